From an optimization exercise on the open Yosys and OpenROAD flow, aimed at small area and a short achievable clock period; shortcuts taken in it are not production practice.
In this exercise RTL edits were held to simulation tests only and were not proved equivalent to the original.
Order is by start time. A run may have started before the one above it ended, and the first run may already hold edits.
The series may have gaps, and a smaller design here may also do less where the tests do not look.
Power and IR drop assume default switching activity.

<file path="design/flow/design.v">
module sort2in1 
#(parameter W =12 ) 
(
    input clk,
    input synrst,
    input DataEn,
    input [W-1:0]DataIn,
    output     [W-1:0] DataMax,
    output reg [W+4-1:0]DataSumOut
    );
    reg [W-1:0]R00;
    reg [W-1:0]R01;
    reg [W-1:0]R02;
    reg [W-1:0]R03;
    reg [W-1:0]R04;
    reg [W-1:0]R05;
    reg [W-1:0]R06;
    reg [W-1:0]R07;
    reg [W-1:0]R08;
    reg [W-1:0]R09;
    reg [W-1:0]R10;
    reg [W-1:0]R11;
    reg [W-1:0]R12;
    reg [W-1:0]R13;
    reg [W-1:0]R14;
    reg [W-1:0]R15;
    reg [W-1:0]R00_next;
    reg [W-1:0]R01_next;
    reg [W-1:0]R02_next;
    reg [W-1:0]R03_next;
    reg [W-1:0]R04_next;
    reg [W-1:0]R05_next;
    reg [W-1:0]R06_next;
    reg [W-1:0]R07_next;
    reg [W-1:0]R08_next;
    reg [W-1:0]R09_next;
    reg [W-1:0]R10_next;
    reg [W-1:0]R11_next;
    reg [W-1:0]R12_next;
    reg [W-1:0]R13_next;
    reg [W-1:0]R14_next;
    reg [W-1:0]R15_next;
assign DataMax=R15;
always@(posedge clk)
    if(synrst)begin
        R00<=0;
        R01<=0;
        R02<=0;
        R03<=0;
        R04<=0;
        R05<=0;
        R06<=0;
        R07<=0;
        R08<=0;
        R09<=0;
        R10<=0;
        R11<=0;
        R12<=0;
        R13<=0;
        R14<=0;
        R15<=0;
    end
    else if(DataEn)begin
        R00<=R00_next;
        R01<=R01_next;
        R02<=R02_next;
        R03<=R03_next;
        R04<=R04_next;
        R05<=R05_next;
        R06<=R06_next;
        R07<=R07_next;
        R08<=R08_next;
        R09<=R09_next;
        R10<=R10_next;
        R11<=R11_next;
        R12<=R12_next;
        R13<=R13_next;
        R14<=R14_next;
        R15<=R15_next;
    end
wire  R00_flag=DataIn>=R00;
wire  R01_flag=DataIn>=R01;
wire  R02_flag=DataIn>=R02;
wire  R03_flag=DataIn>=R03;
wire  R04_flag=DataIn>=R04;
wire  R05_flag=DataIn>=R05;
wire  R06_flag=DataIn>=R06;
wire  R07_flag=DataIn>=R07;
wire  R08_flag=DataIn>=R08;
wire  R09_flag=DataIn>=R09;
wire  R10_flag=DataIn>=R10;
wire  R11_flag=DataIn>=R11;
wire  R12_flag=DataIn>=R12;
wire  R13_flag=DataIn>=R13;
wire  R14_flag=DataIn>=R14;
wire  R15_flag=DataIn>=R15;
wire R00_shift_flag;
wire R01_shift_flag;
wire R02_shift_flag;
wire R03_shift_flag;
wire R04_shift_flag;
wire R05_shift_flag;
wire R06_shift_flag;
wire R07_shift_flag;
wire R08_shift_flag;
wire R09_shift_flag;
wire R10_shift_flag;
wire R11_shift_flag;
wire R12_shift_flag;
wire R13_shift_flag;
wire R14_shift_flag;
wire R15_shift_flag;
assign  R00_shift_flag=R01_shift_flag | R01_flag;
assign  R01_shift_flag=R02_shift_flag | R02_flag;
assign  R02_shift_flag=R03_shift_flag | R03_flag;
assign  R03_shift_flag=R04_shift_flag | R04_flag;
assign  R04_shift_flag=R05_shift_flag | R05_flag;
assign  R05_shift_flag=R06_shift_flag | R06_flag;
assign  R06_shift_flag=R07_shift_flag | R07_flag;
assign  R07_shift_flag=R08_shift_flag | R08_flag;
assign  R08_shift_flag=R09_shift_flag | R09_flag;
assign  R09_shift_flag=R10_shift_flag | R10_flag;
assign  R10_shift_flag=R11_shift_flag | R11_flag;
assign  R11_shift_flag=R12_shift_flag | R12_flag;
assign  R12_shift_flag=R13_shift_flag | R13_flag;
assign  R13_shift_flag=R14_shift_flag | R14_flag;
assign  R14_shift_flag=R15_shift_flag | R15_flag;
assign  R15_shift_flag=1'b0;
always @(*)                                     		 if(R15_flag)  R15_next = DataIn ; else R15_next=R15;
always @(*)  if(R14_shift_flag)  R14_next=R15;  else if(R14_flag)  R14_next = DataIn ; else R14_next=R14;
always @(*)  if(R13_shift_flag)  R13_next=R14;  else if(R13_flag)  R13_next = DataIn ; else R13_next=R13;
always @(*)  if(R12_shift_flag)  R12_next=R13;  else if(R12_flag)  R12_next = DataIn ; else R12_next=R12;
always @(*)  if(R11_shift_flag)  R11_next=R12;  else if(R11_flag)  R11_next = DataIn ; else R11_next=R11;
always @(*)  if(R10_shift_flag)  R10_next=R11;  else if(R10_flag)  R10_next = DataIn ; else R10_next=R10;
always @(*)  if(R09_shift_flag)  R09_next=R10;  else if(R09_flag)  R09_next = DataIn ; else R09_next=R09;
always @(*)  if(R08_shift_flag)  R08_next=R09;  else if(R08_flag)  R08_next = DataIn ; else R08_next=R08;
always @(*)  if(R07_shift_flag)  R07_next=R08;  else if(R07_flag)  R07_next = DataIn ; else R07_next=R07;
always @(*)  if(R06_shift_flag)  R06_next=R07;  else if(R06_flag)  R06_next = DataIn ; else R06_next=R06;
always @(*)  if(R05_shift_flag)  R05_next=R06;  else if(R05_flag)  R05_next = DataIn ; else R05_next=R05;
always @(*)  if(R04_shift_flag)  R04_next=R05;  else if(R04_flag)  R04_next = DataIn ; else R04_next=R04;
always @(*)  if(R03_shift_flag)  R03_next=R04;  else if(R03_flag)  R03_next = DataIn ; else R03_next=R03;
always @(*)  if(R02_shift_flag)  R02_next=R03;  else if(R02_flag)  R02_next = DataIn ; else R02_next=R02;
always @(*)  if(R01_shift_flag)  R01_next=R02;  else if(R01_flag)  R01_next = DataIn ; else R01_next=R01;
always @(*)  if(R00_shift_flag)  R00_next=R01;  else if(R00_flag)  R00_next = DataIn ; else R00_next=R00;
wire [W:0] s_0;
wire [W:0] s_1;
wire [W:0] s_2;
wire [W:0] s_3;
wire [W:0] s_4;
wire [W:0] s_5;
wire [W:0] s_6;
wire [W:0] s_7;
assign s_0={1'b0,R15}+{1'b0,R00};
assign s_1={1'b0,R14}+{1'b0,R01};
assign s_2={1'b0,R13}+{1'b0,R02};
assign s_3={1'b0,R12}+{1'b0,R03};
assign s_4={1'b0,R11}+{1'b0,R04};
assign s_5={1'b0,R10}+{1'b0,R05};
assign s_6={1'b0,R09}+{1'b0,R06};
assign s_7={1'b0,R08}+{1'b0,R07};
wire [W+1:0] s0_0;
wire [W+1:0] s0_1;
wire [W+1:0] s0_2;
wire [W+1:0] s0_3;
assign s0_0={1'b0,s_0}+{1'b0,s_7};
assign s0_1={1'b0,s_1}+{1'b0,s_6};
assign s0_2={1'b0,s_2}+{1'b0,s_5};
assign s0_3={1'b0,s_3}+{1'b0,s_4};
wire [W+2:0] s1_0;
wire [W+2:0] s1_1;
assign s1_0={1'b0,s0_0}+{1'b0,s0_3};
assign s1_1={1'b0,s0_1}+{1'b0,s0_2};
wire [W+3:0] s2_0;                   
assign s2_0={1'b0,s1_0}+{1'b0,s1_1}; 
always @(posedge clk)
	if(synrst)
		DataSumOut<='b0;
	else
		DataSumOut<=s2_0;
endmodule
</file>
<file path="design/flow/run.sh">
#!/bin/bash
# synth_recipe.tcl (not shown) runs the flow's synth.tcl, then flattens the netlist and writes it again
# the make line also repeats each setting of config.mk as NAME=value (left out here)
make -C /OpenROAD-flow-scripts/flow DESIGN_CONFIG=/design/flow/config.mk WORK_HOME=/design/flow/orfs CLKGATE_MAP_FILE= SYNTH_SCRIPT=/design/flow/synth_recipe.tcl finish
</file>
<file path="design/flow/config.mk">
export PLATFORM = sky130hd
export DESIGN_NAME = sort2in1
export DESIGN_NICKNAME = sort2in1
export VERILOG_FILES = /design/flow/design.v
export SDC_FILE = /design/flow/constraint.sdc
export NUM_CORES = 4
export LEC_CHECK = 0
export CAP_MARGIN = 20
export CORE_MARGIN = 2
export CORE_UTILIZATION = 40
export SLEW_MARGIN = 20
</file>
<file path="design/flow/constraint.sdc">
create_clock -name core_clock -period 6.5 [get_ports {clk}]
set_input_delay 1.3000 -clock core_clock [delete_from_list [all_inputs] [get_ports {clk}]]
set_output_delay 1.3000 -clock core_clock [all_outputs]
set_load 0.01 [all_outputs]
</file>
==> flow_summary.toml, run 1 <==
[outcome]
status = "finished clean"

[grt]
gr-total-overflow = 0
antenna_found_initial = 1
grt_pass1_vias = 15400
grt_pass1_wl_mm = 90.5
grt_max_degree = 94
track_usage = 0.245

[routing]
ant_nets = 0
drc = 0
wirelength_mm = 57.6
vias_per_cell = 5.57
wl_per_cell_um = 20.9
firstDrtPassIters = 6
num_vias = 15400
drt_iter0_drc = 1150

[clock_network]
postCtsSetupRepairBufs = 0
clock_sinks = 208
clock_latency_ns = 0.57
post_cts_resized = 0
numCtsBuffers = 27
clkTransAtPathRegs_ns = 0.06
cts_hold_buffers = 0
cts_tree = "built"
cts_max_path_buffers = 3
htree_num_levels = 1
root_buffer = "clkbuf_16"

[cells_and_area]
largest_reg_flops = 16
drive_above_1_share = 0.0686
largest-register = "DataSumOut"
utilization = 0.454
n_antenna_cell = 0
syn_to_final_growth_pct = 11.7
fin_cells = 2759
nets = 2535
fill_cells = 4456

[run]
cap_violations = 0

[setup_path]
endpoint_kind = "flip-flop"
rr_worst_depth = 20
path_delay_family = "adder cells"
worst_path_largest_cell_delay_ns = 0.58
r2r-start = "R09[2]"
cp_data_arrival_time_ns = 6.50
required_ns = 6.92
path_common_cell = "fa_1"
rr_endpoint = "DataSumOut[14]"
crit_buf_inv = 4
critPathSlowestCell = "fa_1"
path_cells = "fa_1 > inv_1 > fa_1 > inv_1 > fa_1 > inv_1 > fa_1 > fa_1 > inv_1 > fa_1 > ha_1 > fa_1 > a21o_1 > a21oi_1 > o21bai_1 > a2111o_1 > a41oi_1 > o21ai_0 > xnor2_1 > nor2_1"
rrSetupSlack_ns = 0.42
crit_path_start_kind = "flip-flop"
path_class = "reg -> reg"
crit_fanout = 4

[timing]
maxSlewViolCount = 0
fmax_mhz = 165
fin_tns_setup_ns = 0
worstMarginPinSlew_ns = 1.04
max_slew_margin = 0.309
min_period_ns = 6.08
period_share = 0.935
rsz0062_at_grt = "no"
hold_viol_final = 0
finClkSkew_ns = 0.0206
final-setup-viol-count = 0

[synthesis]
synth_edf_count = 0
ys_async_sr_fraction = 0
synth_ff_type = "dfxtp_1"
synth_warnings = 1
ys_ff_latch = 208
ys_types = 70
synth.cell_area_um2 = 18500
ys_seq_area_frac = 0.225
synth_area_per_cell_um2 = 8.70
syn-instance-count = 2128

[floorplan]
row_count = 78
die_w_um = 219
die_area_um2 = 48000
initial_core_util = 0.406
die_y_um = 219
core_um2 = 45600
io_pins = 43

[placed_design]
hpwl_mm = 43.8
port_buffers = 42
dp.cells = 2709
gp_congestion = 0.916

[worst_hold_path]
hold_class = "reg -> reg"
min_from = "R11[1]"
whs_path_depth = 2
hold_end = "R10[1]"

[power_and_ir_drop]
power_density_nw_per_um2 = 398
p_leak_nw = 9.27
peakVddDrop_mv = 0.654
==> synthesized netlist by cell type (all sizes together) (3+ instances only) <==
| cell type | number | area [um2] |
|---|---|---|
| fa | 164 | 3280 |
| nand3 | 36 | 185 |
| o21a | 3 | 22.5 |
| xnor2 | 4 | 35.0 |
| nor4 | 3 | 18.8 |
| o211ai | 13 | 97.6 |
| nor2 | 220 | 826 |
| ha | 217 | 2720 |
| nor3 | 33 | 165 |
| a31oi | 7 | 43.8 |
| and3 | 5 | 36.3 |
| dfxtp | 208 | 4160 |
| buf | 42 | 229 |
| a21o | 16 | 120 |
| a211oi | 82 | 616 |
| a311oi | 48 | 420 |
| mux2i | 99 | 991 |
| o22ai | 4 | 25.0 |
| o21ai | 94 | 470 |
| a2111oi | 4 | 60.1 |
| nor3b | 3 | 27.5 |
| o221a | 12 | 135 |
| or3 | 4 | 25.0 |
| inv | 375 | 1410 |
| nand4 | 7 | 50.1 |
| a21oi | 163 | 820 |
| xor2 | 7 | 61.3 |
| nor4b | 3 | 53.8 |
| nor2b | 14 | 87.6 |
| o2111ai | 6 | 52.6 |
| a221oi | 5 | 43.8 |
| nand2b | 5 | 31.3 |
| nand2 | 70 | 263 |
| clkbuf | 86 | 324 |
| o311a | 11 | 110 |
| o31ai | 4 | 43.8 |
| a41oi | 26 | 228 |
==> worst max-delay path by stage <==
stage	start	end	slack, ns	cells past startpoint
2_1_floorplan	R09[2]	DataSumOut[14]	0.80	20
3_3_place_gp	R09[2]	DataSumOut[14]	0.47	20
3_5_place_dp	R09[2]	DataSumOut[14]	0.41	20
4_1_cts	R09[2]	DataSumOut[14]	0.39	20
5_1_grt	R09[2]	DataSumOut[14]	0.06	20
6_report	R09[2]	DataSumOut[14]	0.42	20
==> kinds of logic after synthesis <==
logic type | Yosys count | share of synthesized area
flops | 208 | 0.225
mux | 100 | 0.0541
xor+xnor | 11 | 0.00520
compound gates | 515 | 0.187
buf+inv | 503 | 0.106
fa+ha+maj | 381 | 0.324
simple gates | 410 | 0.0992
==> per-layer routing <==
layer	vias up	global-route usage	wire, um
met5	-	0	0
met4	0	0.0764	1920
met3	105	0.0286	3360
met2	475	0.409	27000
met1	7469	0.332	25300
li1	7305	-	-
==> stage by stage <==
| stage | total power, mW | hold slack [ns] | setup WS (ns) | instance area [um2] |
|---|---|---|---|---|
| floorplan | 5.31 | 0.468 | 0.797 | 18500 |
| global placement | 6.68 | 0.485 | 0.470 | 19700 |
| detailed placement | 6.68 | 0.488 | 0.408 | 19700 |
| CTS | 8.33 | 0.496 | 0.390 | 20700 |
| global route | 9.11 | 0.510 | 0.0615 | 20700 |
| finish | 8.24 | 0.497 | 0.425 | 20700 |
==> report_power, final <==
group,internal (mW),switching (mW),total (mW)
logic,2.17,2.90,5.07
clock network,0.970,0.641,1.61
registers,1.44,0.119,1.56
==> layout by cell type (no fill, tap or decap), types with 70 or more instances in the layout <==
master,instances
dfxtp_1,208
mux2i_1,99
o21ai_0,93
a211oi_1,82
nand2_1,70
nor2_1,220
inv_1,375
a21oi_1,161
ha_1,217
fa_1,164
==> worst register-to-register path: cells and delay by family, from the launching register on <==
kind	cells	cell delay [ns]
buffers and inverters	4	0.24
and+or+nand+nor	1	0.05
DFF	1	0.35
xor gates and xnor gates	1	0.16
adders and majority gates	8	3.74
AOI/OAI and AO/OA	6	1.40
==> cell type report <==
cell class / count / area (um2) / share of cell area
Timing Repair Buffer: 110 / 972 / 0.0470
Clock inverter: 9 / 97.6 / 0.00472
Inverter: 375 / 1410 / 0.0681
Multi-Input combinational cell: 1417 / 12400 / 0.602
Tap cell: 600 / 751 / 0.0363
Sequential cell: 208 / 4160 / 0.201
Clock buffer: 40 / 845 / 0.0408
==> inputs of run 2 (changes only) <==
==> design/flow/design.v (replaced) <==
module sort2in1
#(parameter W = 12)
(
    input clk,
    input synrst,
    input DataEn,
    input [W-1:0] DataIn,
    output [W-1:0] DataMax,
    output reg [W+4-1:0] DataSumOut
);
    reg [W-1:0] Rn [0:15];
    wire [W-1:0] R [0:15];
    reg [W-1:0] Delta;
    wire [16:0] flag;
    assign flag[16] = 1'b0;
    wire go = DataEn & ~synrst;
    genvar i;
    generate
        for (i = 0; i < 16; i = i + 1) begin : g_slot
            assign flag[i] = DataIn >= R[i];
            wire [W-1:0] up = (i == 15) ? {W{1'b0}} : R[(i == 15) ? 15 : i + 1];
            wire s_up   = go & flag[i+1];
            wire s_in   = go & flag[i] & ~flag[i+1];
            wire s_hold = ~synrst & ~(DataEn & flag[i]);
            assign R[i] = ~Rn[i];
            always @(posedge clk)
                Rn[i] <= ~(({W{s_up}} & up) | ({W{s_in}} & DataIn) | ({W{s_hold}} & R[i]));
        end
    endgenerate
    assign DataMax = R[15];
    always @(posedge clk)
        if (synrst || !(DataEn && flag[0]))
            Delta <= {W{1'b0}};
        else
            Delta <= DataIn - R[0];
    always @(posedge clk)
        if (synrst)
            DataSumOut <= {(W+4){1'b0}};
        else
            DataSumOut <= DataSumOut + {4'b0, Delta};
endmodule
==> run 2 against run 1 <==
  * Still clean on timing, DRC and antenna
  * Power down 53%
  * Hold slack worse by 0.0035 ns
  * Combinational power down 85%
  * Final cell count down 33%
  * Register-to-register slack better by 3.1 ns
  * Utilization up 0.34 points
  * Sequential cell count up 12
  * Maximum frequency up 37%
  * First-iteration DRC count down 54%
  * Clock power down 4%
  * Synthesized cell count down 34%
  * Critical path type is now in -> reg
==> flow_summary.toml, run 2 <==
[outcome]
status = "finished clean"

[floorplan]
core_um2 = 31400
die_y_um = 182
io_pins = 43
die_w_um = 182
initial_core_util = 0.405
row_count = 65
die_area_um2 = 33200

[clock_network]
root_buffer = "clkbuf_16"
numCtsBuffers = 26
clock_latency_ns = 0.54
cts_max_path_buffers = 3
clkTransAtPathRegs_ns = 0.06
postCtsSetupRepairBufs = 0
post_cts_resized = 0
clock_sinks = 220
htree_num_levels = 1
cts_hold_buffers = 0
cts_tree = "built"

[placed_design]
gp_congestion = 0.784
placed_area_um2 = 13400
hpwl_mm = 24.2
port_buffers = 42

[cells_and_area]
nets = 1649
largest-register = "Rn"
utilization = 0.457
n_antenna_cell = 0
reg.largest.list = "Rn x192, DataSumOut x16, Delta x12"
final_common_cell = "dfxtp_1"
drive_above_1_share = 0.0892
mostFrequentLayoutCells = "dfxtp_1, ha_1, a21oi_1"
largest_reg_flops = 192
stdcell_area_um2 = 14400
syn_to_final_growth_pct = 12.9
fill_cells = 3030

[setup_path]
crit_path_start_kind = "primary input"
required_ns = 6.89
rr_endpoint = "Rn[1][5]"
endpoint_kind = "flip-flop"
cp_data_arrival_time_ns = 4.81
path_class = "in -> reg"
crit_fanout = 17
rr_worst_depth = 9
endpoint = "Rn[0][6]"
critPathLaunch = "DataIn[0]"
rrSetupSlack_ns = 3.50
r2r-start = "Rn[1][0]"

[synthesis]
synth_most_common_cell = "dfxtp_1"
synth_compound_area_frac = 0.280
yosysTopAreaCell = "dfxtp_1"
synth_top_family_by_area = "compound AO/OA/AOI/OAI gates"
synth_edf_count = 0
synth_ff_type = "dfxtp_1"
synth.cell_area_um2 = 12700
synth_xor_area_frac = 0.0131
ys_ff_latch = 220
syn-instance-count = 1409
synth_top_area_share = 0.346
ys_seq_area_frac = 0.346
synth_warnings = 2
ys_async_sr_fraction = 0
ys_types = 59
synthMuxAreaShare = 0.000886
synthSimpleGateAreaFrac = 0.101
synthTopCellsByArea = "dfxtp_1, ha_1, a21oi_1"
synth_commonest_cells = "dfxtp_1, ha_1, a21oi_1"
synth_area_per_cell_um2 = 9.02
synth_fa_ha_area_frac = 0.204

[timing]
worstMarginPinSlew_ns = 1.10
period_share = 0.680
min_period_ns = 4.42
rsz0062_at_grt = "no"
final-setup-viol-count = 0
fin_tns_setup_ns = 0
hold_viol_final = 0
maxSlewViolCount = 0
max_slew_margin = 0.265
fmax_mhz = 226
finClkSkew_ns = 0.0120

[grt]
grt_pass1_vias = 10700
gr-total-overflow = 0
antenna_found_initial = 0
track_usage = 0.209
grt_pass1_wl_mm = 56.9
grt_max_degree = 29

[routing]
drc = 0
firstDrtPassIters = 5
drt_iter0_drc = 529
ant_nets = 0
num_vias = 10800
wl_per_cell_um = 18.8
wirelength_mm = 34.8
vias_per_cell = 5.83

[power_and_ir_drop]
peakVddDrop_mv = 0.222
total_power_mw = 3.87
p_leak_nw = 6.05
power_density_nw_per_um2 = 270

[worst_hold_path]
hold_class = "reg -> reg"

[run]
cap_violations = 0
run 2: cell count changes after synthesis, moves of 45 or more:
cell | previous run | this run
inv_1 | 375 | 92
mux2i_1 | 99 | 0
clkbuf_1 | 85 | 40
o22ai_1 | 4 | 97
nor2_1 | 220 | 154
o21ai_0 | 93 | 28
a211oi_1 | 82 | 11
a221oi_1 | 5 | 64
fa_1 | 164 | 2
a311oi_1 | 48 | 0
run 2: kinds of logic (layout without fill, tap and decap cells):
| family | Yosys count | in the layout |
|---|---|---|
| AO/OA/AOI/OAI | 504 | 504 |
| AND/OR/NAND/NOR | 288 | 288 |
| flip-flops | 220 | 220 |
| adder cells (fa/ha/maj) | 206 | 206 |
| buffers and inverters | 171 | 208 |
| XOR/XNOR | 19 | 19 |
| multiplexers | 1 | 1 |
run 2: layer usage:
layer | track usage | part of all wire
met1 | 0.269 | 0.46
met2 | 0.367 | 0.48
met3 | 0.0249 | 0.035
met4 | 0.0594 | 0.027
met5 | 0 | 0
run 2: report_power, final:
group          total, mW  leakage (nW)  switching, mW  internal (mW)
Clock               1.54         0.450          0.591          0.951
Combinational      0.766          3.80          0.446          0.320
Sequential          1.56          1.80         0.0988           1.46
run 2: how the worst min path moves through the flow:
stage | from | to | slack, ns | depth (start not counted)
after global placement | Rn[15][0] | Rn[15][0] | 0.48 | 2
after global routing | Rn[13][1] | Rn[13][1] | 0.51 | 2
after detailed placement | Rn[12][1] | Rn[12][1] | 0.48 | 2
after floorplan | Rn[1][10] | Rn[1][10] | 0.46 | 2
after CTS | Rn[13][1] | Rn[13][1] | 0.50 | 2
final | Rn[13][1] | Rn[13][1] | 0.49 | 2
run 2: worst max-delay path, cell delays in order:
cell and delay, ns:
clkdlybuf4s50_1 0.45, buf_4 0.26, inv_1 0.23, ha_1 0.27, inv_1 0.07, fa_1 0.21, a21o_1 0.14, a21oi_1 0.06
a2111o_1 0.36, o211ai_1 0.14, nand2_1 0.30, a21oi_1 0.84, a21oi_1 0.15
run 2: area by class of cell:
class	instances	area, um2	area share
flip-flops and latches	220	4400	0.307
clock inverters	8	115	0.00802
multi-input cells	1018	7620	0.531
well taps	402	503	0.0350
repair buffers	69	573	0.0399
inverters	93	349	0.0243
clock buffers	38	787	0.0548
run 2: metrics by stage:
step	instances	setup WS, ns	hold slack [ns]
after global placement	1802	1.47	0.478
after global routing	1848	1.77	0.512
final	1848	2.08	0.494
after CTS	1848	2.14	0.498
after floorplan	1409	2.46	0.458
after detailed placement	1802	1.57	0.484
==> inputs of run 3 (changes only) <==
--- a/design/flow/design.v
+++ b/design/flow/design.v
@@ -11,13 +11,32 @@
     reg [W-1:0] Rn [0:15];
     wire [W-1:0] R [0:15];
     reg [W-1:0] Delta;
+    function automatic ge12(input [11:0] a, input [11:0] b);
+        reg [11:0] g, l;
+        reg [5:0] g1, l1;
+        reg [2:0] g2, l2;
+        integer k;
+        begin
+            g = a & ~b;
+            l = ~a & b;
+            for (k = 0; k < 6; k = k + 1) begin
+                g1[k] = g[2*k+1] | (~l[2*k+1] & g[2*k]);
+                l1[k] = l[2*k+1] | (~g[2*k+1] & l[2*k]);
+            end
+            for (k = 0; k < 3; k = k + 1) begin
+                g2[k] = g1[2*k+1] | (~l1[2*k+1] & g1[2*k]);
+                l2[k] = l1[2*k+1] | (~g1[2*k+1] & l1[2*k]);
+            end
+            ge12 = g2[2] | (~l2[2] & (g2[1] | (~l2[1] & ~l2[0])));
+        end
+    endfunction
     wire [16:0] flag;
     assign flag[16] = 1'b0;
     wire go = DataEn & ~synrst;
     genvar i;
     generate
         for (i = 0; i < 16; i = i + 1) begin : g_slot
-            assign flag[i] = DataIn >= R[i];
+            assign flag[i] = ge12(DataIn, R[i]);
             wire [W-1:0] up = (i == 15) ? {W{1'b0}} : R[(i == 15) ? 15 : i + 1];
             wire s_up   = go & flag[i+1];
             wire s_in   = go & flag[i] & ~flag[i+1];
==> run 3 against run 2 <==
  * Via count up 26%
  * Maximum frequency shrank 11%
  * Hold slack lost 0.0028 ns
  * Combinational power shrank about 50%
  * Sequential cell count stayed put
  * Largest power group is now the clock network
  * Register-to-register slack got worse by 0.57 ns
  * Wire length increased by 34%
  * Worst setup slack lost 0.52 ns
  * Critical path depth fell by 4
  * Still clean
  * Non-clock buffer count is 8 higher
==> flow_summary.toml, run 3 <==
[outcome]
status = "finished clean"

[setup_path]
path_class = "in -> reg"
path_cells = "clkdlybuf4s50_1 > inv_2 > a221oi_2 > a31oi_1 > o211ai_1 > a31oi_1 > nor2_2 > a21oi_1 > a221oi_1"
required_ns = 6.87
path_delay_family = "compound AO/OA/AOI/OAI gates"
critPathSlowestCell = "a21oi_1"
endpoint_kind = "flip-flop"
cp_data_arrival_time_ns = 5.31
crit_fanout = 23
path_common_cell = "a31oi_1"
worst_path_largest_cell_delay_ns = 0.86
crit_path_start_kind = "primary input"
crit_buf_inv = 2

[timing]
hold_viol_final = 0
finClkSkew_ns = 0.0229
hold_slack_ns = 0.491
maxSlewViolCount = 0
min_period_ns = 4.94
worstMarginPinSlew_ns = 1.09
rsz0062_at_grt = "no"
fmax_mhz = 202
max_slew_margin = 0.270
setup_ws_ns = 1.56
fin_tns_setup_ns = 0
final-setup-viol-count = 0
period_share = 0.761

[clock_network]
post_cts_resized = 0
htree_num_levels = 1
cts_max_path_buffers = 3
cts_tree = "built"
numCtsBuffers = 25
clock_latency_ns = 0.54
clkTransAtPathRegs_ns = 0.06
clock_sinks = 220
postCtsSetupRepairBufs = 0
cts_hold_buffers = 0
root_buffer = "clkbuf_16"

[cells_and_area]
mostFrequentLayoutCells = "dfxtp_1, nor2_1, inv_1"
fin_cells = 2131
n_antenna_cell = 0
largest-register = "Rn"
syn_to_final_growth_pct = 10.4
largest_reg_flops = 192
drive_above_1_share = 0.100
nets = 1719
final_common_cell = "dfxtp_1"
reg.largest.list = "Rn x192, DataSumOut x16, Delta x12"

[grt]
grt_pass1_wl_mm = 72.0
grt_max_degree = 55
grt_pass1_vias = 12500
gr-total-overflow = 0
track_usage = 0.257
antenna_found_initial = 0

[routing]
ant_nets = 0
vias_per_cell = 6.35
wl_per_cell_um = 21.8
firstDrtPassIters = 7
drc = 0
drt_iter0_drc = 1207
wirelength_mm = 46.5
num_vias = 13500

[synthesis]
synth_top_area_share = 0.327
ys_types = 77
synth_most_common_cell = "dfxtp_1"
synth_warnings = 2
ys_ff_latch = 220
synth_area_per_cell_um2 = 7.94
ys_async_sr_fraction = 0
yosysTopAreaCell = "dfxtp_1"
synth_commonest_cells = "dfxtp_1, nor2_1, inv_1"
ys_seq_area_frac = 0.327
synth.cell_area_um2 = 13500
synth_ff_type = "dfxtp_1"
syn-instance-count = 1697
synth_edf_count = 0
synthTopCellsByArea = "dfxtp_1, nor2_1, a221oi_1"

[floorplan]
die_w_um = 187
initial_core_util = 0.404
core_um2 = 33400
die_y_um = 187
io_pins = 43
die_area_um2 = 35200
row_count = 67

[placed_design]
pre_cts_slack_ns = 1.18
hpwl_mm = 31.9
port_buffers = 42
gp_congestion = 0.877
dp.cells = 2087

[power_and_ir_drop]
power_density_nw_per_um2 = 225
peakVddDrop_mv = 0.203
p_leak_nw = 6.07
total_power_mw = 3.34

[worst_hold_path]
hold_class = "reg -> reg"

[run]
cap_violations = 0
[run 3: layout make-up]
type	instances	area, um2
multi-input cells	1184	7760
fillers	3330	18500
clock inverters	5	128
well taps	448	561
clock buffers	39	768
repair buffers	77	653
flip-flops and latches	220	4400
inverters	158	593
[run 3: path summary, 6_finish.rpt]
path              start    endpoint  slack [ns]  cells after the start
max           DataIn[7]   Rn[10][9]        1.56                      9
min          Rn[15][11]  Rn[15][11]        0.49                      2
max reg2reg   Rn[10][1]   Rn[10][9]        2.93                      8
min reg2reg  Rn[15][11]  Rn[15][11]        0.49                      2
[run 3: worst register-to-register path, delay by kind of cell, from the launching register on]
family | cells | cell delay (ns)
AO/OA/AOI/OAI | 6 | 2.59
AND/OR/NAND/NOR | 2 | 0.49
flip-flops | 1 | 0.32
[run 3: cells by family (layout without fill, tap and decap cells)]
kind of cell    Yosys count  after routing  share of synthesized area
compound gates          595            595                      0.337
simple gates            518            518                      0.178
buf+inv                 293            279                     0.0975
flops                   220            220                      0.327
fa+ha+maj                53             53                     0.0478
xor+xnor                 15             15                    0.00976
mux                       3              3                    0.00242
[run 3: layer usage]
layer	vias to the layer above	GRT usage	routed length, um
li1	6363	-	-
met1	6436	0.348	20200
met2	614	0.418	20900
met3	123	0.0311	3490
met4	0	0.0996	1940
met5	-	0	0
[run 3: power breakdown]
part           internal (mW)  leakage (nW)  switching, mW
clock                  0.964         0.435          0.585
combinational          0.121          3.84          0.264
sequential              1.38          1.79         0.0261
total                   2.46          6.07          0.875
[run 3: through the flow]
stage	cell area, um2	util
5_1_grt	14900	0.446
3_5_place_dp	14000	0.419
2_1_floorplan	13500	-
4_1_cts	14900	0.446
6_report	14900	0.446
3_3_place_gp	14000	0.419
==> inputs of run 4 (changes only) <==
==> design/flow/design.v (replaced) <==
module s2i_ge #(parameter W = 12) (
    input  [W-1:0] a,
    input  [W-1:0] bn,
    output         ge
);
    wire [11:0] g = a & bn;
    wire [11:0] l = ~a & ~bn;
    wire [5:0] g1, l1;
    wire [2:0] g2, l2;
    genvar k;
    generate
        for (k = 0; k < 6; k = k + 1) begin : g_l1
            assign g1[k] = g[2*k+1] | (~l[2*k+1] & g[2*k]);
            assign l1[k] = l[2*k+1] | (~g[2*k+1] & l[2*k]);
        end
        for (k = 0; k < 3; k = k + 1) begin : g_l2
            assign g2[k] = g1[2*k+1] | (~l1[2*k+1] & g1[2*k]);
            assign l2[k] = l1[2*k+1] | (~g1[2*k+1] & l1[2*k]);
        end
    endgenerate
    assign ge = g2[2] | (~l2[2] & (g2[1] | (~l2[1] & ~l2[0])));
endmodule
module s2i_sel #(parameter W = 12) (
    input          s_up,
    input          s_in,
    input          s_hold,
    input  [W-1:0] up,
    input  [W-1:0] din,
    input  [W-1:0] cur,
    output [W-1:0] nxt_n
);
    assign nxt_n = ~(({W{s_up}} & up) | ({W{s_in}} & din) | ({W{s_hold}} & cur));
endmodule
module sort2in1
#(parameter W = 12)
(
    input clk,
    input synrst,
    input DataEn,
    input [W-1:0] DataIn,
    output [W-1:0] DataMax,
    output reg [W+4-1:0] DataSumOut
);
    reg  [W-1:0] Rn [0:15];
    wire [W-1:0] R  [0:15];
    reg  [W-1:0] Delta;
    wire [16:0] flag;
    assign flag[16] = 1'b0;
    wire go = DataEn & ~synrst;
    genvar i;
    generate
        for (i = 0; i < 16; i = i + 1) begin : g_slot
            wire [W-1:0] nxt_n;
            wire [W-1:0] up = (i == 15) ? {W{1'b0}} : R[(i == 15) ? 15 : i + 1];
            assign R[i] = ~Rn[i];
            s2i_ge #(.W(W)) u_ge (.a(DataIn), .bn(Rn[i]), .ge(flag[i]));
            s2i_sel #(.W(W)) u_sel (
                .s_up(go & flag[i+1]),
                .s_in(go & flag[i] & ~flag[i+1]),
                .s_hold(~synrst & ~(DataEn & flag[i])),
                .up(up), .din(DataIn), .cur(R[i]), .nxt_n(nxt_n));
            always @(posedge clk)
                Rn[i] <= nxt_n;
        end
    endgenerate
    assign DataMax = R[15];
    always @(posedge clk)
        if (synrst || !(DataEn && flag[0]))
            Delta <= {W{1'b0}};
        else
            Delta <= DataIn - R[0];
    always @(posedge clk)
        if (synrst)
            DataSumOut <= {(W+4){1'b0}};
        else
            DataSumOut <= DataSumOut + {4'b0, Delta};
endmodule
--- a/design/flow/config.mk
+++ b/design/flow/config.mk
@@ -8,4 +8,6 @@
 export CAP_MARGIN = 20
 export CORE_MARGIN = 2
 export CORE_UTILIZATION = 40
+export SETUP_SLACK_MARGIN = 3.5
 export SLEW_MARGIN = 20
+export SYNTH_HIERARCHICAL = 1
==> run 4 against run 3 <==
  * Synthesized cell count is 15% lower
  * Critical endpoint is now Rn[4][1]
  * Combinational power increased by 71%
  * Maximum frequency increased by 58%
  * Via count grew 1.7%
  * Wire length up 2.0%
  * Critical path depth increased by 2
  * Die area decreased by 5.1%
  * Clock power decreased by 6%
  * Design area increased by 17%
==> flow_summary.toml, run 4 <==
[cells_and_area]
final_common_cell = "dfxtp_1"
n_antenna_cell = 0
stdcell_area_um2 = 17400
mostFrequentLayoutCells = "dfxtp_1, inv_1, a222oi_1"
multi_input_area_um2 = 8490
fill_cells = 2724
syn_to_final_growth_pct = 36.6
regArea_um2 = 4400
largest_reg_flops = 192
drive_above_1_share = 0.234
reg.largest.list = "Rn x192, DataSumOut x16, Delta x12"
fin_cells = 2030
largest-register = "Rn"
nets = 1651

[timing]
fin_tns_setup_ns = 0
hold_viol_final = 0
worstMarginPinSlew_ns = 0.764
max_slew_margin = 0.490
period_share = 0.480
hold_slack_ns = 0.504
rsz0062_at_grt = "yes"
fmax_mhz = 321
min_period_ns = 3.12
maxSlewViolCount = 0
finClkSkew_ns = 0.00852
final-setup-viol-count = 0

[setup_path]
critPathLaunch = "DataIn[0]"
path_common_cell = "buf_16"
r2r-start = "Rn[4][1]"
endpoint_kind = "flip-flop"
crit_path_start_kind = "primary input"
rrSetupSlack_ns = 4.00
critPathSlowestCell = "a2111oi_2"
path_cells = "buf_16 > buf_16 > o21ai_4 > a211oi_2 > a2111oi_2 > o211ai_1 > maj3_2 > and2_4 > nor2b_4 > buf_12 > a222oi_1"
rr_worst_depth = 9
required_ns = 6.91
rr_endpoint = "Rn[4][1]"
path_class = "in -> reg"
cp_data_arrival_time_ns = 3.53
crit_fanout = 11
worst_path_largest_cell_delay_ns = 0.40

[placed_design]
hpwl_mm = 25.6
port_buffers = 42
gp_congestion = 0.832
dp.cells = 1862
placed_area_um2 = 13600

[synthesis]
ys_async_sr_fraction = 0
synth_top_area_share = 0.345
synth_area_per_cell_um2 = 8.85
ys_types = 54
ys_ff_latch = 220
synth_warnings = 9
syn-instance-count = 1443
synthTopCellsByArea = "dfxtp_1, a222oi_1, inv_1"
synth_fa_ha_area_frac = 0.0398
synth_most_common_cell = "dfxtp_1"
synthSimpleGateAreaFrac = 0.0673
synth_commonest_cells = "dfxtp_1, inv_1, a222oi_1"
synth_edf_count = 0
yosysTopAreaCell = "dfxtp_1"
synthMuxAreaShare = 0.00686
ys_seq_area_frac = 0.345
synth_ff_type = "dfxtp_1"
synth_top_family_by_area = "compound AO/OA/AOI/OAI gates"
synth_xor_area_frac = 0.00480
synth_compound_area_frac = 0.437
synth.cell_area_um2 = 12800

[floorplan]
io_pins = 43
die_w_um = 183
die_area_um2 = 33400
die_y_um = 183
core_um2 = 31500
initial_core_util = 0.406
row_count = 65

[clock_network]
numCtsBuffers = 26
clkTransAtPathRegs_ns = 0.06
cts_max_path_buffers = 3
htree_num_levels = 1
clock_latency_ns = 0.54
clock_sinks = 220
cts_tree = "built"
root_buffer = "clkbuf_16"
cts_hold_buffers = 0

[run]
cap_violations = 0

[grt]
grt_pass1_wl_mm = 66.2
grt_max_degree = 70
gr-total-overflow = 0
grt_pass1_vias = 12500
antenna_found_initial = 0
track_usage = 0.242

[routing]
ant_nets = 0
vias_per_cell = 6.78
wirelength_mm = 47.4
drc = 0
drt_iter0_drc = 2029
wl_per_cell_um = 23.4
num_vias = 13800
firstDrtPassIters = 12

[worst_hold_path]
min_from = "Rn[13][11]"
whs_path_depth = 2
hold_class = "reg -> reg"
hold_end = "Rn[13][11]"

[power_and_ir_drop]
total_power_mw = 3.58
power_density_nw_per_um2 = 205
peakVddDrop_mv = 0.210
p_leak_nw = 7.64

[outcome]
status = "finished clean"
## run 4: cell count changes after synthesis, sizes merged, moves of 45 or more
cell    before  now
inv        155  211
nand2      116   28
clkbuf      51    6
a221oi      91    0
nor4        69    0
nor2       198   48
o21ai       46  123
a222oi      11  192
a31oi       69   18
## run 4: cells by family (layout without fill, tap and decap cells)
| logic type | count (synthesis) | count (layout) |
|---|---|---|
| compound gates | 723 | 723 |
| xor+xnor | 7 | 7 |
| fa+ha+maj | 41 | 41 |
| buf+inv | 267 | 429 |
| flops | 220 | 220 |
| mux | 8 | 8 |
| other cells | 1 | 15 |
| simple gates | 176 | 185 |
## run 4: repair_timing
item	CTS	global route
pin swaps	57	151
resized for setup	171	123
buffers inserted	53	35
endpoints found under the hold margin	0	0
cloned	15	20
endpoints found under the setup margin	204	186
## run 4: layer usage
layer,share of wire,global-route usage,vias to the layer above
li1,-,-,6242
met2,0.47,0.407,638
met5,0,0,-
met4,0.039,0.0855,0
met1,0.41,0.319,6771
met3,0.075,0.0305,115
## run 4: metrics by stage
step,util,worst slack [ns]
finish,0.554,3.38
global route,0.554,3.35
CTS,0.509,3.42
detailed placement,0.432,1.45
global placement,0.432,1.50
floorplan,-,3.43
## run 4: layout make-up
cell class / count / share of cell area
Clock buffer: 40 / 0.0433
Clock inverter: 5 / 0.00430
Inverter: 211 / 0.0454
Multi-Input combinational cell: 979 / 0.487
Sequential cell: 220 / 0.252
Tap cell: 402 / 0.0288
Timing Repair Buffer: 173 / 0.139
## run 4: worst max path at each step
stage | to | slack [ns]
finish | Rn[4][1] | 3.38
global route | Rn[6][11] | 3.35
CTS | Rn[8][0] | 3.42
detailed placement | Rn[0][11] | 1.45
global placement | Rn[0][8] | 1.50
floorplan | Rn[1][1] | 3.43
## run 4: power breakdown
| part | total [mW] | switching (mW) | leakage (nW) | internal (mW) |
|---|---|---|---|---|
| logic | 0.659 | 0.368 | 5.44 | 0.290 |
| registers | 1.45 | 0.0581 | 1.79 | 1.40 |
| clock network | 1.46 | 0.593 | 0.406 | 0.871 |
## run 4: worst max-delay path: cells and delay by family
kind	cells	cell delay [ns]
compound gates	5	1.15
simple gates	2	0.29
buf+inv	3	0.42
fa+ha+maj	1	0.36
==> inputs of run 5 (changes only) <==
--- a/design/flow/config.mk
+++ b/design/flow/config.mk
@@ -8,6 +8,6 @@
 export CAP_MARGIN = 20
 export CORE_MARGIN = 2
 export CORE_UTILIZATION = 40
-export SETUP_SLACK_MARGIN = 3.5
+export SETUP_SLACK_MARGIN = 2.5
 export SLEW_MARGIN = 20
 export SYNTH_HIERARCHICAL = 1
==> run 5 against run 4 <==
  * Sequential power barely moved
  * Non-clock buffer count fell by 116
  * Clock-buffer cell count fell by 1
  * Combinational power fell by 31%
  * Via count fell by 9.9%
  * Final cell count fell by 6.2%
  * First-iteration DRC count fell by 16%
  * Sequential cell count did not move
  * Die area did not move
  * Synthesized cell count did not move
  * Critical path type unchanged
==> flow_summary.toml, run 5 <==
[outcome]
status = "finished clean"

[synthesis]
synth_top_area_share = 0.345
synth_area_per_cell_um2 = 8.85
synth_top_family_by_area = "compound AO/OA/AOI/OAI gates"
synthSimpleGateAreaFrac = 0.0673
ys_types = 54
synthTopCellsByArea = "dfxtp_1, a222oi_1, inv_1"
synthMuxAreaShare = 0.00686
ys_async_sr_fraction = 0
synth_most_common_cell = "dfxtp_1"
ys_seq_area_frac = 0.345
synth_ff_type = "dfxtp_1"
ys_ff_latch = 220
synth_warnings = 9
synth_edf_count = 0
synth_compound_area_frac = 0.437
synth_xor_area_frac = 0.00480
synth_commonest_cells = "dfxtp_1, inv_1, a222oi_1"
yosysTopAreaCell = "dfxtp_1"
synth_fa_ha_area_frac = 0.0398
synth.cell_area_um2 = 12800
syn-instance-count = 1443

[setup_path]
path_class = "in -> reg"
critPathLaunch = "DataIn[0]"
crit_fanout = 49
endpoint_kind = "flip-flop"
cp_data_arrival_time_ns = 4.17
crit_path_start_kind = "primary input"
required_ns = 6.86
r2r-start = "Rn[12][1]"

[timing]
final-setup-viol-count = 0
period_share = 0.585
fmax_mhz = 263
maxSlewViolCount = 0
hold_viol_final = 0
rsz0062_at_grt = "no"
max_slew_margin = 0.289
finClkSkew_ns = 0.0187
min_period_ns = 3.80
fin_tns_setup_ns = 0
worstMarginPinSlew_ns = 1.07
setup_ws_ns = 2.70

[clock_network]
numCtsBuffers = 26
clock_latency_ns = 0.54
cts_tree = "built"
cts_hold_buffers = 0
clkTransAtPathRegs_ns = 0.06
clock_sinks = 220
root_buffer = "clkbuf_16"
htree_num_levels = 1
cts_max_path_buffers = 3

[cells_and_area]
nets = 1526
multi_input_area_um2 = 7250
fill_cells = 3087
largest_reg_flops = 192
mostFrequentLayoutCells = "dfxtp_1, inv_1, a222oi_1"
n_antenna_cell = 0
final_common_cell = "dfxtp_1"
regArea_um2 = 4400
reg.largest.list = "Rn x192, DataSumOut x16, Delta x12"
drive_above_1_share = 0.0905
largest-register = "Rn"
fin_cells = 1905
syn_to_final_growth_pct = 12.2

[power_and_ir_drop]
p_leak_nw = 6.34
total_power_mw = 3.35
power_density_nw_per_um2 = 234
peakVddDrop_mv = 0.184

[floorplan]
row_count = 65
core_um2 = 31500
die_area_um2 = 33400
die_y_um = 183
io_pins = 43
die_w_um = 183
initial_core_util = 0.406

[worst_hold_path]
min_from = "Rn[0][11]"
hold_class = "reg -> reg"

[grt]
grt_max_degree = 99
gr-total-overflow = 0
track_usage = 0.213
grt_pass1_vias = 11400
antenna_found_initial = 0
grt_pass1_wl_mm = 59.1

[routing]
ant_nets = 0
num_vias = 12400
vias_per_cell = 6.51
drc = 0
firstDrtPassIters = 10
wirelength_mm = 37.0
drt_iter0_drc = 1708
wl_per_cell_um = 19.4

[placed_design]
port_buffers = 42
pre_cts_slack_ns = 1.32
hpwl_mm = 24.9
dp.cells = 1860
gp_congestion = 0.826

[run]
cap_violations = 0
## run 5: cell counts after synthesis
No cell type changed its count.
## run 5: worst paths after layout
kind                endpoint  slack [ns]  cells past startpoint
hold reg to reg    Rn[0][11]        0.49                      2
setup reg to reg  Rn[12][10]        3.58                      7
setup / recovery  Rn[12][10]        2.70                      8
hold / removal     Rn[0][11]        0.49                      2
## run 5: timing repair
action | 4_1_cts | 5_1_grt
gates resized for setup | 22 | 19
endpoints found under the hold margin | 0 | 0
setup buffers | 0 | 0
setup endpoints to repair | 193 | 193
## run 5: through the flow
stage	cell area, um2	util	hold WS [ns]
final	14300	0.455	0.492
after global routing	14300	0.455	0.518
after CTS	14200	0.453	0.495
after detailed placement	13300	0.424	0.486
after global placement	13300	0.424	0.479
after floorplan	12800	-	0.459
## run 5: logic make-up after synthesis
family / count (synthesis)
and+or+nand+nor: 176
xor gates and xnor gates: 7
AOI/OAI and AO/OA: 723
DFF: 220
muxes: 8
buffers and inverters: 267
adders and majority gates: 41
other: 1
## run 5: layer usage
| metal | GRT usage | wire length (um) | vias up |
|---|---|---|---|
| met4 | 0.0429 | 497 | 0 |
| met3 | 0.0247 | 2390 | 43 |
| met5 | 0 | 0 | - |
| met2 | 0.362 | 17400 | 414 |
| li1 | - | - | 5957 |
| met1 | 0.292 | 16700 | 5984 |
## run 5: where the power goes
group          total, mW  switching (mW)  internal [mW]
registers           1.44          0.0451           1.40
logic              0.458           0.290          0.167
clock network       1.45           0.587          0.864
## run 5: final cells by class
cell class | instances | share of cell area
clock buffers | 39 | 0.0544
clock inverters | 6 | 0.00507
inverters | 211 | 0.0553
multi-input cells | 970 | 0.506
flip-flops and latches | 220 | 0.308
well taps | 402 | 0.0351
repair buffers | 57 | 0.0366
## run 5: worst max-delay path, cell delays in order
cell       delay, ns
clkbuf_4        0.34
o21ai_0         0.31
a211oi_1        0.11
a2111oi_1       0.53
o211ai_1        0.19
maj3_2          0.36
a21oi_1         0.81
a222oi_1        0.20
==> inputs of run 6 (changes only) <==
==> design/flow/design.v (replaced) <==
module s2i_take #(parameter W = 12) (
    input          go,
    input  [W-1:0] a,
    input  [W-1:0] bn,
    output         take
);
    wire [W:0] c;
    assign c[0] = 1'b1;
    genvar k;
    generate
        for (k = 0; k < W; k = k + 1) begin : g_bit
            assign c[k+1] = (a[k] & bn[k]) | (a[k] & c[k]) | (bn[k] & c[k]);
        end
    endgenerate
    assign take = go & c[W];
endmodule
module s2i_sel #(parameter W = 12) (
    input          s_up,
    input          s_in,
    input          s_hold,
    input  [W-1:0] up,
    input  [W-1:0] din,
    input  [W-1:0] cur,
    output [W-1:0] nxt_n
);
    assign nxt_n = ~(({W{s_up}} & up) | ({W{s_in}} & din) | ({W{s_hold}} & cur));
endmodule
module sort2in1
#(parameter W = 12)
(
    input clk,
    input synrst,
    input DataEn,
    input [W-1:0] DataIn,
    output [W-1:0] DataMax,
    output reg [W+4-1:0] DataSumOut
);
    reg  [W-1:0] Rn [0:14];
    reg  [W-1:0] R15;
    wire [W-1:0] R  [0:15];
    wire [W-1:0] RnAll [0:15];
    reg  [W-1:0] Delta;
    wire [16:0] take;
    assign take[16] = 1'b0;
    wire go = DataEn & ~synrst;
    genvar i;
    generate
        for (i = 0; i < 15; i = i + 1) begin : g_slot
            wire [W-1:0] nxt_n;
            assign R[i] = ~Rn[i];
            assign RnAll[i] = Rn[i];
            s2i_sel #(.W(W)) u_sel (
                .s_up(take[i+1]),
                .s_in(take[i] & ~take[i+1]),
                .s_hold(~synrst & ~take[i]),
                .up(R[i+1]), .din(DataIn), .cur(R[i]), .nxt_n(nxt_n));
            always @(posedge clk)
                Rn[i] <= nxt_n;
        end
        for (i = 0; i < 16; i = i + 1) begin : g_cmp
            s2i_take #(.W(W)) u_take (.go(go), .a(DataIn), .bn(RnAll[i]), .take(take[i]));
        end
    endgenerate
    assign R[15] = R15;
    assign RnAll[15] = ~R15;
    always @(posedge clk)
        if (synrst)
            R15 <= {W{1'b0}};
        else if (take[15])
            R15 <= DataIn;
    assign DataMax = R15;
    always @(posedge clk)
        if (take[0])
            Delta <= DataIn - R[0];
        else
            Delta <= {W{1'b0}};
    always @(posedge clk)
        if (synrst)
            DataSumOut <= {(W+4){1'b0}};
        else
            DataSumOut <= DataSumOut + {4'b0, Delta};
endmodule
--- a/design/flow/config.mk
+++ b/design/flow/config.mk
@@ -8,6 +8,7 @@
 export CAP_MARGIN = 20
 export CORE_MARGIN = 2
 export CORE_UTILIZATION = 40
-export SETUP_SLACK_MARGIN = 2.5
+export CTS_BUF_LIST = sky130_fd_sc_hd__clkbuf_4 sky130_fd_sc_hd__clkbuf_8
+export SETUP_SLACK_MARGIN = 3.5
 export SLEW_MARGIN = 20
 export SYNTH_HIERARCHICAL = 1
==> run 6 against run 5 <==
  * Clock-buffer cell count is 25 higher
  * Largest power group is now registers
  * Critical path depth stayed put
  * Design area is 7.6% lower
==> flow_summary.toml, run 6 <==
[setup_path]
crit_fanout = 29
endpoint_kind = "flip-flop"
rr_endpoint = "DataSumOut[14]"
path_class = "in -> reg"
path_delay_family = "compound AO/OA/AOI/OAI gates"
critPathSlowestCell = "nor2_1"
rr_worst_depth = 7
path_cells = "buf_2 > buf_4 > a31oi_1 > o21ai_0 > o211ai_1 > a31oi_2 > nor2_1 > a222oi_1"
rrSetupSlack_ns = 4.20
crit_path_start_kind = "primary input"
cp_data_arrival_time_ns = 3.30
crit_buf_inv = 2
r2r-start = "DataSumOut[0]"
worst_path_largest_cell_delay_ns = 0.73
required_ns = 6.87

[timing]
rsz0062_at_grt = "yes"
hold_slack_ns = 0.489
max_slew_margin = 0.399
worstMarginPinSlew_ns = 0.899
fin_tns_setup_ns = 0
finClkSkew_ns = 0.0315
maxSlewViolCount = 0
hold_viol_final = 0
fmax_mhz = 341
period_share = 0.451
final-setup-viol-count = 0
min_period_ns = 2.93

[routing]
drc = 0
wl_per_cell_um = 19.7
vias_per_cell = 6.30
ant_nets = 0
wirelength_mm = 35.1
drt_iter0_drc = 1963
firstDrtPassIters = 11
num_vias = 11200

[cells_and_area]
largest_reg_flops = 180
drive_above_1_share = 0.120
fill_cells = 2770
utilization = 0.474
final_common_cell = "dfxtp_1"
mostFrequentLayoutCells = "dfxtp_1, inv_1, a222oi_1"
reg.largest.list = "Rn x180, DataSumOut x16"
n_antenna_cell = 0
nets = 1419
largest-register = "Rn"
fin_cells = 1781
syn_to_final_growth_pct = 16.0

[synthesis]
syn-instance-count = 1307
synthTopCellsByArea = "dfxtp_1, a222oi_1, inv_1"
synth_warnings = 9
ys_types = 56
synth_commonest_cells = "dfxtp_1, inv_1, a222oi_1"
ys_ff_latch = 220
ys_async_sr_fraction = 0
synth_ff_type = "dfxtp_1"
synth.cell_area_um2 = 11400
synth_edf_count = 0
ys_seq_area_frac = 0.386
synth_most_common_cell = "dfxtp_1"
yosysTopAreaCell = "dfxtp_1"
synth_area_per_cell_um2 = 8.72
synth_top_area_share = 0.386

[floorplan]
io_pins = 43
die_area_um2 = 29900
initial_core_util = 0.408
row_count = 61
die_y_um = 173
core_um2 = 27900
die_w_um = 173

[clock_network]
numCtsBuffers = 40
htree_num_levels = 2
cts_tree = "built"
root_buffer = "clkbuf_8"
clkTransAtPathRegs_ns = 0.06
clock_latency_ns = 0.56
cts_max_path_buffers = 3
clock_sinks = 220
cts_hold_buffers = 0

[grt]
track_usage = 0.225
gr-total-overflow = 0
antenna_found_initial = 1
grt_pass1_wl_mm = 56.0
grt_pass1_vias = 10400
grt_max_degree = 66

[outcome]
status = "finished clean"

[power_and_ir_drop]
power_density_nw_per_um2 = 303
peakVddDrop_mv = 0.130
total_power_mw = 4.00
p_leak_nw = 5.97

[placed_design]
port_buffers = 42
dp.cells = 1705
hpwl_mm = 23.0
gp_congestion = 0.824

[worst_hold_path]
hold_end = "Rn[4][1]"
hold_class = "reg -> reg"
min_from = "Rn[4][1]"
whs_path_depth = 2

[run]
cap_violations = 0
[run 6: cells by family (layout without fill, tap and decap cells)]
family | Yosys count | after routing | synth area share
flip-flops | 220 | 220 | 0.386
buffers and inverters | 252 | 348 | 0.105
XOR/XNOR | 9 | 9 | 0.00691
AO/OA/AOI/OAI | 591 | 591 | 0.382
adder cells (fa/ha/maj) | 25 | 25 | 0.0288
AND/OR/NAND/NOR | 190 | 190 | 0.0727
multiplexers | 20 | 20 | 0.0189
[run 6: cell type report]
type | count | area [um2] | area share
well taps | 378 | 473 | 0.0358
multi-input cells | 835 | 6000 | 0.453
inverters | 200 | 752 | 0.0568
flip-flops and latches | 220 | 4400 | 0.333
clock inverters | 2 | 10.0 | 0.000757
repair buffers | 82 | 823 | 0.0622
clock buffers | 64 | 768 | 0.0581
[run 6: worst reg2reg max path: stages, from the launching register on]
cell	delay [ns]
dfxtp_1	0.33
ha_1	0.26
fa_1	0.45
a211oi_2	0.26
nor2_2	0.10
o311ai_2	0.29
a21o_1	0.21
mux2_4	0.30
[run 6: power by group]
part	internal, mW	switching, mW
Clock	0.739	0.570
Sequential	1.55	0.169
Combinational	0.406	0.573
[run 6: worst max-delay path by stage]
stage | slack, ns | endpoint | start | cells past startpoint
2_1_floorplan | 3.50 | Rn[14][1] | synrst | 10
3_3_place_gp | 2.19 | Rn[8][11] | DataIn[6] | 9
3_5_place_dp | 2.15 | Rn[12][5] | DataIn[6] | 9
4_1_cts | 3.48 | Rn[4][5] | DataIn[5] | 9
5_1_grt | 3.47 | Rn[4][7] | DataIn[7] | 9
6_report | 3.57 | Rn[0][10] | DataIn[2] | 8
[run 6: stage by stage]
stage                     setup WS (ns)  cell area [um2]
after floorplan                    3.50            11400
after global placement             2.19            12000
after detailed placement           2.15            12000
after CTS                          3.48            13100
after global routing               3.47            13200
final                              3.57            13200
[run 6: routing by layer]
metal | part of all wire | routed length (um) | vias up | GRT usage
met5 | 0.00031 | 11 | - | 0
met1 | 0.46 | 16000 | 5310 | 0.330
met2 | 0.43 | 15000 | 551 | 0.331
met4 | 0.016 | 558 | 2 | 0.0653
met3 | 0.10 | 3500 | 57 | 0.0486
li1 | - | - | 5304 | -
[run 6: what timing repair did]
| item | CTS | global route |
|---|---|---|
| endpoints found under the setup margin | 193 | 181 |
| buffers inserted | 5 | 4 |
| resized for setup | 50 | 29 |
| pin swaps | 1 | 2 |
| gates cloned | 0 | 1 |
==> inputs of run 7 (changes only) <==
==> design/flow/design.v (replaced) <==
module s2i_ge #(parameter W = 12) (
    input  [W-1:0] a,
    input  [W-1:0] bn,
    output         ge
);
    wire [W:0] c;
    assign c[0] = 1'b1;
    genvar k;
    generate
        for (k = 0; k < W; k = k + 1) begin : g_bit
            assign c[k+1] = (a[k] & bn[k]) | (a[k] & c[k]) | (bn[k] & c[k]);
        end
    endgenerate
    assign ge = c[W];
endmodule
module s2i_ctl (
    input  rst,
    input  vld,
    input  ge_here,
    input  ge_above,
    output s_up,
    output s_in,
    output s_hold
);
    assign s_up   = ~rst & vld & ge_above;
    assign s_in   = ~rst & vld & ge_here & ~ge_above;
    assign s_hold = ~rst & ~(vld & ge_here);
endmodule
module s2i_sel #(parameter W = 12) (
    input          s_up,
    input          s_in,
    input          s_hold,
    input  [W-1:0] up,
    input  [W-1:0] din,
    input  [W-1:0] cur,
    output [W-1:0] nxt_n
);
    assign nxt_n = ~(({W{s_up}} & up) | ({W{s_in}} & din) | ({W{s_hold}} & cur));
endmodule
module sort2in1
#(parameter W = 12)
(
    input clk,
    input synrst,
    input DataEn,
    input [W-1:0] DataIn,
    output [W-1:0] DataMax,
    output reg [W+4-1:0] DataSumOut
);
    reg  [W-1:0] Pend;
    reg          PendVld;
    reg  [W-1:0] Max;
    reg  [W-1:0] Rn [0:15];
    wire [W-1:0] R  [0:16];
    assign R[16] = {W{1'b0}};
    always @(posedge clk) begin
        Pend    <= DataIn;
        PendVld <= DataEn & ~synrst;
    end
    wire max_ge;
    s2i_ge #(.W(W)) u_max_ge (.a(DataIn), .bn(~Max), .ge(max_ge));
    always @(posedge clk)
        if (synrst)
            Max <= {W{1'b0}};
        else if (DataEn && max_ge)
            Max <= DataIn;
    assign DataMax = Max;
    wire [16:0] ge;
    assign ge[16] = 1'b0;
    genvar i;
    generate
        for (i = 0; i < 16; i = i + 1) begin : g_slot
            wire [W-1:0] nxt_n;
            assign R[i] = ~Rn[i];
            s2i_ge #(.W(W)) u_ge (.a(Pend), .bn(Rn[i]), .ge(ge[i]));
            wire s_up, s_in, s_hold;
            s2i_ctl u_ctl (
                .rst(synrst), .vld(PendVld), .ge_here(ge[i]), .ge_above(ge[i+1]),
                .s_up(s_up), .s_in(s_in), .s_hold(s_hold));
            s2i_sel #(.W(W)) u_sel (
                .s_up(s_up), .s_in(s_in), .s_hold(s_hold),
                .up(R[i+1]), .din(Pend), .cur(R[i]), .nxt_n(nxt_n));
            always @(posedge clk)
                Rn[i] <= nxt_n;
        end
    endgenerate
    wire [W+3:0] sum_take = DataSumOut + {4'b0, Pend} + {4'hF, Rn[0]} + 16'd1;
    always @(posedge clk)
        if (synrst)
            DataSumOut <= {(W+4){1'b0}};
        else if (PendVld && ge[0])
            DataSumOut <= sum_take;
endmodule
--- a/design/flow/config.mk
+++ b/design/flow/config.mk
@@ -9,6 +9,6 @@
 export CORE_MARGIN = 2
 export CORE_UTILIZATION = 40
 export CTS_BUF_LIST = sky130_fd_sc_hd__clkbuf_4 sky130_fd_sc_hd__clkbuf_8
-export SETUP_SLACK_MARGIN = 3.5
+export SETUP_SLACK_MARGIN = 4.0
 export SLEW_MARGIN = 20
 export SYNTH_HIERARCHICAL = 1
==> run 7 against run 6 <==
  * Still clean
  * Die area up 4.1%
  * Combinational power down 37%
  * Hold slack worse by 0.014 ns
  * Sequential cell count up 13
  * Wire length up 24%
  * Critical endpoint is now DataSumOut[12]
  * Largest power group unchanged
==> flow_summary.toml, run 7 <==
[outcome]
status = "finished clean"

[timing]
final-setup-viol-count = 0
hold_viol_final = 0
setup_ws_ns = 3.95
fmax_mhz = 392
maxSlewViolCount = 0
worstMarginPinSlew_ns = 0.669
max_slew_margin = 0.554
rsz0062_at_grt = "yes"
finClkSkew_ns = 0.0237
period_share = 0.392
min_period_ns = 2.55
fin_tns_setup_ns = 0

[routing]
detailroute.wirelength.met3_mm = 4.46
ant_nets = 0
routed-wl-met2_mm = 19.8
vias_per_cell = 6.65
drc = 0
met1_length_mm = 17.2
num_vias = 12100
wirelength_mm = 43.5
firstDrtPassIters = 12
top_layer = "met4"
wl_per_cell_um = 23.9
drt_iter0_drc = 2183

[setup_path]
path_class = "reg -> reg"
cp_data_arrival_time_ns = 3.01
crit_path_start_kind = "flip-flop"
required_ns = 6.95
crit_fanout = 4
endpoint_kind = "flip-flop"

[cells_and_area]
largest_reg_flops = 192
fill_cells = 2822
drive_above_1_share = 0.207
nets = 1446
reg.largest.list = "Rn x192, DataSumOut x16"
n_antenna_cell = 0
largest-register = "Rn"
final_common_cell = "inv_1"
fin_cells = 1823
syn_to_final_growth_pct = 22.3
stdcell_area_um2 = 14500
mostFrequentLayoutCells = "inv_1, a222oi_1, dfxtp_1"

[floorplan]
die_y_um = 176
io_pins = 43
die_area_um2 = 31100
die_w_um = 176
row_count = 63
initial_core_util = 0.403
core_um2 = 29500

[clock_network]
numCtsBuffers = 43
htree_num_levels = 2
cts_tree = "built"
clock_sinks = 233
clkTransAtPathRegs_ns = 0.07
cts_max_path_buffers = 3
clock_latency_ns = 0.57
root_buffer = "clkbuf_8"
cts_hold_buffers = 0

[synthesis]
synth_area_per_cell_um2 = 9.23
synth_edf_count = 0
yosysTopAreaCell = "dfxtp_1"
synth_xor_area_frac = 0.000737
ys_seq_area_frac = 0.393
ys_async_sr_fraction = 0
synth_top_area_share = 0.393
synthMuxAreaShare = 0.000842
synth.cell_area_um2 = 11900
syn-instance-count = 1287
synth_top_family_by_area = "compound AO/OA/AOI/OAI gates"
ys_types = 54
synth_most_common_cell = "dfxtp_1"
synthTopCellsByArea = "dfxtp_1, a222oi_1, inv_1"
ys_ff_latch = 233
synth_warnings = 9
synth_commonest_cells = "dfxtp_1, inv_1, a222oi_1"
synth_fa_ha_area_frac = 0.0371
synthSimpleGateAreaFrac = 0.0857
synth_ff_type = "dfxtp_1"
synth_compound_area_frac = 0.375

[run]
cap_violations = 0

[placed_design]
port_buffers = 42
placed_area_um2 = 12400
hpwl_mm = 21.4
dp.cells = 1678
gp_congestion = 0.817
pre_cts_slack_ns = 3.09

[grt]
antenna_found_initial = 0
gr-total-overflow = 0
track_usage = 0.268
grt_pass1_vias = 11500
grt_pass1_wl_mm = 65.1
grt_max_degree = 51

[power_and_ir_drop]
peakVddDrop_mv = 0.149
total_power_mw = 3.55
power_density_nw_per_um2 = 245
p_leak_nw = 6.66

[worst_hold_path]
hold_class = "reg -> reg"
## run 7: changes by cell type after synthesis, moves of 17 or more
cell,before,now
nor2_1,120,43
nand2_1,22,61
a221oi_1,0,17
o31ai_1,16,36
a22oi_1,0,34
a222oi_1,180,209
o21ai_0,102,62
a21oi_1,92,64
nor2b_1,23,2
inv_1,199,216
a31oi_1,48,18
## run 7: worst paths after layout
path                          to     startpoint  slack [ns]  cells past startpoint
hold / removal            Max[9]         Max[9]        0.48                      2
hold reg to reg           Max[9]         Max[9]        0.48                      2
setup / recovery  DataSumOut[12]  DataSumOut[2]        3.95                      8
setup reg to reg  DataSumOut[12]  DataSumOut[2]        3.95                      8
## run 7: power breakdown
part	leakage, nW	switching, mW	internal, mW
clock network	0.449	0.634	0.798
registers	1.91	0.0446	1.46
logic	4.31	0.371	0.242
total	6.66	1.05	2.50
## run 7: modules after synthesis, one instance, submodules excluded, a selection
module,flip-flops and latches,cells inside,copies in the design,area (um2)
sort2in1,233,659,1,6910
s2i_ctl,0,3,16,27.5
## run 7: final cells by class
type | count | area [um2] | area share
clock buffers | 67 | 822 | 0.0566
clock inverters | 8 | 41.3 | 0.00284
inverters | 216 | 811 | 0.0558
multi-input cells | 798 | 6360 | 0.438
flip-flops and latches | 233 | 4740 | 0.326
well taps | 390 | 488 | 0.0336
repair buffers | 111 | 1260 | 0.0871
## run 7: routing by layer
layer  vias to the layer above  global-route usage
met5                         -                   0
met4                         0               0.123
met3                       143              0.0553
met2                       671               0.429
met1                      5859               0.347
li1                       5445                   -
## run 7: stage by stage
| step | hold slack [ns] | util |
|---|---|---|
| 6_report | 0.475 | 0.493 |
| 5_1_grt | 0.500 | 0.493 |
| 4_1_cts | 0.477 | 0.479 |
| 3_5_place_dp | 0.467 | 0.422 |
| 3_3_place_gp | 0.462 | 0.422 |
| 2_1_floorplan | 0.454 | - |
## run 7: cell families after synthesis
logic type / after synthesis
buffers and inverters: 273
AO/OA/AOI/OAI: 571
multiplexers: 1
other: 1
adder cells (fa/ha/maj): 28
XOR/XNOR: 1
flip-flops: 233
AND/OR/NAND/NOR: 179
## run 7: critical path: stages (launching register included)
cell and delay (ns):
dfxtp_2 0.34, fa_1 0.59, ha_4 0.23, nor2b_4 0.14
o31a_1 0.33, o2111ai_4 0.26, a21oi_2 0.10, or3_1 0.38
o311ai_1 0.07
## run 7: what timing repair did
| item | CTS | global route |
|---|---|---|
| cloned | 0 | 4 |
| setup buffers | 48 | 18 |
| pin swaps | 5 | 26 |
| setup endpoints to repair | 240 | 175 |
| gates resized for setup | 98 | 104 |
==> inputs of run 8 (changes only) <==
==> design/flow/flow/run.sh (new file) <==
#!/bin/bash
# Standard synthesis and layout; the only change is the cell used for the port
# buffers (a plain buf_2 instead of the delay buffer buffer_ports picks).
set -euo pipefail
bash standard.sh synth > synth.log 2>&1
BUFFER_PORTS_ARGS="-buffer_cell sky130_fd_sc_hd__buf_2" bash standard.sh finish > layout.log 2>&1
==> design/flow/standard.sh (new file) <==
#!/bin/bash
# synth_recipe.tcl (not shown) runs the flow's synth.tcl, then flattens the netlist and writes it again
# the make line also repeats each setting of config.mk as NAME=value (left out here)
make -C /OpenROAD-flow-scripts/flow DESIGN_CONFIG=/design/flow/config.mk WORK_HOME=/design/flow/orfs CLKGATE_MAP_FILE= SYNTH_SCRIPT=/design/flow/synth_recipe.tcl "${@:-finish}"
--- a/design/flow/config.mk
+++ b/design/flow/config.mk
@@ -8,7 +8,9 @@
 export CAP_MARGIN = 20
 export CORE_MARGIN = 2
 export CORE_UTILIZATION = 40
-export CTS_BUF_LIST = sky130_fd_sc_hd__clkbuf_4 sky130_fd_sc_hd__clkbuf_8
+export CTS_BUF_LIST = sky130_fd_sc_hd__clkbuf_8
+export CTS_CLUSTER_DIAMETER = 60
+export CTS_CLUSTER_SIZE = 12
 export SETUP_SLACK_MARGIN = 4.0
 export SLEW_MARGIN = 20
 export SYNTH_HIERARCHICAL = 1
removed: design/flow/run.sh
==> run 8 against run 7 <==
  * Non-clock buffer count shrank 2
  * Largest cell class unchanged
  * Register-to-register slack gained 0.03 ns
  * First-iteration DRC count grew 2.1%
  * Final cell count shrank 2.5%
  * Critical path depth is the same
  * Highest routed layer unchanged
  * Power shrank 13%
  * Still clean on timing, DRC and antenna
  * Via count shrank 2.0%
  * Hold slack lost 0.010 ns
  * Synthesized cell count is the same
  * Worst setup slack gained 0.026 ns
  * Clock-buffer cell count shrank 42
  * Critical path type unchanged
  * Sequential share of layout area grew 1.5 points
==> flow_summary.toml, run 8 <==
[outcome]
status = "finished clean"

[setup_path]
cp_data_arrival_time_ns = 3.00
crit_fanout = 4
path_cells = "fa_2 > ha_4 > nor2b_4 > o31a_1 > o2111ai_2 > a21oi_2 > or3_1 > o311ai_1"
worst_path_largest_cell_delay_ns = 0.61
rrSetupSlack_ns = 3.97
required_ns = 6.97
critPathSlowestCell = "fa_2"
crit_path_start_kind = "flip-flop"
endpoint_kind = "flip-flop"
path_class = "reg -> reg"

[routing]
wl_per_cell_um = 23.7
firstDrtPassIters = 13
vias_per_cell = 6.68
wirelength_mm = 42.0
drc = 0
ant_nets = 0
num_vias = 11900
drt_iter0_drc = 2229

[grt]
antenna_found_initial = 0
grt_max_degree = 51
gr-total-overflow = 0
track_usage = 0.260
use_met2 = 0.417
grt_pass1_wl_mm = 63.9
grtUsageMet3 = 0.0418
grt_use_met1 = 0.349
grt_pass1_vias = 11300
grt_most_used_layer = "met2"

[synthesis]
synth_xor_area_frac = 0.000737
synthMuxAreaShare = 0.000842
ys_seq_area_frac = 0.393
synth_fa_ha_area_frac = 0.0371
synth_commonest_cells = "dfxtp_1, inv_1, a222oi_1"
synth_top_family_by_area = "compound AO/OA/AOI/OAI gates"
synth_compound_area_frac = 0.375
synth_most_common_cell = "dfxtp_1"
synthTopCellsByArea = "dfxtp_1, a222oi_1, inv_1"
synth_area_per_cell_um2 = 9.23
synth_ff_type = "dfxtp_1"
synth_warnings = 9
synthSimpleGateAreaFrac = 0.0857
yosysTopAreaCell = "dfxtp_1"
ys_async_sr_fraction = 0
synth.cell_area_um2 = 11900
ys_ff_latch = 233
ys_types = 54
synth_top_area_share = 0.393
synth_edf_count = 0
syn-instance-count = 1287

[floorplan]
die_w_um = 176
row_count = 63
core_um2 = 29500
die_y_um = 176
io_pins = 43
initial_core_util = 0.403
die_area_um2 = 31100

[placed_design]
hpwl_mm = 21.2
port_buffers = 42
dp.cells = 1678
gp_congestion = 0.844

[power_and_ir_drop]
p_leak_nw = 6.39
power_density_nw_per_um2 = 224
peakVddDrop_mv = 0.173

[cells_and_area]
reg.largest.list = "Rn x192, DataSumOut x16"
n_antenna_cell = 0
drive_above_1_share = 0.174
final_common_cell = "inv_1"
fill_cells = 2843
largest_reg_flops = 192
fin_cells = 1777
syn_to_final_growth_pct = 16.3
nets = 1423
mostFrequentLayoutCells = "inv_1, dfxtp_1, a222oi_1"
regArea_um2 = 4720
multi_input_area_um2 = 6260
largest-register = "Rn"

[clock_network]
clock_latency_ns = 0.57
htree_num_levels = 1
clock_sinks = 233
numCtsBuffers = 25
cts_hold_buffers = 0
cts_max_path_buffers = 3
clkTransAtPathRegs_ns = 0.08
root_buffer = "clkbuf_8"
cts_tree = "built"

[timing]
rsz0062_at_grt = "yes"
maxSlewViolCount = 0
finClkSkew_ns = 0.0151
fin_tns_setup_ns = 0
min_period_ns = 2.53
worstMarginPinSlew_ns = 0.643
hold_viol_final = 0
period_share = 0.389
final-setup-viol-count = 0
fmax_mhz = 396
max_slew_margin = 0.571

[run]
cap_violations = 0

[worst_hold_path]
hold_class = "reg -> reg"
run 8: cell counts after synthesis:
No cell type changed its count.
run 8: cell families after synthesis:
group	Yosys count
AOI/OAI and AO/OA	571
xor gates and xnor gates	1
adders and majority gates	28
buffers and inverters	273
DFF	233
muxes	1
other	1
and+or+nand+nor	179
run 8: critical path: cells and delay by family (launching register included):
family / cells / cell delay [ns]
AOI/OAI and AO/OA: 4 / 0.73
and+or+nand+nor: 2 / 0.49
DFF: 1 / 0.38
adders and majority gates: 2 / 0.83
run 8: area by class of cell:
type	instances	area share
Clock inverter	9	0.00924
Tap cell	390	0.0353
Sequential cell	233	0.341
Timing Repair Buffer	109	0.0771
Multi-Input combinational cell	795	0.453
Inverter	216	0.0587
Clock buffer	25	0.0249
run 8: per-module statistics from Yosys, one instance, submodules excluded, excerpt:
module    flops+latches  area, um2  copies in the design  cells inside
s2i_ctl               0       27.5                    16             3
sort2in1            233       6910                     1           659
run 8: report_power, final:
group / total, mW / internal, mW / switching [mW]
registers: 1.50 / 1.46 / 0.0420
logic: 0.582 / 0.224 / 0.358
clock network: 1.02 / 0.475 / 0.543
total: 3.10 / 2.16 / 0.943
run 8: layer usage:
layer  vias to the layer above  share of wire
li1                       5364              -
met1                      5747           0.40
met3                       119           0.10
met2                       641           0.45
met5                         -              0
met4                         0          0.042
run 8: path summary, 6_finish.rpt:
path,end,cells after the start,startpoint
min reg2reg,DataSumOut[0],2,DataSumOut[0]
max reg2reg,DataSumOut[12],8,Pend[2]
min,DataSumOut[0],2,DataSumOut[0]
max,DataSumOut[12],8,Pend[2]
run 8: metrics by stage:
stage | hold WS (ns) | power (mW) | area, um2 | util | setup slack, ns
floorplan | 0.454 | 1.85 | 12000 | - | 3.98
global placement | 0.457 | 1.97 | 12200 | 0.415 | 3.11
detailed placement | 0.462 | 1.97 | 12200 | 0.415 | 3.10
CTS | 0.467 | 3.05 | 13400 | 0.454 | 3.91
global route | 0.497 | 3.22 | 13800 | 0.469 | 3.89
finish | 0.465 | 3.10 | 13800 | 0.469 | 3.97
run 8: repair_timing:
item,4_1_cts,5_1_grt
pin swaps,1,10
gates cloned,0,1
resized for setup,21,51
setup endpoints to repair,206,123
buffers inserted,40,24
==> inputs of run 9 (changes only) <==
--- a/design/flow/config.mk
+++ b/design/flow/config.mk
@@ -7,7 +7,7 @@
 export LEC_CHECK = 0
 export CAP_MARGIN = 20
 export CORE_MARGIN = 2
-export CORE_UTILIZATION = 40
+export CORE_UTILIZATION = 55
 export CTS_BUF_LIST = sky130_fd_sc_hd__clkbuf_8
 export CTS_CLUSTER_DIAMETER = 60
 export CTS_CLUSTER_SIZE = 12
==> run 9 against run 8 <==
  * Sequential power barely moved
  * Still clean
  * Clock-buffer cell count grew 1
  * Highest routed layer unchanged
  * Clock skew rose by 0.0027 ns
  * Critical path depth unchanged
==> flow_summary.toml, run 9 <==
[clock_network]
cts_tree = "built"
clkTransAtPathRegs_ns = 0.08
clock_sinks = 233
cts_hold_buffers = 0
cts_max_path_buffers = 3
root_buffer = "clkbuf_8"
htree_num_levels = 1
numCtsBuffers = 24
clock_latency_ns = 0.57

[placed_design]
dp.cells = 1563
port_buffers = 42
gp_congestion = 0.847
hpwl_mm = 20.4

[timing]
max_slew_margin = 0.370
final-setup-viol-count = 0
period_share = 0.391
min_period_ns = 2.54
worstMarginPinSlew_ns = 0.945
finClkSkew_ns = 0.0178
fmax_mhz = 394
hold_viol_final = 0
fin_tns_setup_ns = 0
maxSlewViolCount = 0
rsz0062_at_grt = "yes"

[power_and_ir_drop]
power_density_nw_per_um2 = 222
peakVddDrop_mv = 0.160
p_leak_nw = 6.33

[synthesis]
synth_top_area_share = 0.393
synth_ff_type = "dfxtp_1"
synth_commonest_cells = "dfxtp_1, inv_1, a222oi_1"
ys_async_sr_fraction = 0
yosysTopAreaCell = "dfxtp_1"
ys_seq_area_frac = 0.393
synth_most_common_cell = "dfxtp_1"
synth_warnings = 9
syn-instance-count = 1287
ys_ff_latch = 233
synth_area_per_cell_um2 = 9.23
ys_types = 54
synthTopCellsByArea = "dfxtp_1, a222oi_1, inv_1"
synth.cell_area_um2 = 11900
synth_edf_count = 0

[floorplan]
initial_core_util = 0.563
core_um2 = 21100
die_area_um2 = 22800
die_y_um = 151
die_w_um = 151
row_count = 53
io_pins = 43

[setup_path]
path_delay_family = "adder cells"
critPathSlowestCell = "fa_1"
path_class = "reg -> reg"
required_ns = 6.96
path_cells = "fa_1 > ha_4 > nor2b_4 > o31a_1 > o2111ai_4 > a21oi_2 > or3_1 > o311ai_1"
rr_worst_depth = 8
cp_data_arrival_time_ns = 3.00
worst_path_largest_cell_delay_ns = 0.61
rrSetupSlack_ns = 3.96
endpoint_kind = "flip-flop"
crit_fanout = 4
r2r-start = "DataSumOut[2]"
rr_endpoint = "DataSumOut[12]"
crit_buf_inv = 0
crit_path_start_kind = "flip-flop"

[worst_hold_path]
whs_path_depth = 2
hold_class = "reg -> reg"
hold_end = "Max[2]"
min_from = "Max[2]"

[routing]
drt_iter0_drc = 1893
drc = 0
ant_nets = 0
vias_per_cell = 7.07
firstDrtPassIters = 10
wirelength_mm = 39.5
num_vias = 11700
wl_per_cell_um = 23.9

[cells_and_area]
largest-register = "Rn"
drive_above_1_share = 0.159
fin_cells = 1650
mostFrequentLayoutCells = "inv_1, dfxtp_1, a222oi_1"
syn_to_final_growth_pct = 13.3
n_antenna_cell = 0
final_common_cell = "inv_1"
reg.largest.list = "Rn x192, DataSumOut x16"
largest_reg_flops = 192
nets = 1409

[grt]
grt_max_degree = 83
grt_pass1_wl_mm = 61.1
grt_pass1_vias = 11100
antenna_found_initial = 0
track_usage = 0.341
gr-total-overflow = 0

[run]
cap_violations = 0

[outcome]
status = "finished clean"
-- run 9: layer usage --
metal,GRT usage,vias to the layer above,routed length [um]
met2,0.541,631,17900
met3,0.0539,104,3860
met5,0,-,0
li1,-,5352,-
met1,0.464,5582,16000
met4,0.142,0,1760
-- run 9: through the flow --
step | power [mW] | worst slack (ns) | hold WS [ns] | cell area [um2] | util
after floorplan | 1.85 | 3.98 | 0.454 | 12000 | -
after global placement | 1.96 | 3.39 | 0.458 | 12100 | 0.573
after detailed placement | 1.97 | 3.36 | 0.464 | 12100 | 0.573
after CTS | 2.95 | 3.92 | 0.477 | 13200 | 0.628
after global routing | 3.10 | 3.83 | 0.503 | 13500 | 0.638
final | 2.98 | 3.96 | 0.475 | 13500 | 0.638
-- run 9: Yosys stat by module (local to each module, per instance), excerpt --
| module | flops+latches | cells inside | area, um2 | copies in the design |
|---|---|---|---|---|
| s2i_ctl | 0 | 3 | 27.5 | 16 |
| sort2in1 | 233 | 659 | 6910 | 1 |
-- run 9: timing repair --
| action | CTS | global route |
|---|---|---|
| endpoints found under the setup margin | 171 | 189 |
| resized for setup | 10 | 43 |
| pin swaps | 4 | 16 |
| hold endpoints to repair | 0 | 0 |
| buffers inserted | 46 | 6 |
-- run 9: worst register-to-register path, cell delays in order (launching register included) --
cell,delay (ns)
dfxtp_1,0.35
fa_1,0.61
ha_4,0.23
nor2b_4,0.13
o31a_1,0.32
o2111ai_4,0.28
a21oi_2,0.10
or3_1,0.35
o311ai_1,0.08
-- run 9: worst max path at each step --
| stage | from | to | slack, ns | cells past startpoint |
|---|---|---|---|---|
| after detailed placement | synrst | DataSumOut[15] | 3.36 | 7 |
| after global placement | synrst | DataSumOut[15] | 3.39 | 7 |
| final | DataSumOut[2] | DataSumOut[12] | 3.96 | 8 |
| after CTS | DataSumOut[0] | DataSumOut[8] | 3.92 | 12 |
| after global routing | Pend[1] | DataSumOut[12] | 3.83 | 9 |
| after floorplan | Pend[3] | DataSumOut[12] | 3.98 | 8 |
-- run 9: cell type report --
cell class,count,area (um2)
fillers,1836,7630
multi-input cells,794,6160
flip-flops and latches,233,4720
repair buffers,97,1000
inverters,216,811
clock buffers,26,358
well taps,275,344
clock inverters,9,66.3
-- run 9: cell families (layout without fill, tap and decap cells) --
group | after synthesis | count (layout) | share of synthesized area
fa+ha+maj | 28 | 28 | 0.0371
flops | 233 | 233 | 0.393
simple gates | 179 | 179 | 0.0857
other cells | 1 | 14 | 0.000316
buf+inv | 273 | 348 | 0.108
compound gates | 571 | 571 | 0.375
mux | 1 | 1 | 0.000842
xor+xnor | 1 | 1 | 0.000737
-- run 9: power breakdown --
| group | internal (mW) | leakage, nW | switching (mW) |
|---|---|---|---|
| logic | 0.212 | 4.19 | 0.346 |
| clock network | 0.403 | 0.236 | 0.519 |
| registers | 1.46 | 1.90 | 0.0435 |
| total | 2.07 | 6.33 | 0.909 |
==> inputs of run 10 (changes only) <==
--- a/design/flow/config.mk
+++ b/design/flow/config.mk
@@ -7,10 +7,10 @@
 export LEC_CHECK = 0
 export CAP_MARGIN = 20
 export CORE_MARGIN = 2
-export CORE_UTILIZATION = 55
+export CORE_UTILIZATION = 50
 export CTS_BUF_LIST = sky130_fd_sc_hd__clkbuf_8
 export CTS_CLUSTER_DIAMETER = 60
 export CTS_CLUSTER_SIZE = 12
-export SETUP_SLACK_MARGIN = 4.0
+export SETUP_SLACK_MARGIN = 4.1
 export SLEW_MARGIN = 20
 export SYNTH_HIERARCHICAL = 1
==> run 10 against run 9 <==
  * Combinational power rose by 6.3%
  * Synthesized cell count did not move
  * Critical path depth did not move
  * Register-to-register slack improved by 0.03 ns
  * Highest routed layer is now met5
  * Area after synthesis did not move
  * Clock power fell by 3.8%
==> flow_summary.toml, run 10 <==
[worst_hold_path]
hold_class = "reg -> reg"
min_from = "Max[2]"
hold_end = "Max[2]"
whs_path_depth = 2

[floorplan]
core_um2 = 23400
initial_core_util = 0.508
die_area_um2 = 25000
io_pins = 43
die_w_um = 158
die_y_um = 158
row_count = 56

[routing]
vias_per_cell = 6.88
wl_per_cell_um = 23.7
ant_nets = 0
drt_iter0_drc = 1996
num_vias = 11800
firstDrtPassIters = 12
drc = 0
wirelength_mm = 40.6

[synthesis]
synth_area_per_cell_um2 = 9.23
ys_seq_area_frac = 0.393
synth_edf_count = 0
synth.cell_area_um2 = 11900
syn-instance-count = 1287
ys_types = 54
ys_ff_latch = 233
synth_most_common_cell = "dfxtp_1"
synth_warnings = 9
synth_commonest_cells = "dfxtp_1, inv_1, a222oi_1"
synth_ff_type = "dfxtp_1"
synthTopCellsByArea = "dfxtp_1, a222oi_1, inv_1"
synth_top_area_share = 0.393
ys_async_sr_fraction = 0
yosysTopAreaCell = "dfxtp_1"

[setup_path]
rr_worst_depth = 8
rr_endpoint = "DataSumOut[12]"
endpoint_kind = "flip-flop"
path_class = "reg -> reg"
cp_data_arrival_time_ns = 2.97
rrSetupSlack_ns = 3.99
crit_path_start_kind = "flip-flop"
r2r-start = "Pend[2]"
crit_fanout = 4
required_ns = 6.96

[clock_network]
cts_hold_buffers = 0
clkTransAtPathRegs_ns = 0.09
cts_max_path_buffers = 3
cts_tree = "built"
numCtsBuffers = 24
htree_num_levels = 1
root_buffer = "clkbuf_8"
clock_sinks = 233
clock_latency_ns = 0.58

[grt]
grtUsageMet3 = 0.0619
grt_max_degree = 55
antenna_found_initial = 1
track_usage = 0.307
grt_pass1_vias = 10700
grt_use_met1 = 0.413
gr-total-overflow = 0
grt_most_used_layer = "met2"
use_met2 = 0.507
grt_pass1_wl_mm = 60.3

[timing]
period_share = 0.386
fmax_mhz = 398
min_period_ns = 2.51
fin_tns_setup_ns = 0
final-setup-viol-count = 0
finClkSkew_ns = 0.0248
hold_viol_final = 0
maxSlewViolCount = 0
worstMarginPinSlew_ns = 0.763
max_slew_margin = 0.492
rsz0062_at_grt = "yes"

[outcome]
status = "finished clean"

[placed_design]
port_buffers = 42
hpwl_mm = 21.3
gp_congestion = 0.823
placed_area_um2 = 12200

[cells_and_area]
fill_cells = 2123
nets = 1428
largest-register = "Rn"
multi_input_area_um2 = 6540
largest_reg_flops = 192
syn_to_final_growth_pct = 17.4
reg.largest.list = "Rn x192, DataSumOut x16"
regArea_um2 = 4780
stdcell_area_um2 = 14000
n_antenna_cell = 0
drive_above_1_share = 0.202
mostFrequentLayoutCells = "inv_1, a222oi_1, dfxtp_1"
final_common_cell = "inv_1"

[run]
cap_violations = 0

[power_and_ir_drop]
peakVddDrop_mv = 0.148
power_density_nw_per_um2 = 214
p_leak_nw = 6.43
## run 10: cell counts after synthesis
No cell type changed its count.
## run 10: repair_timing
item                                   4_1_cts  5_1_grt
gates resized for setup                     52      102
buffers inserted                            33       29
pin swaps                                   15       18
setup endpoints to repair                  223      226
endpoints found under the hold margin        0        0
cloned                                       0        9
## run 10: per-stage QoR
stage | setup slack (ns) | utilization | std cells | power (mW) | hold WS (ns)
global route | 3.92 | 0.596 | 1713 | 3.11 | 0.489
finish | 3.99 | 0.596 | 1713 | 2.99 | 0.467
detailed placement | 3.12 | 0.522 | 1607 | 1.99 | 0.466
CTS | 3.92 | 0.566 | 1675 | 2.94 | 0.471
global placement | 3.18 | 0.522 | 1607 | 1.98 | 0.457
floorplan | 4.02 | - | 1300 | 1.87 | 0.454
## run 10: kinds of logic (layout without fill, tap and decap cells)
group / after synthesis / in the layout / synth area share
compound gates: 571 / 571 / 0.375
buf+inv: 273 / 358 / 0.108
flops: 233 / 233 / 0.393
simple gates: 179 / 188 / 0.0857
fa+ha+maj: 28 / 28 / 0.0371
other cells: 1 / 14 / 0.000316
xor+xnor: 1 / 1 / 0.000737
mux: 1 / 1 / 0.000842
## run 10: worst max-delay path: stages (launching register included)
cell	delay [ns]
dfxtp_4	0.39
fa_1	0.52
ha_4	0.22
nor2b_4	0.13
o31a_1	0.32
o2111ai_4	0.26
a21oi_2	0.10
or3_1	0.37
o311ai_1	0.07
## run 10: worst max path at each step
stage	slack (ns)	startpoint	cells after the start	end
6_report	3.99	Pend[2]	8	DataSumOut[12]
5_1_grt	3.92	Pend[1]	9	DataSumOut[6]
4_1_cts	3.92	Pend[10]	7	DataSumOut[15]
3_5_place_dp	3.12	synrst	7	DataSumOut[15]
3_3_place_gp	3.18	synrst	7	DataSumOut[15]
2_1_floorplan	4.02	Pend[2]	8	DataSumOut[12]
## run 10: cell type report
class | instances | area share
inverter | 216 | 0.0581
clock inverter | 10 | 0.00359
clock buffer | 25 | 0.0247
sequential | 233 | 0.342
timing repair buffer | 107 | 0.0744
multi-input combinational | 803 | 0.468
tap | 319 | 0.0286
## run 10: per-module statistics from Yosys (local to each module, per instance), excerpt
module    flip-flops and latches  copies in the design  cells
sort2in1                     233                     1    659
s2i_ctl                        0                    16      3
## run 10: power breakdown
part	total [mW]	leakage, nW	internal [mW]	switching, mW
logic	0.593	4.30	0.237	0.356
registers	1.51	1.91	1.46	0.0451
clock network	0.888	0.221	0.353	0.535
total	2.99	6.43	2.05	0.936
## run 10: routing by layer
layer / vias up / share of wire / wire [um]
met2: 612 / 0.46 / 18600
met5: - / 0.00032 / 13
met4: 2 / 0.026 / 1070
met3: 75 / 0.099 / 4030
li1: 5404 / - / -
met1: 5686 / 0.42 / 16900
==> inputs of run 11 (changes only) <==
==> design/flow/config.mk (replaced) <==
export PLATFORM = sky130hd
export DESIGN_NAME = sort2in1
export DESIGN_NICKNAME = sort2in1
export VERILOG_FILES = /design/flow/design.v
export SDC_FILE = /design/flow/constraint.sdc
export NUM_CORES = 4
export LEC_CHECK = 0
export CAP_MARGIN = 20
export CORE_MARGIN = 2
export CORE_UTILIZATION = 55
export CTS_BUF_LIST = sky130_fd_sc_hd__clkbuf_8
export CTS_CLUSTER_DIAMETER = 80
export CTS_CLUSTER_SIZE = 16
export SETUP_SLACK_MARGIN = 4.0
export SLEW_MARGIN = 20
export SYNTH_HIERARCHICAL = 1
==> run 11 against run 10 <==
  * Still clean on timing, DRC and antenna
  * Sequential power about the same
  * Sequential share of layout area rose by 0.99 points
  * Worst setup slack got worse by 0.10 ns
  * Clock skew decreased by 0.0066 ns
  * Non-clock buffer count shrank 11
  * Power fell by 4.0%
  * Wire length fell by 4.6%
==> flow_summary.toml, run 11 <==
[synthesis]
ys_types = 54
synth.cell_area_um2 = 11900
synth_edf_count = 0
synth_most_common_cell = "dfxtp_1"
synth_top_area_share = 0.393
ys_async_sr_fraction = 0
ys_ff_latch = 233
synth_warnings = 9
synth_ff_type = "dfxtp_1"
synth_commonest_cells = "dfxtp_1, inv_1, a222oi_1"
synthTopCellsByArea = "dfxtp_1, a222oi_1, inv_1"
yosysTopAreaCell = "dfxtp_1"
synth_area_per_cell_um2 = 9.23
syn-instance-count = 1287
ys_seq_area_frac = 0.393

[placed_design]
gp_congestion = 0.847
dp.cells = 1563
pre_cts_slack_ns = 3.36
placed_area_um2 = 12100
hpwl_mm = 20.4
port_buffers = 42

[setup_path]
crit_fanout = 4
worst_path_largest_cell_delay_ns = 0.61
r2r-start = "Pend[2]"
path_class = "reg -> reg"
path_cells = "fa_2 > ha_4 > nor2b_4 > o31a_1 > buf_4 > o2111ai_4 > a21oi_2 > or3_1 > o311ai_1"
crit_buf_inv = 1
critPathSlowestCell = "fa_2"
crit_path_start_kind = "flip-flop"
critPathLaunch = "Pend[2]"
path_delay_family = "adder cells"
cp_data_arrival_time_ns = 3.07
required_ns = 6.96
rr_worst_depth = 9
cp.depth = 9
endpoint_kind = "flip-flop"

[timing]
setup_ws_ns = 3.89
final-setup-viol-count = 0
max_slew_margin = 0.540
hold_slack_ns = 0.479
min_period_ns = 2.61
finClkSkew_ns = 0.0182
period_share = 0.402
fin_tns_setup_ns = 0
worstMarginPinSlew_ns = 0.690
hold_viol_final = 0
rsz0062_at_grt = "yes"
fmax_mhz = 383
maxSlewViolCount = 0

[clock_network]
cts_max_path_buffers = 3
clkTransAtPathRegs_ns = 0.11
clock_latency_ns = 0.55
cts_tree = "built"
root_buffer = "clkbuf_8"
clock_sinks = 233
htree_num_levels = 1
cts_hold_buffers = 0
numCtsBuffers = 18

[cells_and_area]
syn_to_final_growth_pct = 12.7
utilization = 0.635
nets = 1403
n_antenna_cell = 0
largest_reg_flops = 192
reg.largest.list = "Rn x192, DataSumOut x16"
stdcell_area_um2 = 13400
fin_cells = 1641
mostFrequentLayoutCells = "inv_1, dfxtp_1, a222oi_1"
drive_above_1_share = 0.155
final_common_cell = "inv_1"
largest-register = "Rn"

[routing]
num_vias = 11600
drc = 0
wirelength_mm = 38.7
ant_nets = 0
vias_per_cell = 7.07
firstDrtPassIters = 13
wl_per_cell_um = 23.6
drt_iter0_drc = 1895

[power_and_ir_drop]
p_leak_nw = 6.28
comb_power_share = 0.192
power_density_nw_per_um2 = 214
peakVddDrop_mv = 0.182
swShare = 0.306
total_power_mw = 2.87
clkPwrFrac = 0.284
intPower_mw = 1.99
seqPwrFrac = 0.524
power_switching_mw = 0.879

[grt]
grt_pass1_vias = 11000
track_usage = 0.337
grt_pass1_wl_mm = 60.7
antenna_found_initial = 0
grt_max_degree = 83
gr-total-overflow = 0

[run]
cap_violations = 0

[floorplan]
core_um2 = 21100
io_pins = 43
row_count = 53
initial_core_util = 0.563
die_area_um2 = 22800
die_w_um = 151
die_y_um = 151

[worst_hold_path]
whs_path_depth = 2
min_from = "Max[1]"
hold_class = "reg -> reg"

[outcome]
status = "finished clean"
[run 11: layer usage]
metal	wire length (um)	share of wire	up-vias	GRT usage
met5	0	0	-	0
met4	1530	0.039	0	0.130
met2	17800	0.46	600	0.548
met1	15900	0.41	5573	0.460
met3	3510	0.091	86	0.0413
li1	-	-	5343	-
[run 11: area by class of cell]
| cell class | instances | area, um2 |
|---|---|---|
| Timing Repair Buffer | 96 | 992 |
| Clock buffer | 20 | 275 |
| Fill cell | 1843 | 7690 |
| Tap cell | 275 | 344 |
| Sequential cell | 233 | 4720 |
| Multi-Input combinational cell | 795 | 6210 |
| Clock inverter | 6 | 48.8 |
| Inverter | 216 | 811 |
[run 11: worst paths after layout]
check / to / slack (ns)
min reg2reg: Max[1] / 0.48
max: DataSumOut[12] / 3.89
min: Max[1] / 0.48
max reg2reg: DataSumOut[12] / 3.89
[run 11: worst register-to-register path: stages (launching register included)]
cell and delay [ns]:
dfxtp_4 0.39, fa_2 0.61, ha_4 0.22, nor2b_4 0.13
o31a_1 0.28, buf_4 0.16, o2111ai_4 0.21, a21oi_2 0.10
or3_1 0.35, o311ai_1 0.08
[run 11: logic make-up after synthesis]
kind of cell,share of synthesized area
AOI/OAI and AO/OA,0.375
buffers and inverters,0.108
DFF,0.393
and+or+nand+nor,0.0857
adders and majority gates,0.0371
other,0.000316
xor gates and xnor gates,0.000737
muxes,0.000842
[run 11: timing repair]
item | 4_1_cts | 5_1_grt
resized for setup | 24 | 33
setup buffers | 47 | 4
cloned | 0 | 1
setup endpoints to repair | 171 | 93
pin swaps | 4 | 12
[run 11: Yosys stat by module, one instance, submodules excluded, excerpt]
module,cell area (um2),cells,flip-flops and latches
s2i_ctl,27.5,3,0
sort2in1,6910,659,233
[run 11: power groups by stage]
stage | sequential, mW | clock, mW | combinational, mW
2_1_floorplan | 1.56 | 0 | 0.287
3_3_place_gp | 1.58 | 0 | 0.382
3_5_place_dp | 1.58 | 0 | 0.383
4_1_cts | 1.50 | 0.828 | 0.522
5_1_grt | 1.51 | 0.877 | 0.599
6_report | 1.50 | 0.814 | 0.552
==> inputs of run 12 (changes only) <==
--- a/design/flow/config.mk
+++ b/design/flow/config.mk
@@ -9,8 +9,8 @@
 export CORE_MARGIN = 2
 export CORE_UTILIZATION = 55
 export CTS_BUF_LIST = sky130_fd_sc_hd__clkbuf_8
-export CTS_CLUSTER_DIAMETER = 80
-export CTS_CLUSTER_SIZE = 16
+export CTS_CLUSTER_DIAMETER = 70
+export CTS_CLUSTER_SIZE = 14
 export SETUP_SLACK_MARGIN = 4.0
 export SLEW_MARGIN = 20
 export SYNTH_HIERARCHICAL = 1
==> run 12 against run 11 <==
  * Register-to-register slack worse by 0.02 ns
  * Utilization is 0.24 points lower
  * Maximum frequency is 0.66% lower
  * Combinational power hardly changed
  * Via count is 0.67% higher
  * Die area stayed put
  * Highest routed layer unchanged
==> flow_summary.toml, run 12 <==
[grt]
antenna_found_initial = 0
gr-total-overflow = 0
grt_pass1_wl_mm = 60.8
grt_max_degree = 83
track_usage = 0.340
grt_pass1_vias = 11100

[floorplan]
initial_core_util = 0.563
row_count = 53
die_y_um = 151
io_pins = 43
die_area_um2 = 22800
core_um2 = 21100
die_w_um = 151

[synthesis]
synth_edf_count = 0
synth_most_common_cell = "dfxtp_1"
synth_area_per_cell_um2 = 9.23
yosysTopAreaCell = "dfxtp_1"
synth_commonest_cells = "dfxtp_1, inv_1, a222oi_1"
synth_ff_type = "dfxtp_1"
synth_top_area_share = 0.393
syn-instance-count = 1287
synthTopCellsByArea = "dfxtp_1, a222oi_1, inv_1"
synth_warnings = 9
synth.cell_area_um2 = 11900
ys_seq_area_frac = 0.393
ys_ff_latch = 233
ys_async_sr_fraction = 0
ys_types = 54

[placed_design]
pre_cts_slack_ns = 3.36
gp_congestion = 0.847
hpwl_mm = 20.4
dp.cells = 1563
placed_area_um2 = 12100
port_buffers = 42

[clock_network]
clkTransAtPathRegs_ns = 0.10
root_buffer = "clkbuf_8"
htree_num_levels = 1
cts_tree = "built"
clock_sinks = 233
clock_latency_ns = 0.55
numCtsBuffers = 20
cts_max_path_buffers = 3

[run]
cap_violations = 0

[cells_and_area]
final_common_cell = "inv_1"
nets = 1402
reg.largest.list = "Rn x192, DataSumOut x16"
fin_cells = 1639
mostFrequentLayoutCells = "inv_1, dfxtp_1, a222oi_1"
syn_to_final_growth_pct = 12.3
drive_above_1_share = 0.154
largest-register = "Rn"
n_antenna_cell = 0
largest_reg_flops = 192
regArea_um2 = 4720
fill_cells = 1830
utilization = 0.633
stdcell_area_um2 = 13300
multi_input_area_um2 = 6180

[routing]
vias_per_cell = 7.13
ant_nets = 0
drt_iter0_drc = 1811
num_vias = 11700
wirelength_mm = 39.2
wl_per_cell_um = 23.9
firstDrtPassIters = 11
drc = 0

[timing]
hold_slack_ns = 0.478
finClkSkew_ns = 0.0232
maxSlewViolCount = 0
hold_viol_final = 0
setup_ws_ns = 3.87
max_slew_margin = 0.547
fin_tns_setup_ns = 0
final-setup-viol-count = 0
fmax_mhz = 380
worstMarginPinSlew_ns = 0.680
rsz0062_at_grt = "yes"
min_period_ns = 2.63
period_share = 0.405

[setup_path]
required_ns = 6.95
critPathSlowestCell = "fa_2"
crit_path_start_kind = "flip-flop"
worst_path_largest_cell_delay_ns = 0.61
path_cells = "fa_2 > ha_4 > nor2b_4 > o31a_1 > buf_6 > o2111ai_4 > a21oi_2 > or3_1 > o311ai_1"
crit_buf_inv = 1
cp_data_arrival_time_ns = 3.08
path_delay_family = "adder cells"
rrSetupSlack_ns = 3.87
crit_fanout = 4
path_class = "reg -> reg"
endpoint_kind = "flip-flop"

[outcome]
status = "finished clean"

[power_and_ir_drop]
total_power_mw = 2.88
p_leak_nw = 6.26
peakVddDrop_mv = 0.160
power_density_nw_per_um2 = 216

[worst_hold_path]
hold_class = "reg -> reg"
## run 12: per-module statistics from Yosys (local to each module, per instance), excerpt
module | cell area (um2) | times used
sort2in1 | 6910 | 1
s2i_ctl | 27.5 | 16
## run 12: final timing paths
check,from,endpoint,cells after the start
worst max-delay path,Pend[2],DataSumOut[12],9
worst min-delay path,Max[2],Max[2],2
worst max register to register,Pend[2],DataSumOut[12],9
worst min register to register,Max[2],Max[2],2
## run 12: cells by family (layout without fill, tap and decap cells)
| group | after synthesis | in the layout | share of synthesized area |
|---|---|---|---|
| buffers and inverters | 273 | 336 | 0.108 |
| muxes | 1 | 1 | 0.000842 |
| adders and majority gates | 28 | 28 | 0.0371 |
| AOI/OAI and AO/OA | 571 | 571 | 0.375 |
| xor gates and xnor gates | 1 | 1 | 0.000737 |
| other | 1 | 14 | 0.000316 |
| and+or+nand+nor | 179 | 180 | 0.0857 |
| DFF | 233 | 233 | 0.393 |
## run 12: area by class of cell
class	count	area share
well taps	275	0.0258
repair buffers	93	0.0713
multi-input cells	795	0.463
inverters	216	0.0608
flip-flops and latches	233	0.353
clock inverters	6	0.00366
clock buffers	21	0.0217
## run 12: repair_timing
action	4_1_cts	5_1_grt
buffers inserted	46	2
setup endpoints to repair	139	123
gates resized for setup	17	35
pin swaps	4	13
hold buffers	0	0
gates cloned	0	1
## run 12: report_power, final
| part | internal [mW] | total (mW) | switching [mW] | leakage [nW] |
|---|---|---|---|---|
| logic | 0.208 | 0.549 | 0.341 | 4.17 |
| clock network | 0.334 | 0.833 | 0.499 | 0.192 |
| registers | 1.46 | 1.50 | 0.0446 | 1.90 |
## run 12: worst reg2reg max path, cell delays in order, from the launching register on
cell and delay [ns]:
dfxtp_4 0.38, fa_2 0.61, ha_4 0.22, nor2b_4 0.13
o31a_1 0.29, buf_6 0.14, o2111ai_4 0.24, a21oi_2 0.10
or3_1 0.35, o311ai_1 0.08
## run 12: per-layer routing
metal	up-vias	wire, um	global-route usage
li1	5349	-	-
met1	5613	16000	0.455
met2	604	18000	0.549
met3	114	3490	0.0524
met4	0	1800	0.143
met5	-	0	0

[static timing again, ports no longer ideal]
How much do the figures lean on ideal ports? The routed layouts below were timed once more, with nothing changed but the port constraints. Step 1 (the two cells are an assumption about what drives the block):
set clk [get_ports {clk}]
set_driving_cell -lib_cell sky130_fd_sc_hd__clkbuf_16 $clk
set_driving_cell -lib_cell sky130_fd_sc_hd__buf_2 [delete_from_list [all_inputs] $clk]
Step 2, shift: input delay + t, output delay - t, t = (earliest + latest rising clock arrival at the registers) / 2. This alone moves slack from input paths to output paths. Slacks: ideal / step 1 / step 2; pairs: ideal / step 1.
run	t, ns	setup WS [ns]	slew at the worst register clock pin (ns)
run 1	0.619	0.425 / 0.425 / 0.425	0.07 / 0.07
run 2	0.577	2.078 / 2.102 / 1.525	0.06 / 0.06
run 3	0.575	1.555 / 1.574 / 1.000	0.06 / 0.06
run 4	0.586	3.380 / 3.304 / 2.718	0.06 / 0.06
run 5	0.583	2.695 / 2.707 / 2.124	0.06 / 0.06
run 6	0.587	3.570 / 3.560 / 3.006	0.07 / 0.07
run 7	0.602	3.949 / 3.949 / 3.481	0.07 / 0.07
run 8	0.609	3.975 / 3.975 / 3.545	0.09 / 0.09
run 9	0.605	3.961 / 3.961 / 3.509	0.10 / 0.10
run 10	0.611	3.989 / 3.989 / 3.448	0.09 / 0.09
run 11	0.590	3.886 / 3.886 / 3.461	0.12 / 0.12
run 12	0.583	3.869 / 3.869 / 3.432	0.10 / 0.10
After both steps setup and hold are still met in every run listed. The setup slack of run 4, which loses most, moves by -0.076 ns with the drivers and by -0.662 ns with both steps.
